What follows belongs to an exercise in optimizing a design on an open flow for small area and a short achievable clock period; a production flow would make more cautious choices.
At most, simulation tests tie the RTL to the original design; equivalence was not proved.
Runs are listed by start time; runs that overlapped did not see each other's results, and the first one shown may already differ from the original design.
Not every run is shown, and edits may drop behaviour that the tests do not exercise.
The RTL of runs 2 and 3 was laid out without a check of its function.
Power and IR drop assume default switching activity.

## flow/design.v

```verilog
module single_cycle (
   input  logic           clk_i,
   input  logic           rst_ni,
   input  logic  [W-1:0]  io_sw_i,
   input  logic  [W-1:0]  imem_rdata_i,
   output logic  [W-1:0]  pc_debug_o,
   output logic  [W-1:0]  io_lcd_o,
   output logic  [W-1:0]  io_ledg_o,
   output logic  [W-1:0]  io_ledr_o,
   output logic  [W-1:0]  io_hex0_o,
   output logic  [W-1:0]  io_hex1_o,
   output logic  [W-1:0]  io_hex2_o,
   output logic  [W-1:0]  io_hex3_o,
   output logic  [W-1:0]  io_hex4_o,
   output logic  [W-1:0]  io_hex5_o,
   output logic  [W-1:0]  io_hex6_o,
   output logic  [W-1:0]  io_hex7_o
);
parameter W = 32;
logic [31:0] pc, pcD, instrD_r, iD;
logic        bubD;
logic        hazard, taken;
logic [31:0] target;
logic [31:0] opA, opX, opY, pcE;
logic        digA, digB, digBo;
logic        wenE, dmemE, buE, pcselE, brE, jalrE, validE;
logic [1:0]  wbE;
logic [3:0]  aluE;
logic [2:0]  f3E;
logic [4:0]  rdE;
logic [31:0] alu_data;
logic [31:0] alu_dataM, auxM, resM, ld_data;
logic [1:0]  wbM;
logic [2:0]  f3M;
logic [4:0]  rdM;
logic        wenM, dmemM;
logic [31:0] resW, wb_data;
logic [4:0]  rdW;
logic        wenW, hexW;
logic [3:0]  dig;
always_ff @(posedge clk_i or negedge rst_ni) begin
   if (!rst_ni)      pc <= 32'd0;
   else if (!hazard) pc <= taken ? target : pc + 32'd4;
end
assign pc_debug_o = pc;
always_ff @(posedge clk_i or negedge rst_ni) begin
   if (!rst_ni)      bubD <= 1'b1;
   else if (!hazard) bubD <= taken;
end
always_ff @(posedge clk_i) begin
   if (!hazard) instrD_r <= imem_rdata_i;
   pcD <= pc;
end
assign iD = bubD ? 32'd0 : instrD_r;
logic [4:0] opD, rs1D, rs2D, rdD;
logic [2:0] f3D;
assign opD  = iD[6:2];
assign f3D  = iD[14:12];
assign rs1D = iD[19:15];
assign rs2D = iD[24:20];
assign rdD  = iD[11:7];
logic       wenD, dmemD, opaD, opbD, pcselD, brD, buD, jalrD;
logic [1:0] wbD;
logic [3:0] aluD;
always_comb begin
   wenD = 1'b0; dmemD = 1'b0; opaD = 1'b0; opbD = 1'b0;
   pcselD = 1'b0; brD = 1'b0; buD = 1'b0; wbD = 2'b00; aluD = 4'd0;
   case (opD)
      5'b11111: begin wbD = 2'b11; wenD = 1'b1; end                   
      5'b01100: begin                                                 
         wenD = 1'b1;
         case (f3D)
            3'b000: aluD = iD[30] ? 4'd1 : 4'd0;
            3'b001: aluD = 4'd5;
            3'b010: aluD = 4'd8;
            3'b011: begin aluD = 4'd9; buD = 1'b1; end
            3'b100: aluD = 4'd2;
            3'b101: aluD = iD[30] ? 4'd7 : 4'd6;
            3'b110: aluD = 4'd4;
            default: aluD = 4'd3;
         endcase
      end
      5'b00100: begin                                                 
         wenD = 1'b1; opbD = 1'b1;
         case (f3D)
            3'b000: aluD = 4'd0;
            3'b001: aluD = 4'd5;
            3'b010: aluD = 4'd8;
            3'b011: begin aluD = 4'd9; buD = 1'b1; end
            3'b100: aluD = 4'd2;
            3'b101: aluD = iD[30] ? 4'd7 : 4'd6;
            3'b110: aluD = 4'd4;
            default: aluD = 4'd3;
         endcase
      end
      5'b00000: begin wenD = 1'b1; opbD = 1'b1; wbD = 2'b01; end      
      5'b01000: begin dmemD = 1'b1; opbD = 1'b1; end                  
      5'b11000: if (f3D[2:1] != 2'b01) begin                          
         pcselD = 1'b1; brD = 1'b1; buD = f3D[1];
      end
      5'b01101: begin wenD = 1'b1; opbD = 1'b1; aluD = 4'd10; end     
      5'b00101: begin wenD = 1'b1; opaD = 1'b1; opbD = 1'b1; end      
      5'b11011: begin pcselD = 1'b1; wbD = 2'b10; wenD = 1'b1; end    
      5'b11001: begin pcselD = 1'b1; wbD = 2'b10; wenD = 1'b1; end    
      default: ;
   endcase
end
assign jalrD = (iD[6:0] == 7'b1100111);
logic [31:0] immI, immS, immB, immU, immJ, immX, immT, tgtD;
assign immI = {{20{iD[31]}}, iD[31:20]};
assign immS = {{20{iD[31]}}, iD[31:25], iD[11:7]};
assign immB = {{19{iD[31]}}, iD[31], iD[7], iD[30:25], iD[11:8], 1'b0};
assign immU = {iD[31:12], 12'b0};
assign immJ = {{12{iD[31]}}, iD[19:12], iD[20], iD[30:21], 1'b0};
assign immX = opD[0] ? immU : (opD[3] ? immS : immI);
assign immT = !opD[0] ? immB : (opD[1] ? immJ : immI);
assign tgtD = jalrD ? immT : pcD + immT;
logic [31:0] rf [1:31];
logic [31:1] rfv;
logic [31:0] rf_rs1, rf_rs2;
wire         rf_we = wenW & (rdW != 5'd0);
always_ff @(posedge clk_i) begin
   if (rf_we) rf[rdW] <= wb_data;
end
always_ff @(posedge clk_i or negedge rst_ni) begin
   if (!rst_ni)    rfv <= '0;
   else if (rf_we) rfv[rdW] <= 1'b1;
end
always_comb begin
   rf_rs1 = 32'd0;
   rf_rs2 = 32'd0;
   for (int k = 1; k < 32; k++) begin
      if (rs1D == 5'(k) && rfv[k]) rf_rs1 = rf[k];
      if (rs2D == 5'(k) && rfv[k]) rf_rs2 = rf[k];
   end
end
assign hazard = dmemE & validE & ((rdE == rs1D) | (rdE == rs2D));
wire wenEv = wenE & validE;
wire hexM  = (wbM == 2'b11);
wire mA = (rs1D == rdE) & wenEv & (rdE != 5'd0);
wire wA = (rs1D == rdM) & wenM  & (rdM != 5'd0);
wire tA = (rs1D == rdW) & wenM  & (rdW != 5'd0);
wire mB = (rs2D == rdE) & wenEv & (rdE != 5'd0);
wire wB = (rs2D == rdM) & wenM  & (rdM != 5'd0);
wire tB = (rs2D == rdW) & wenM  & (rdW != 5'd0);
wire [31:0] rs1n = wA ? resM : (tA ? wb_data : rf_rs1);
wire [31:0] rs2n = wB ? resM : (tB ? wb_data : rf_rs2);
always_ff @(posedge clk_i) begin
   opA   <= (mA & !opaD)  ? alu_data : (opaD  ? pcD  : rs1n);
   opX   <= (mB & !opbD)  ? alu_data : (opbD  ? immX : rs2n);
   opY   <= (mB & dmemD)  ? alu_data : (dmemD ? rs2n : tgtD);
   pcE   <= pcD;
   digA  <= !opaD & !mA & wA & hexM;
   digB  <= !mB & wB & hexM;
   digBo <= !opbD & !mB & wB & hexM;
   wenE  <= wenD;
   dmemE <= dmemD;
   wbE   <= wbD;
   aluE  <= aluD;
   buE   <= buD;
   pcselE <= pcselD;
   brE   <= brD;
   jalrE <= jalrD;
   f3E   <= f3D;
   rdE   <= rdD;
end
always_ff @(posedge clk_i or negedge rst_ni) begin
   if (!rst_ni) validE <= 1'b0;
   else         validE <= !(taken | hazard);
end
logic [31:0] a, b;
assign a = digA  ? {28'd0, dig} : opA;
assign b = digBo ? {28'd0, dig} : opX;
logic        eq, ltu, lts, lt, cond;
logic [31:0] sum;
assign eq  = (a == b);
assign ltu = (a < b);
assign lts = (a[31] ^ b[31]) ? a[31] : (ltu | (eq & a[31]));
assign lt  = buE ? ltu : lts;
assign sum = (aluE == 4'd1) ? a - b : a + b;
wire [63:0] sra = {{32{a[31]}}, a} >> b[4:0];
always_comb begin
   case (aluE)
      4'd0, 4'd1: alu_data = sum;
      4'd2:       alu_data = a ^ b;
      4'd3:       alu_data = a & b;
      4'd4:       alu_data = a | b;
      4'd5:       alu_data = a << b[4:0];
      4'd6:       alu_data = a >> b[4:0];
      4'd7:       alu_data = sra[31:0];
      4'd8, 4'd9: alu_data = {31'd0, lt};
      4'd10:      alu_data = b;
      default:    alu_data = 32'd0;
   endcase
end
assign cond   = f3E[2] ? (lt ^ f3E[0]) : (eq ^ f3E[0]);
assign taken  = validE & pcselE & (!brE | cond);
assign target = jalrE ? a + opY : opY;
wire [31:0] sdE = digB ? {28'd0, dig} : opY;
always_ff @(posedge clk_i) begin
   alu_dataM <= alu_data;
   auxM      <= (wbE == 2'b10) ? pcE + 32'd4 : sdE;
   wbM       <= wbE;
   f3M       <= f3E;
end
always_ff @(posedge clk_i or negedge rst_ni) begin
   if (!rst_ni) begin
      wenM <= 1'b0; dmemM <= 1'b0; rdM <= 5'd0;
   end else begin
      wenM  <= wenE & validE;
      dmemM <= dmemE & validE;
      rdM   <= validE ? rdE : 5'd0;
   end
end
logic [31:0] dm [0:15];
logic [31:0] io [0:10];
logic [3:0]  mask;
logic [31:0] rw;
logic [7:0]  ld_b;
logic [15:0] ld_h;
wire  [31:0] addr = alu_dataM;
wire         peri_ok = (addr[3:2] == 2'b00) && (addr[7:4] <= 4'hA);
always_comb begin
   case (f3M[1:0])
      2'b00:   mask = 4'b0001 << addr[1:0];
      2'b01:   mask = addr[1] ? 4'b1100 : 4'b0011;
      2'b10:   mask = 4'b1111;
      default: mask = 4'b0000;
   endcase
end
always_ff @(posedge clk_i) begin
   if (dmemM && !addr[11]) begin
      for (int j = 0; j < 4; j++)
         if (mask[j]) dm[addr[5:2]][8*j +: 8] <= auxM[8*j +: 8];
   end
   if (dmemM && addr[11:8] == 4'h8 && peri_ok) begin
      for (int j = 0; j < 4; j++)
         if (mask[j]) io[addr[7:4]][8*j +: 8] <= auxM[8*j +: 8];
   end
end
always_comb begin
   if (!addr[11])                rw = dm[addr[5:2]];
   else if (addr[11:8] == 4'h8)  rw = peri_ok ? io[addr[7:4]] : 32'd0;
   else if (addr[11:8] == 4'h9)  rw = io_sw_i;
   else                          rw = 32'd0;
end
assign ld_b = rw[8*addr[1:0] +: 8];
assign ld_h = addr[1] ? rw[31:16] : rw[15:0];
always_comb begin
   case (f3M[1:0])
      2'b00:   ld_data = {(f3M[2] ? 24'd0 : {24{ld_b[7]}}), ld_b};
      2'b01:   ld_data = {(f3M[2] ? 16'd0 : {16{ld_h[15]}}), ld_h};
      default: ld_data = rw;
   endcase
end
assign resM = (wbM == 2'b01) ? ld_data : ((wbM == 2'b10) ? auxM : alu_dataM);
assign io_hex0_o = io[0];
assign io_hex1_o = io[1];
assign io_hex2_o = io[2];
assign io_hex3_o = io[3];
assign io_hex4_o = io[4];
assign io_hex5_o = io[5];
assign io_hex6_o = io[6];
assign io_hex7_o = io[7];
assign io_ledr_o = io[8];
assign io_ledg_o = io[9];
assign io_lcd_o  = io[10];
always_ff @(posedge clk_i) begin
   resW <= resM;
   hexW <= hexM;
end
always_ff @(posedge clk_i or negedge rst_ni) begin
   if (!rst_ni) begin
      wenW <= 1'b0; rdW <= 5'd0;
   end else begin
      wenW <= wenM; rdW <= rdM;
   end
end
assign wb_data = hexW ? {28'd0, dig} : resW;
localparam CV_IDLE = 2'd0, CV_RUN = 2'd1, CV_GAP = 2'd2, CV_FIN = 2'd3;
logic [1:0]  cph;
logic [4:0]  ccnt;
logic [3:0]  cstg;
logic [4:0]  cacc;
logic [31:0] cquo;
logic [3:0]  digs [0:9];
wire        cstart = (io_sw_i == rf_rs1);
wire        cge    = (cacc >= 5'd10);
wire [3:0]  cred   = cge ? (cacc[3:0] - 4'd10) : cacc[3:0];
always_ff @(posedge clk_i or negedge rst_ni) begin
   if (!rst_ni) begin
      cph  <= CV_IDLE;
      ccnt <= 5'd0;
      cstg <= 4'd0;
      for (int k = 0; k < 10; k++) digs[k] <= 4'd0;
   end else begin
      case (cph)
         CV_IDLE: if (cstart) begin cph <= CV_RUN; ccnt <= 5'd0; cstg <= 4'd0; end
         CV_RUN: begin
            if (ccnt == 5'd31) begin
               digs[cstg] <= cred;
               cph <= (cstg == 4'd9) ? CV_FIN : CV_GAP;
            end else begin
               ccnt <= ccnt + 5'd1;
            end
         end
         CV_GAP: begin cph <= CV_RUN; ccnt <= 5'd0; cstg <= cstg + 4'd1; end
         default: ;
      endcase
   end
end
always_ff @(posedge clk_i) begin
   case (cph)
      CV_IDLE: begin cacc <= {4'd0, rf_rs1[31]}; cquo <= {rf_rs1[30:0], 1'b0}; end
      CV_RUN:  begin cacc <= {cred, cquo[31]};   cquo <= {cquo[30:0], cge}; end
      CV_GAP:  begin cacc <= {4'd0, cquo[31]};   cquo <= {cquo[30:0], 1'b0}; end
      default: ;
   endcase
end
wire [3:0] dsel = imem_rdata_i[31:28];
assign dig = (dsel < 4'd10) ? digs[dsel] : 4'd0;
endmodule
```

## flow/run.sh

```bash
#!/bin/bash
# synth_recipe.tcl (not shown) runs the flow's synth.tcl, then flattens the netlist and writes it again
# the make line also repeats each setting of config.mk as NAME=value (left out here)
make -C /OpenROAD-flow-scripts/flow DESIGN_CONFIG=/design/flow/config.mk WORK_HOME=/design/flow/orfs CLKGATE_MAP_FILE= SYNTH_SCRIPT=/design/flow/synth_recipe.tcl finish
```

## flow/config.mk

```make
export PLATFORM = sky130hd
export DESIGN_NAME = single_cycle
export DESIGN_NICKNAME = single_cycle
export VERILOG_FILES = /design/flow/design.v
export SDC_FILE = /design/flow/constraint.sdc
export NUM_CORES = 4
export LEC_CHECK = 0
export CAP_MARGIN = 20
export CELL_PAD_IN_SITES_DETAIL_PLACEMENT = 1
export CELL_PAD_IN_SITES_GLOBAL_PLACEMENT = 2
export CORE_MARGIN = 2
export CORE_UTILIZATION = 35
export PLACE_DENSITY = 0.5
export SLEW_MARGIN = 20
```

## flow/constraint.sdc

```tcl
create_clock -name core_clock -period 12.0 [get_ports {clk_i}]
set_input_delay 2.4000 -clock core_clock [delete_from_list [all_inputs] [get_ports {clk_i}]]
set_output_delay 2.4000 -clock core_clock [all_outputs]
set_load 0.01 [all_outputs]
```

==> flow_summary.yaml, run 1 <==
outcome:
  status: "timing/DRC/antenna clean"
sta:
  finClkSkew_ps: 108
  tightest_slew_ps: 1350
  finalSetupTns_ps: 0
  rsz0062_at_grt: "false"
  finalHoldViolations: 0
  slew_violations: 0
  whs_ps: 349
  fin_crit_sh_pct: 81.6
  fmax_ghz: 0.102
  maxSlewHeadroom_pct: 9.22
  min_period_ps: 9790
  setup_viol: 0
  setup_ws_ps: 2210
logic_synthesis:
  synth_compound_area_share_pct: 17.0
  netlist_top_cells_area: "edfxtp_1, mux4_2, dfxtp_1"
  yosys.area.top_type_share_pct: 51.1
  ys_seq_elements: 2398
  synth.area.mux_share_pct: 7.27
  synthesis.area_um2: 117000
  async_flop_share_pct: 5.38
  ys.warnings.count: 2
  ys.flop_type: "edfxtp_1"
  yosys.cell_count.top_type: "edfxtp_1"
  ys_types: 100
  synth_common_cells: "edfxtp_1, nand2_1, nor2_1"
  synth_top_family_by_area: "compound AO/OA/AOI/OAI gates"
  synth_edf_count: 1984
  post-synth-top-area-cell: "edfxtp_1"
  avgSynthCellArea_um2: 12.1
  yosys.area_share.simple_pct: 10.9
  synth_adder_area_share_pct: 2.05
  seq_area_frac_synth_pct: 58.7
  synth_cells: 9637
  yosys.area_share.xor_xnor_pct: 1.11
layout:
  utilization_pct: 41.6
  multi_input_area_um2: 45900
  layout.nets: 10500
  area_growth_pct: 18.5
  fillCellCount: 34900
  register_area_um2: 68500
  layout-drive-gt1-share_pct: 14.4
worst_setup_path:
  r2r_cells: 19
  start_kind: "input port"
  r2r_setup_slack_ps: 3980
  cp-end-kind: "register"
  cp_data_arrival_time_ps: 10580
  crit_end: "opX[31]"
  critPathMaxFanout: 24
  rr_endpoint: "cstg[3]"
  critPathLaunch: "imem_rdata_i[30]"
  required_ps: 12790
  critical_path_class: "in2reg"
  regToRegStartpoint: "bubD"
floorplanning:
  die_w_um: 581
  coreArea_um2: 333000
  die_height_um: 581
  io_pins: 450
  rows: 212
  die_area_um2: 338000
  start_util_pct: 35.1
placed_design:
  hpwl_um: 510000
  gp_congestion: 1.01
  place_worst_setup_slack_ps: 1400
  portBuffers: 449
clock_network:
  clk_latency_ps: 960
  cts_hold_buf: 0
  post_cts_buffers: 0
  cts_tree: "done"
  cts_buffers: 287
  cts_repair_resize_count: 0
  clk_pin_slew_ps: 60
  clkSinkCount: 2398
  htreeDepth: 5
  cts-root-buf: "clkbuf_16"
  clock_path_buffers: 4
power:
  leakage_uw: 0.0475
  power_density_nw_per_um2: 221
  ir_drop_mv: 0.141
global_routing:
  overflow: 0
  track_usage_pct: 40.4
  grt_max_degree: 96
  grt_pass1_vias: 97800
  antenna_found_initial: 119
  grt_pass1_wl_um: 928000
worst_hold_path:
  hold_class: "reg2reg"
  hold_path.startpoint: "f3E[1]"
drt:
  viasPerCell: 6.79
  post_drt_wl_per_cell_um: 47.1
  vias: 101000
  final_antenna_net_count: 0
  routed_wl_um: 702000
  first_pass_iters: 9
  drc_errors: 0
  first_iter_violations: 16500
job:
  cap_violations: 0
routing by layer:
| metal | vias up | share of wire (%) | GRT usage (%) |
|---|---|---|---|
| li1 | 39200 | - | - |
| met1 | 53100 | 40 | 54.6 |
| met2 | 7238 | 42 | 58.1 |
| met3 | 1542 | 12 | 12.7 |
| met4 | 66 | 5.8 | 20.1 |
| met5 | - | 0.064 | 0 |
power breakdown:
part	internal, uW	switching (uW)	total (uW)
Combinational	2840	7150	9990
Sequential	10500	1140	11700
Clock	5030	3810	8840
Total	18400	12100	30500
worst max-delay path, stage by stage:
cell and delay, ps:
clkdlybuf4s50_1 810, nor2b_1 340, a22o_1 280, a222oi_1 530, a21oi_1 310, mux2i_1 870
ha_1 490, nor3_1 300, o21a_1 210, a2111oi_0 80, buf_4 180, a211oi_1 640
o31ai_1 240, a2111oi_0 860, o21ai_0 360, a21oi_1 200, a311oi_1 70, xor2_1 160
a21oi_1 690, o22ai_1 240, mux2_2 310
layout by cell type (no fill, tap or decap), types with 59 or more instances in the layout:
cell,Yosys,layout
inv_1,192,187
mux4_2,270,270
a222oi_1,82,82
mux2i_1,141,141
o221ai_1,77,77
a21o_1,81,78
clkdlybuf4s50_1,0,448
xor2_1,67,67
edfxtp_1,1984,1984
a22o_1,74,74
a22oi_1,281,281
nor3_1,165,145
conb_1,1,59
a211oi_1,125,116
nor2b_1,125,99
clkbuf_1,558,59
o211ai_1,91,91
o21ai_0,552,541
nand2b_1,76,74
a221oi_1,126,125
nand3_1,302,298
a21oi_1,556,548
nand2_1,689,685
dfxtp_1,285,272
buf_4,2,471
a31oi_1,121,120
and2_1,70,68
and3_1,111,107
xnor2_1,81,81
mux2_2,88,88
nor2_1,686,645
o22ai_1,220,220
nand4_1,83,83
dfrtp_1,128,128
ha_1,185,185
clkbuf_16,0,294
sequential cells by signal, indices dropped and copies added, names as in the netlist, 31 cells and up:
signal and flops:
auxM 32, rf 992, instrD_r 32, cquo 32
resW 32, pcE 32, dm 512, opX 32
io 411, opA 32, opY 32, pcD 32
pc 32, alu_dataM 32, rfv 31, digs 40
area by class of cell:
cell class,count,area share (%)
inverters,200,0.543
clock inverters,149,1.06
well taps,4387,3.97
diodes,50,0.0905
flip-flops and latches,2398,49.6
clock buffers,366,5.61
repair buffers,933,5.98
multi-input cells,6415,33.2
through the flow:
| stage | power (uW) | area (um^2) | instances |
|---|---|---|---|
| floorplan | 15900 | 117000 | 9695 |
| global placement | 21300 | 129000 | 14300 |
| detailed placement | 21400 | 129000 | 14300 |
| CTS | 30200 | 138000 | 14800 |
| global route | 31100 | 138000 | 14900 |
| finish | 30500 | 138000 | 14900 |
worst min-delay path by stage:
stage | to | slack, ps | cells past startpoint
floorplan | f3M[1] | 310 | 0
global placement | wbM[0] | 330 | 0
detailed placement | f3M[1] | 340 | 0
CTS | f3M[1] | 360 | 0
global route | f3M[1] | 360 | 0
finish | f3M[1] | 350 | 0
kinds of logic (layout without fill, tap and decap cells):
family	Yosys count	after routing
adders and majority gates	189	189
xor gates and xnor gates	148	148
and+or+nand+nor	2607	2607
buffers and inverters	882	1648
DFF	2398	2398
other	1	109
muxes	499	499
AOI/OAI and AO/OA	2913	2913
==> run 2, diff against run 1 <==
--- a/flow/design.v
+++ b/flow/design.v
@@ -22,7 +22,7 @@
 logic        hazard, taken;
 logic [31:0] target;
 logic [31:0] opA, opX, opY, pcE;
-logic        digA, digB, digBo;
+logic        digA, digB, digBo, subE;
 logic        wenE, dmemE, buE, pcselE, brE, jalrE, validE;
 logic [1:0]  wbE;
 logic [3:0]  aluE;
@@ -51,24 +51,28 @@
    if (!hazard) instrD_r <= imem_rdata_i;
    pcD <= pc;
 end
-assign iD = bubD ? 32'd0 : instrD_r;
+assign iD = instrD_r;
 logic [4:0] opD, rs1D, rs2D, rdD;
 logic [2:0] f3D;
 assign opD  = iD[6:2];
 assign f3D  = iD[14:12];
-assign rs1D = iD[19:15];
-assign rs2D = iD[24:20];
-assign rdD  = iD[11:7];
+assign rs1D = bubD ? 5'd0 : iD[19:15];
+assign rs2D = bubD ? 5'd0 : iD[24:20];
+assign rdD  = bubD ? 5'd0 : iD[11:7];
 logic       wenD, dmemD, opaD, opbD, pcselD, brD, buD, jalrD;
+logic       wenDr, dmemDr, pcselDr;
 logic [1:0] wbD;
 logic [3:0] aluD;
+assign wenD   = wenDr | bubD;
+assign dmemD  = dmemDr & !bubD;
+assign pcselD = pcselDr & !bubD;
 always_comb begin
-   wenD = 1'b0; dmemD = 1'b0; opaD = 1'b0; opbD = 1'b0;
-   pcselD = 1'b0; brD = 1'b0; buD = 1'b0; wbD = 2'b00; aluD = 4'd0;
+   wenDr = 1'b0; dmemDr = 1'b0; opaD = 1'b0; opbD = 1'b0;
+   pcselDr = 1'b0; brD = 1'b0; buD = 1'b0; wbD = 2'b00; aluD = 4'd0;
    case (opD)
-      5'b11111: begin wbD = 2'b11; wenD = 1'b1; end                   
+      5'b11111: begin wbD = 2'b11; wenDr = 1'b1; end                   
       5'b01100: begin                                                 
-         wenD = 1'b1;
+         wenDr = 1'b1;
          case (f3D)
             3'b000: aluD = iD[30] ? 4'd1 : 4'd0;
             3'b001: aluD = 4'd5;
@@ -81,7 +85,7 @@
          endcase
       end
       5'b00100: begin                                                 
-         wenD = 1'b1; opbD = 1'b1;
+         wenDr = 1'b1; opbD = 1'b1;
          case (f3D)
             3'b000: aluD = 4'd0;
             3'b001: aluD = 4'd5;
@@ -93,15 +97,15 @@
             default: aluD = 4'd3;
          endcase
       end
-      5'b00000: begin wenD = 1'b1; opbD = 1'b1; wbD = 2'b01; end      
-      5'b01000: begin dmemD = 1'b1; opbD = 1'b1; end                  
+      5'b00000: begin wenDr = 1'b1; opbD = 1'b1; wbD = 2'b01; end      
+      5'b01000: begin dmemDr = 1'b1; opbD = 1'b1; end                  
       5'b11000: if (f3D[2:1] != 2'b01) begin                          
-         pcselD = 1'b1; brD = 1'b1; buD = f3D[1];
+         pcselDr = 1'b1; brD = 1'b1; buD = f3D[1];
       end
-      5'b01101: begin wenD = 1'b1; opbD = 1'b1; aluD = 4'd10; end     
-      5'b00101: begin wenD = 1'b1; opaD = 1'b1; opbD = 1'b1; end      
-      5'b11011: begin pcselD = 1'b1; wbD = 2'b10; wenD = 1'b1; end    
-      5'b11001: begin pcselD = 1'b1; wbD = 2'b10; wenD = 1'b1; end    
+      5'b01101: begin wenDr = 1'b1; opbD = 1'b1; aluD = 4'd10; end     
+      5'b00101: begin wenDr = 1'b1; opaD = 1'b1; opbD = 1'b1; end      
+      5'b11011: begin pcselDr = 1'b1; wbD = 2'b10; wenDr = 1'b1; end    
+      5'b11001: begin pcselDr = 1'b1; wbD = 2'b10; wenDr = 1'b1; end    
       default: ;
    endcase
 end
@@ -126,14 +130,9 @@
    if (!rst_ni)    rfv <= '0;
    else if (rf_we) rfv[rdW] <= 1'b1;
 end
-always_comb begin
-   rf_rs1 = 32'd0;
-   rf_rs2 = 32'd0;
-   for (int k = 1; k < 32; k++) begin
-      if (rs1D == 5'(k) && rfv[k]) rf_rs1 = rf[k];
-      if (rs2D == 5'(k) && rfv[k]) rf_rs2 = rf[k];
-   end
-end
+wire [31:0] rfv0 = {rfv, 1'b0};
+assign rf_rs1 = rfv0[rs1D] ? rf[rs1D] : 32'd0;
+assign rf_rs2 = rfv0[rs2D] ? rf[rs2D] : 32'd0;
 assign hazard = dmemE & validE & ((rdE == rs1D) | (rdE == rs2D));
 wire wenEv = wenE & validE;
 wire hexM  = (wbM == 2'b11);
@@ -146,9 +145,10 @@
 wire [31:0] rs1n = wA ? resM : (tA ? wb_data : rf_rs1);
 wire [31:0] rs2n = wB ? resM : (tB ? wb_data : rf_rs2);
 always_ff @(posedge clk_i) begin
-   opA   <= (mA & !opaD)  ? alu_data : (opaD  ? pcD  : rs1n);
-   opX   <= (mB & !opbD)  ? alu_data : (opbD  ? immX : rs2n);
-   opY   <= (mB & dmemD)  ? alu_data : (dmemD ? rs2n : tgtD);
+   opA   <= (mA & !opaD)  ? alu_data : (opaD  ? pcD  : (wA & hexM ? 32'd0 : rs1n));
+   opX   <= (mB & !opbD)  ? alu_data : (opbD  ? immX : (wB & hexM ? 32'd0 : rs2n));
+   opY   <= (mB & dmemD)  ? alu_data : (dmemD ? (wB & hexM ? 32'd0 : rs2n) : tgtD);
+   subE  <= (aluD == 4'd1);
    pcE   <= pcD;
    digA  <= !opaD & !mA & wA & hexM;
    digB  <= !mB & wB & hexM;
@@ -168,17 +168,30 @@
    if (!rst_ni) validE <= 1'b0;
    else         validE <= !(taken | hazard);
 end
-logic [31:0] a, b;
-assign a = digA  ? {28'd0, dig} : opA;
-assign b = digBo ? {28'd0, dig} : opX;
-logic        eq, ltu, lts, lt, cond;
+logic [3:0]  dA, dB;
+logic [31:0] a, b, bs;
+assign dA = digA  ? dig : 4'd0;
+assign dB = digBo ? dig : 4'd0;
+assign a  = {opA[31:4], opA[3:0] | dA};
+assign b  = {opX[31:4], opX[3:0] | dB};
+assign bs = subE ? ~b : b;
+logic [4:0]  s_lo;
+logic [27:0] s_h0, s_h1;
 logic [31:0] sum;
-assign eq  = (a == b);
-assign ltu = (a < b);
+assign s_lo = {1'b0, a[3:0]} + {1'b0, bs[3:0]} + {4'd0, subE};
+assign s_h0 = a[31:4] + bs[31:4];
+assign s_h1 = a[31:4] + bs[31:4] + 28'd1;
+assign sum  = {({28{s_lo[4]}} & s_h1) | ({28{~s_lo[4]}} & s_h0), s_lo[3:0]};
+logic        eq, ltu, lts, lt, cond, h_eq, h_lt, l_eq, l_lt;
+assign h_eq = (a[31:4] == b[31:4]);
+assign h_lt = (a[31:4] <  b[31:4]);
+assign l_eq = (a[3:0] == b[3:0]);
+assign l_lt = (a[3:0] <  b[3:0]);
+assign eq  = h_eq & l_eq;
+assign ltu = h_lt | (h_eq & l_lt);
 assign lts = (a[31] ^ b[31]) ? a[31] : (ltu | (eq & a[31]));
 assign lt  = buE ? ltu : lts;
-assign sum = (aluE == 4'd1) ? a - b : a + b;
-wire [63:0] sra = {{32{a[31]}}, a} >> b[4:0];
+wire [63:0] srx = {{32{a[31] & (aluE == 4'd7)}}, a} >> b[4:0];
 always_comb begin
    case (aluE)
       4'd0, 4'd1: alu_data = sum;
@@ -186,8 +199,7 @@
       4'd3:       alu_data = a & b;
       4'd4:       alu_data = a | b;
       4'd5:       alu_data = a << b[4:0];
-      4'd6:       alu_data = a >> b[4:0];
-      4'd7:       alu_data = sra[31:0];
+      4'd6, 4'd7: alu_data = srx[31:0];
       4'd8, 4'd9: alu_data = {31'd0, lt};
       4'd10:      alu_data = b;
       default:    alu_data = 32'd0;
@@ -195,8 +207,13 @@
 end
 assign cond   = f3E[2] ? (lt ^ f3E[0]) : (eq ^ f3E[0]);
 assign taken  = validE & pcselE & (!brE | cond);
-assign target = jalrE ? a + opY : opY;
-wire [31:0] sdE = digB ? {28'd0, dig} : opY;
+logic [4:0]  t_lo;
+logic [27:0] t_h0, t_h1;
+assign t_lo = {1'b0, a[3:0]} + {1'b0, opY[3:0]};
+assign t_h0 = a[31:4] + opY[31:4];
+assign t_h1 = a[31:4] + opY[31:4] + 28'd1;
+assign target = jalrE ? {({28{t_lo[4]}} & t_h1) | ({28{~t_lo[4]}} & t_h0), t_lo[3:0]} : opY;
+wire [31:0] sdE = {opY[31:4], opY[3:0] | (digB ? dig : 4'd0)};
 always_ff @(posedge clk_i) begin
    alu_dataM <= alu_data;
    auxM      <= (wbE == 2'b10) ? pcE + 32'd4 : sdE;
--- a/flow/config.mk
+++ b/flow/config.mk
@@ -9,6 +9,6 @@
 export CELL_PAD_IN_SITES_DETAIL_PLACEMENT = 1
 export CELL_PAD_IN_SITES_GLOBAL_PLACEMENT = 2
 export CORE_MARGIN = 2
-export CORE_UTILIZATION = 35
-export PLACE_DENSITY = 0.5
+export CORE_UTILIZATION = 55
+export PLACE_DENSITY = 0.65
 export SLEW_MARGIN = 20
==> run 2 against run 1 <==
  * Synthesized cell count down 3.4%
  * Worst hold slack worse by 17 ps
  * Core utilization increased by 21 points
  * Sequential share of layout area rose by 0.71 points
  * Cell area decreased by 2.7%
  * Register-to-register slack better by 930 ps
  * Clock power decreased by 8.7%
  * First-iteration DRC count down 0.41%
  * Maximum frequency is 12% higher
  * Largest power group unchanged
==> flow_summary.yaml, run 2 <==
worst_setup_path:
  start_kind: "input port"
  cp_data_arrival_time_ps: 9530
  critPathSlowestCell: "clkdlybuf4s50_1"
  cpPeakStageDelay_ps: 1130
  cp-end-kind: "register"
  critPathTopFamily: "compound AO/OA/AOI/OAI gates"
  required_ps: 12780
  critPathMaxFanout: 47
  cp_num_buf_inv: 2
  cp_cell_sequence: "clkdlybuf4s50_1, mux4_2, a211o_1, a21o_2, inv_4, xnor2_1, ha_1, a21o_1, a21o_1, and4_1, nand2_1, or4_1, nor3_1, o2111ai_1, nor4_2, nand2b_1, xnor2_1, o2111ai_1, o21ai_0, a21oi_1"
  critical_path_class: "in2reg"
logic_synthesis:
  ys_types: 115
  async_flop_share_pct: 5.45
  yosys.area_share.xor_xnor_pct: 1.65
  yosys.area_share.simple_pct: 8.67
  netlist_top_cells_area: "edfxtp_1, mux4_2, dfxtp_1"
  synth_cells: 9314
  synth_top_family_by_area: "multiplexers"
  synth_adder_area_share_pct: 2.37
  synth_common_cells: "edfxtp_1, nand2_1, nor2_1"
  synth.area.mux_share_pct: 13.4
  ys.warnings.count: 2
  yosys.area.top_type_share_pct: 49.6
  avgSynthCellArea_um2: 12.7
  synthesis.area_um2: 118000
  synth_edf_count: 1953
  ys.flop_type: "edfxtp_1"
  synth_compound_area_share_pct: 13.4
  yosys.cell_count.top_type: "edfxtp_1"
  seq_area_frac_synth_pct: 57.2
  ys_seq_elements: 2368
  post-synth-top-area-cell: "edfxtp_1"
global_routing:
  grt_max_degree: 118
  overflow: 0
  grt_pass1_wl_um: 749000
  grt_pass1_vias: 95700
  track_usage_pct: 48.5
  antenna_found_initial: 38
drt:
  final_antenna_net_count: 0
  routed_wl_um: 539000
  vias: 96800
  first_iter_violations: 16400
  post_drt_wl_per_cell_um: 42.4
  drc_errors: 0
  viasPerCell: 7.61
  first_pass_iters: 9
clock_network:
  cts_tree: "done"
  clkSinkCount: 2368
  clk_latency_ps: 970
  cts-root-buf: "clkbuf_16"
  cts_repair_resize_count: 0
  clock_path_buffers: 3
  cts_hold_buf: 0
  cts_buffers: 238
  post_cts_buffers: 0
  htreeDepth: 4
  clk_pin_slew_ps: 80
power:
  switching_share_pct: 37.0
  ir_drop_mv: 0.195
  power_density_nw_per_um2: 202
  sequentialPowerShare_pct: 41.9
  p_switching_uw: 10100
  cell_internal_pwr_uw: 17100
  p_clk_share_pct: 29.7
  comb_power_share_pct: 28.4
  leakage_uw: 0.0471
placed_design:
  hpwl_um: 347000
  place_worst_setup_slack_ps: 2510
  portBuffers: 449
  gp_congestion: 1.05
sta:
  maxSlewHeadroom_pct: 9.94
  min_period_ps: 8760
  rsz0062_at_grt: "false"
  slew_violations: 0
  tightest_slew_ps: 1350
  fin_crit_sh_pct: 73.0
  finClkSkew_ps: 114
  finalSetupTns_ps: 0
  fmax_ghz: 0.114
  finalHoldViolations: 0
  setup_viol: 0
  setup_ws_ps: 3240
layout:
  largest_register: "rf"
  largest_reg_flops: 992
  layout-drive-gt1-share_pct: 13.9
  layout.nets: 9938
  final_cell_mix: "edfxtp_1, nand2_1, nor2_1"
  final_common_cell: "edfxtp_1"
  area_growth_pct: 13.9
job:
  cap_violations: 0
floorplanning:
  coreArea_um2: 214000
  die_area_um2: 219000
  start_util_pct: 55.2
  die_w_um: 468
  die_height_um: 468
  io_pins: 450
  rows: 170
outcome:
  status: "timing/DRC/antenna clean"
worst_hold_path:
  hold_class: "reg2reg"
==> run 2: cell count changes in the layout (fill, tap and decap cells not counted), moves of 74 or more <==
cell,before,now
mux2i_1,141,559
a22oi_1,281,28
buf_4,471,276
nand3_1,298,145
o21ai_0,541,399
mux4_2,270,402
a211oi_1,116,206
a21oi_1,548,462
a311oi_1,6,80
==> run 2: final cells by class <==
class	instances	area [um^2]
Tap cell	2838	3550
Clock buffer	293	6390
Multi-Input combinational cell	6068	47300
Inverter	236	888
Fill cell	20400	79600
Clock inverter	158	1880
Antenna cell	19	47.5
Timing Repair Buffer	739	6860
Sequential cell	2368	67600
==> run 2: stage by stage <==
step	instances	hold slack [ps]	instance area [um^2]	util, %	power (uW)
final	12700	332	135000	62.8	27200
after floorplan	9341	310	118000	-	15000
after global routing	12700	340	135000	62.8	27500
after global placement	12200	314	126000	58.9	18300
after CTS	12700	331	134000	62.8	26700
after detailed placement	12200	314	126000	58.9	18600
==> run 2: cell families (layout without fill, tap and decap cells) <==
logic type / count (synthesis) / count (layout)
adder cells (fa/ha/maj): 221 / 221
flip-flops: 2368 / 2368
multiplexers: 1069 / 1069
AO/OA/AOI/OAI: 2317 / 2317
buffers and inverters: 905 / 1426
AND/OR/NAND/NOR: 2210 / 2210
XOR/XNOR: 223 / 223
other: 1 / 47
==> run 2: layer usage <==
metal | GRT usage (%) | vias to the layer above | routed length (um) | part of all wire, %
met5 | 0 | - | 101 | 0.019
met4 | 31.3 | 14 | 43500 | 8.1
met3 | 14.3 | 2119 | 74200 | 14
met2 | 71.0 | 8787 | 233000 | 43
met1 | 63.0 | 48900 | 189000 | 35
li1 | - | 37000 | - | -
==> run 2: power groups by stage <==
stage               logic [uW]  clock network (uW)  registers, uW
floorplan                 4120                   0          10900
global placement          6920                   0          11400
detailed placement        7150                   0          11400
CTS                       7340                8030          11300
global route              7900                8290          11300
finish                    7700                8070          11400
==> run 2: final timing paths <==
check                                  from       to  slack, ps  cells past startpoint
max                        imem_rdata_i[28]  opX[25]       3240                     20
min                                  f3E[1]   f3M[1]        330                      0
min in group asynchronous            rst_ni  rfv[20]       1510                      1
max reg2reg                    instrD_r[15]  ccnt[3]       4910                     16
max in group asynchronous            rst_ni    pc[8]       8980                      2
min reg2reg                          f3E[1]   f3M[1]        330                      0
==> run 3, diff against run 2 <==
--- a/flow/config.mk
+++ b/flow/config.mk
@@ -11,4 +11,5 @@
 export CORE_MARGIN = 2
 export CORE_UTILIZATION = 55
 export PLACE_DENSITY = 0.65
+export SETUP_SLACK_MARGIN = 4
 export SLEW_MARGIN = 20
==> run 3 against run 2 <==
  * Wire length is essentially flat
  * Count of clock-buffer cells in the layout did not move
  * Combinational power about the same
  * Clock skew increased by 5.6 ps
  * Register-to-register slack got worse by 120 ps
==> flow_summary.yaml, run 3 <==
drt:
  post_drt_wl_per_cell_um: 42.4
  first_pass_iters: 8
  routed_wl_um: 539000
  first_iter_violations: 16400
  vias: 96700
  final_antenna_net_count: 0
  viasPerCell: 7.60
  drc_errors: 0
layout:
  final_cell_mix: "edfxtp_1, nand2_1, nor2_1"
  largest_reg_flops: 992
  final_common_cell: "edfxtp_1"
  layout-drive-gt1-share_pct: 14.0
  fillCellCount: 20400
  multi_input_area_um2: 47300
  layout.nets: 9938
  largest_register: "rf"
  area_growth_pct: 13.9
  register_area_um2: 67600
sta:
  min_period_ps: 7630
  finalSetupTns_ps: 0
  finClkSkew_ps: 120
  setup_ws_ps: 4370
  finalHoldViolations: 0
  slew_violations: 0
  fin_crit_sh_pct: 63.5
  tightest_slew_ps: 1320
  fmax_ghz: 0.131
  setup_viol: 0
  maxSlewHeadroom_pct: 12.0
  rsz0062_at_grt: "false"
worst_setup_path:
  critPathSlowestCell: "or4_1"
  cp_cell_sequence: "buf_2, mux4_2, a211o_1, a21o_2, inv_8, xnor2_1, ha_1, a21o_1, a21o_1, and4_1, nand2_1, or4_1, nor3_1, o2111ai_1, nor4_4, nand2b_1, xnor2_1, o2111ai_1, o21ai_0, a21oi_1"
  critPathMaxFanout: 47
  critPathLaunch: "imem_rdata_i[28]"
  cp-end-kind: "register"
  r2r_setup_slack_ps: 4790
  required_ps: 12770
  cpPeakStageDelay_ps: 590
  cp_data_arrival_time_ps: 8400
  start_kind: "input port"
  regToRegStartpoint: "instrD_r[15]"
  r2r_cells: 16
  rr_endpoint: "ccnt[2]"
  critical_path_class: "in2reg"
  crit_end: "opX[25]"
logic_synthesis:
  ys_seq_elements: 2368
  synth_common_cells: "edfxtp_1, nand2_1, nor2_1"
  ys_types: 115
  async_flop_share_pct: 5.45
  ys.warnings.count: 2
  synth_cells: 9314
  yosys.cell_count.top_type: "edfxtp_1"
  avgSynthCellArea_um2: 12.7
  synthesis.area_um2: 118000
  ys.flop_type: "edfxtp_1"
  netlist_top_cells_area: "edfxtp_1, mux4_2, dfxtp_1"
  synth_edf_count: 1953
  yosys.area.top_type_share_pct: 49.6
  post-synth-top-area-cell: "edfxtp_1"
  seq_area_frac_synth_pct: 57.2
outcome:
  status: "timing/DRC/antenna clean"
floorplanning:
  die_w_um: 468
  rows: 170
  die_area_um2: 219000
  coreArea_um2: 214000
  io_pins: 450
  start_util_pct: 55.2
  die_height_um: 468
job:
  cap_violations: 0
global_routing:
  antenna_found_initial: 38
  grt_max_degree: 118
  overflow: 0
  grt_pass1_vias: 95700
  grt_pass1_wl_um: 749000
  track_usage_pct: 48.4
clock_network:
  clk_pin_slew_ps: 80
  cts_tree: "done"
  clk_latency_ps: 970
  clkSinkCount: 2368
  clock_path_buffers: 3
  cts_buffers: 238
  htreeDepth: 4
  post_cts_buffers: 0
  cts-root-buf: "clkbuf_16"
worst_hold_path:
  hold_path.startpoint: "f3E[1]"
  hold_class: "reg2reg"
placed_design:
  gp_congestion: 1.05
  hpwl_um: 347000
  place_worst_setup_slack_ps: 2510
  portBuffers: 449
power:
  leakage_uw: 0.0471
  ir_drop_mv: 0.195
  power_density_nw_per_um2: 202
[run 3: cell counts after synthesis]
Identical to the previous run, type by type.
[run 3: power by group]
part | total, uW | switching [uW] | internal, uW
logic | 7710 | 5300 | 2410
registers | 11400 | 1160 | 10200
clock network | 8070 | 3590 | 4470
[run 3: worst max-delay path, delay by kind of cell]
kind | cells | cell delay (ps)
AO/OA/AOI/OAI | 8 | 2180
AND/OR/NAND/NOR | 6 | 1780
buffers and inverters | 2 | 750
multiplexers | 1 | 560
adder cells (fa/ha/maj) | 1 | 370
XOR/XNOR | 2 | 270
[run 3: per-stage QoR]
| stage | instance area (um^2) | power, uW | util [%] | hold WS, ps | std cells |
|---|---|---|---|---|---|
| floorplan | 118000 | 15000 | - | 310 | 9341 |
| global placement | 126000 | 18300 | 58.9 | 314 | 12200 |
| detailed placement | 126000 | 18600 | 58.9 | 314 | 12200 |
| CTS | 134000 | 26700 | 62.8 | 331 | 12700 |
| global route | 135000 | 27500 | 62.8 | 340 | 12700 |
| finish | 135000 | 27200 | 62.8 | 331 | 12700 |
[run 3: layout make-up]
cell class	count	area share [%]
tap	2838	2.64
multi-input combinational	6068	35.2
clock inverter	158	1.40
timing repair buffer	739	5.08
inverter	236	0.664
clock buffer	293	4.75
sequential	2368	50.3
antenna	21	0.0390
[run 3: cell families (layout without fill, tap and decap cells)]
logic type,Yosys count,count (layout),share of synthesized area (%)
xor gates and xnor gates,223,223,1.65
and+or+nand+nor,2210,2210,8.67
buffers and inverters,905,1426,3.31
AOI/OAI and AO/OA,2317,2317,13.4
muxes,1069,1069,13.4
adders and majority gates,221,221,2.37
DFF,2368,2368,57.2
other,1,49,0.00317
[run 3: what timing repair did]
action | 4_1_cts | 5_1_grt
gates resized for setup | 9 | 9
hold buffers | 0 | 0
setup endpoints to repair | 50 | 38
[run 3: worst min path at each step]
stage	to	slack, ps	cells past startpoint
2_1_floorplan	f3M[1]	310	0
3_3_place_gp	f3M[1]	310	0
3_5_place_dp	f3M[1]	310	0
4_1_cts	f3M[1]	330	0
5_1_grt	f3M[1]	340	0
6_report	f3M[1]	330	0
[run 3: per-layer routing]
layer | global-route usage [%] | share of wire (%) | vias up
met2 | 70.9 | 43 | 8868
met4 | 31.4 | 8.2 | 14
li1 | - | - | 37000
met1 | 62.9 | 35 | 48700
met3 | 14.4 | 14 | 2156
met5 | 0 | 0.019 | -
==> run 4, diff against run 3 <==
--- a/flow/design.v
+++ b/flow/design.v
@@ -23,9 +23,9 @@
 logic [31:0] target;
 logic [31:0] opA, opX, opY, pcE;
 logic        digA, digB, digBo, subE;
+logic        oAdd, oXor, oAnd, oOr, oSll, oSr, oSra, oSlt, oLui;
 logic        wenE, dmemE, buE, pcselE, brE, jalrE, validE;
 logic [1:0]  wbE;
-logic [3:0]  aluE;
 logic [2:0]  f3E;
 logic [4:0]  rdE;
 logic [31:0] alu_data;
@@ -38,14 +38,16 @@
 logic [4:0]  rdW;
 logic        wenW, hexW;
 logic [3:0]  dig;
+logic [31:0] pc_n;
+mux_late u_pc (.s(taken), .a(target), .b(hazard ? pc : pc + 32'd4), .y(pc_n));
 always_ff @(posedge clk_i or negedge rst_ni) begin
    if (!rst_ni)      pc <= 32'd0;
-   else if (!hazard) pc <= taken ? target : pc + 32'd4;
+   else              pc <= pc_n;
 end
 assign pc_debug_o = pc;
 always_ff @(posedge clk_i or negedge rst_ni) begin
    if (!rst_ni)      bubD <= 1'b1;
-   else if (!hazard) bubD <= taken;
+   else              bubD <= taken | (hazard & bubD);
 end
 always_ff @(posedge clk_i) begin
    if (!hazard) instrD_r <= imem_rdata_i;
@@ -144,11 +146,27 @@
 wire tB = (rs2D == rdW) & wenM  & (rdW != 5'd0);
 wire [31:0] rs1n = wA ? resM : (tA ? wb_data : rf_rs1);
 wire [31:0] rs2n = wB ? resM : (tB ? wb_data : rf_rs2);
+logic [31:0] opA_n, opX_n, opY_n;
+mux_late u_mA (.s(mA & !opaD), .a(alu_data),
+               .b(opaD  ? pcD  : (wA & hexM ? 32'd0 : rs1n)), .y(opA_n));
+mux_late u_mX (.s(mB & !opbD), .a(alu_data),
+               .b(opbD  ? immX : (wB & hexM ? 32'd0 : rs2n)), .y(opX_n));
+mux_late u_mY (.s(mB & dmemD), .a(alu_data),
+               .b(dmemD ? (wB & hexM ? 32'd0 : rs2n) : tgtD), .y(opY_n));
 always_ff @(posedge clk_i) begin
-   opA   <= (mA & !opaD)  ? alu_data : (opaD  ? pcD  : (wA & hexM ? 32'd0 : rs1n));
-   opX   <= (mB & !opbD)  ? alu_data : (opbD  ? immX : (wB & hexM ? 32'd0 : rs2n));
-   opY   <= (mB & dmemD)  ? alu_data : (dmemD ? (wB & hexM ? 32'd0 : rs2n) : tgtD);
+   opA   <= opA_n;
+   opX   <= opX_n;
+   opY   <= opY_n;
    subE  <= (aluD == 4'd1);
+   oAdd  <= (aluD == 4'd0) | (aluD == 4'd1);
+   oXor  <= (aluD == 4'd2);
+   oAnd  <= (aluD == 4'd3);
+   oOr   <= (aluD == 4'd4);
+   oSll  <= (aluD == 4'd5);
+   oSr   <= (aluD == 4'd6) | (aluD == 4'd7);
+   oSra  <= (aluD == 4'd7);
+   oSlt  <= (aluD == 4'd8) | (aluD == 4'd9);
+   oLui  <= (aluD == 4'd10);
    pcE   <= pcD;
    digA  <= !opaD & !mA & wA & hexM;
    digB  <= !mB & wB & hexM;
@@ -156,7 +174,6 @@
    wenE  <= wenD;
    dmemE <= dmemD;
    wbE   <= wbD;
-   aluE  <= aluD;
    buE   <= buD;
    pcselE <= pcselD;
    brE   <= brD;
@@ -168,52 +185,57 @@
    if (!rst_ni) validE <= 1'b0;
    else         validE <= !(taken | hazard);
 end
-logic [3:0]  dA, dB;
-logic [31:0] a, b, bs;
-assign dA = digA  ? dig : 4'd0;
-assign dB = digBo ? dig : 4'd0;
-assign a  = {opA[31:4], opA[3:0] | dA};
-assign b  = {opX[31:4], opX[3:0] | dB};
-assign bs = subE ? ~b : b;
+logic [3:0]  dA, dB, a_lo, b_lo, bs_lo;
+logic [27:0] a_hi, b_hi, bs_hi;
+assign dA    = dig & {4{digA}};
+assign dB    = dig & {4{digBo}};
+assign a_hi  = opA[31:4];
+assign b_hi  = opX[31:4];
+assign a_lo  = opA[3:0] | dA;
+assign b_lo  = opX[3:0] | dB;
+assign bs_hi = subE ? ~b_hi : b_hi;
+assign bs_lo = subE ? ~b_lo : b_lo;
 logic [4:0]  s_lo;
 logic [27:0] s_h0, s_h1;
-logic [31:0] sum;
-assign s_lo = {1'b0, a[3:0]} + {1'b0, bs[3:0]} + {4'd0, subE};
-assign s_h0 = a[31:4] + bs[31:4];
-assign s_h1 = a[31:4] + bs[31:4] + 28'd1;
-assign sum  = {({28{s_lo[4]}} & s_h1) | ({28{~s_lo[4]}} & s_h0), s_lo[3:0]};
-logic        eq, ltu, lts, lt, cond, h_eq, h_lt, l_eq, l_lt;
-assign h_eq = (a[31:4] == b[31:4]);
-assign h_lt = (a[31:4] <  b[31:4]);
-assign l_eq = (a[3:0] == b[3:0]);
-assign l_lt = (a[3:0] <  b[3:0]);
-assign eq  = h_eq & l_eq;
-assign ltu = h_lt | (h_eq & l_lt);
-assign lts = (a[31] ^ b[31]) ? a[31] : (ltu | (eq & a[31]));
-assign lt  = buE ? ltu : lts;
-wire [63:0] srx = {{32{a[31] & (aluE == 4'd7)}}, a} >> b[4:0];
-always_comb begin
-   case (aluE)
-      4'd0, 4'd1: alu_data = sum;
-      4'd2:       alu_data = a ^ b;
-      4'd3:       alu_data = a & b;
-      4'd4:       alu_data = a | b;
-      4'd5:       alu_data = a << b[4:0];
-      4'd6, 4'd7: alu_data = srx[31:0];
-      4'd8, 4'd9: alu_data = {31'd0, lt};
-      4'd10:      alu_data = b;
-      default:    alu_data = 32'd0;
-   endcase
-end
-assign cond   = f3E[2] ? (lt ^ f3E[0]) : (eq ^ f3E[0]);
-assign taken  = validE & pcselE & (!brE | cond);
+add4 u_add_lo (.a(a_lo), .b(bs_lo), .ci(subE), .s(s_lo[3:0]), .co(s_lo[4]));
+assign s_h0 = a_hi + bs_hi;
+assign s_h1 = a_hi + bs_hi + 28'd1;
+logic        eq, lt, h_eq, h_lt, l_eq, l_lt;
+assign h_eq = (a_hi == b_hi);
+assign h_lt = (a_hi <  b_hi);
+assign l_eq = (a_lo == b_lo);
+assign l_lt = (a_lo <  b_lo);
+ex_cmp u_cmp (
+   .h_eq(h_eq), .h_lt(h_lt), .l_eq(l_eq), .l_lt(l_lt),
+   .a31(opA[31]), .b31(opX[31]), .bu(buE), .f3(f3E),
+   .en(validE & pcselE), .br(brE),
+   .eq(eq), .lt(lt), .taken(taken)
+);
+logic [31:0] sh;
+ex_shift u_shift (
+   .a(opA), .da(dA), .amt(opX[4:0]), .db(dB), .left(oSll), .arith(oSra), .y(sh)
+);
+logic [27:0] o_hi, p0_hi, alu_hi;
+logic [3:0]  o_lo;
+assign o_hi  = ({28{oXor}} & (a_hi ^ b_hi)) | ({28{oAnd}} & (a_hi & b_hi)) |
+               ({28{oOr}}  & (a_hi | b_hi)) | ({28{oLui}} & b_hi);
+assign p0_hi = oAdd ? s_h0 : o_hi;
+ex_fin u_fin (
+   .shift(oSll | oSr), .sh(sh[31:4]), .c1(oAdd & s_lo[4]), .h1(s_h1), .h0(p0_hi),
+   .y(alu_hi)
+);
+assign o_lo = ({4{oAdd}} & s_lo[3:0]) | ({4{oXor}} & (a_lo ^ b_lo)) |
+              ({4{oAnd}} & (a_lo & b_lo)) | ({4{oOr}} & (a_lo | b_lo)) |
+              ({4{oLui}} & b_lo) | {3'd0, oSlt & lt};
+assign alu_data = {alu_hi, (oSll | oSr) ? sh[3:0] : o_lo};
 logic [4:0]  t_lo;
-logic [27:0] t_h0, t_h1;
-assign t_lo = {1'b0, a[3:0]} + {1'b0, opY[3:0]};
-assign t_h0 = a[31:4] + opY[31:4];
-assign t_h1 = a[31:4] + opY[31:4] + 28'd1;
-assign target = jalrE ? {({28{t_lo[4]}} & t_h1) | ({28{~t_lo[4]}} & t_h0), t_lo[3:0]} : opY;
-wire [31:0] sdE = {opY[31:4], opY[3:0] | (digB ? dig : 4'd0)};
+logic [27:0] t_h0, t_h1, t_hi;
+add4 u_tgt_lo (.a(a_lo), .b(opY[3:0]), .ci(1'b0), .s(t_lo[3:0]), .co(t_lo[4]));
+assign t_h0 = a_hi + opY[31:4];
+assign t_h1 = a_hi + opY[31:4] + 28'd1;
+ex_csel u_tgt_sel (.c(t_lo[4]), .h0(t_h0), .h1(t_h1), .y(t_hi));
+assign target = jalrE ? {t_hi, t_lo[3:0]} : opY;
+wire [31:0] sdE = {opY[31:4], opY[3:0] | (dig & {4{digB}})};
 always_ff @(posedge clk_i) begin
    alu_dataM <= alu_data;
    auxM      <= (wbE == 2'b10) ? pcE + 32'd4 : sdE;
@@ -334,6 +356,118 @@
       default: ;
    endcase
 end
-wire [3:0] dsel = imem_rdata_i[31:28];
-assign dig = (dsel < 4'd10) ? digs[dsel] : 4'd0;
+logic [9:0] dsel_oh;
+hex_onehot u_doh (.sel(imem_rdata_i[31:28]), .oh(dsel_oh));
+hex_pick u_dig (
+   .oh(dsel_oh),
+   .d0(digs[0]), .d1(digs[1]), .d2(digs[2]), .d3(digs[3]), .d4(digs[4]),
+   .d5(digs[5]), .d6(digs[6]), .d7(digs[7]), .d8(digs[8]), .d9(digs[9]),
+   .dig(dig)
+);
+endmodule
+module ex_csel (
+   input  logic        c,
+   input  logic [27:0] h0,
+   input  logic [27:0] h1,
+   output logic [27:0] y
+);
+assign y = c ? h1 : h0;
+endmodule
+module ex_cmp (
+   input  logic       h_eq, h_lt, l_eq, l_lt, a31, b31, bu,
+   input  logic [2:0] f3,
+   input  logic       en, br,
+   output logic       eq, lt, taken
+);
+logic ltu, lts, cond;
+assign eq    = h_eq & l_eq;
+assign ltu   = h_lt | (h_eq & l_lt);
+assign lts   = (a31 ^ b31) ? a31 : (ltu | (eq & a31));
+assign lt    = bu ? ltu : lts;
+assign cond  = f3[2] ? (lt ^ f3[0]) : (eq ^ f3[0]);
+assign taken = en & (!br | cond);
+endmodule
+module hex_onehot (
+   input  logic [3:0] sel,
+   output logic [9:0] oh
+);
+logic [3:0] lo;
+logic [2:0] hi;
+logic       hi_unused;
+hex_pre2 u_lo (.s(sel[1:0]), .p(lo));
+hex_pre2 u_hi (.s(sel[3:2]), .p({hi_unused, hi}));
+always_comb begin
+   for (int k = 0; k < 10; k++) oh[k] = hi[k / 4] & lo[k % 4];
+end
+endmodule
+module hex_pre2 (
+   input  logic [1:0] s,
+   output logic [3:0] p
+);
+assign p = 4'b0001 << s;
+endmodule
+module hex_pick (
+   input  logic [9:0] oh,
+   input  logic [3:0] d0, d1, d2, d3, d4, d5, d6, d7, d8, d9,
+   output logic [3:0] dig
+);
+assign dig = ({4{oh[0]}} & d0) | ({4{oh[1]}} & d1) | ({4{oh[2]}} & d2) |
+             ({4{oh[3]}} & d3) | ({4{oh[4]}} & d4) | ({4{oh[5]}} & d5) |
+             ({4{oh[6]}} & d6) | ({4{oh[7]}} & d7) | ({4{oh[8]}} & d8) |
+             ({4{oh[9]}} & d9);
+endmodule
+module ex_fin (
+   input  logic        shift,
+   input  logic [27:0] sh,
+   input  logic        c1,
+   input  logic [27:0] h1,
+   input  logic [27:0] h0,
+   output logic [27:0] y
+);
+assign y = shift ? sh : (c1 ? h1 : h0);
+endmodule
+module ex_shift (
+   input  logic [31:0] a,
+   input  logic [3:0]  da,
+   input  logic [4:0]  amt,
+   input  logic [3:0]  db,
+   input  logic        left,
+   input  logic        arith,
+   output logic [31:0] y
+);
+logic [31:0] x;
+logic [4:0]  n;
+logic [63:0] r;
+assign x = {a[31:4], a[3:0] | da};
+assign n = {amt[4], amt[3:0] | db};
+assign r = {{32{arith & x[31]}}, x} >> n;
+assign y = left ? (x << n) : r[31:0];
+endmodule
+module add4 (
+   input  logic [3:0] a,
+   input  logic [3:0] b,
+   input  logic       ci,
+   output logic [3:0] s,
+   output logic       co
+);
+logic [3:0] g, p;
+logic [4:0] c;
+assign g = a & b;
+assign p = a ^ b;
+assign c[0] = ci;
+assign c[1] = g[0] | (p[0] & ci);
+assign c[2] = g[1] | (p[1] & g[0]) | (p[1] & p[0] & ci);
+assign c[3] = g[2] | (p[2] & g[1]) | (p[2] & p[1] & g[0]) | (p[2] & p[1] & p[0] & ci);
+assign c[4] = g[3] | (p[3] & g[2]) | (p[3] & p[2] & g[1]) | (p[3] & p[2] & p[1] & g[0]) |
+              (p[3] & p[2] & p[1] & p[0] & ci);
+assign s  = p ^ c[3:0];
+assign co = c[4];
+endmodule
+module mux_late (
+   input  logic        s,
+   input  logic [31:0] a,
+   input  logic [31:0] b,
+   output logic [31:0] y
+);
+assign y = s ? a : b;
 endmodule
==> flow/flow/run.sh (new file) <==
#!/bin/bash
set -euo pipefail
bash standard.sh SETUP_SLACK_MARGIN=8 finish > standard_flow.log 2>&1
==> flow/standard.sh (new file) <==
#!/bin/bash
# synth_recipe.tcl (not shown) runs the flow's synth.tcl, then flattens the netlist and writes it again
# the make line also repeats each setting of config.mk as NAME=value (left out here)
make -C /OpenROAD-flow-scripts/flow DESIGN_CONFIG=/design/flow/config.mk WORK_HOME=/design/flow/orfs CLKGATE_MAP_FILE= SYNTH_SCRIPT=/design/flow/synth_recipe.tcl "${@:-finish}"
--- a/flow/config.mk
+++ b/flow/config.mk
@@ -11,5 +11,5 @@
 export CORE_MARGIN = 2
 export CORE_UTILIZATION = 55
 export PLACE_DENSITY = 0.65
-export SETUP_SLACK_MARGIN = 4
 export SLEW_MARGIN = 20
+export SYNTH_HIERARCHICAL = 1
removed: flow/run.sh
==> run 4 against run 3 <==
  * Sequential power about the same
  * Area after synthesis is 2.2% higher
  * Critical path type is now reg2reg
  * Combinational power up 23%
  * Power is 6.0% higher
  * Maximum frequency up 34%
  * Highest routed layer unchanged
==> flow_summary.yaml, run 4 <==
worst_hold_path:
  hold_path.startpoint: "f3E[1]"
  hold_class: "reg2reg"
  min_to: "f3M[1]"
  hold-path-cell-count: 0
global_routing:
  grt_pass1_wl_um: 782000
  track_usage_pct: 49.8
  antenna_found_initial: 45
  grt_pass1_vias: 99000
  overflow: 0
  grt_max_degree: 76
floorplanning:
  die_area_um2: 223000
  rows: 171
  die_w_um: 473
  io_pins: 450
  coreArea_um2: 218000
  die_height_um: 473
  start_util_pct: 55.5
worst_setup_path:
  required_ps: 12840
  critPathTopFamily: "compound AO/OA/AOI/OAI gates"
  start_kind: "register"
  r2r_cells: 15
  cp_num_buf_inv: 3
  critical_path_class: "reg2reg"
  critPathSlowestCell: "a2111oi_0"
  cpPeakStageDelay_ps: 580
  rr_endpoint: "opY[20]"
  critPathMaxFanout: 65
  r2r_setup_slack_ps: 6300
  cp-end-kind: "register"
  cp_cell_sequence: "buf_4, buf_12, o21ba_2, buf_12, nor2_1, a2111oi_0, nor3_1, a311oi_1, a21oi_2, nor3_1, o21ai_0, o21ai_0, nor2_1, a31oi_2, mux2_4"
  regToRegStartpoint: "instrD_r[20]"
  cp_data_arrival_time_ps: 6540
job:
  cap_violations: 0
sta:
  fin_crit_sh_pct: 47.5
  fmax_ghz: 0.175
  rsz0062_at_grt: "true"
  finalHoldViolations: 0
  min_period_ps: 5700
  maxSlewHeadroom_pct: 16.8
  finalSetupTns_ps: 0
  slew_violations: 0
  whs_ps: 341
  setup_viol: 0
  finClkSkew_ps: 110
  tightest_slew_ps: 1250
placed_design:
  dp.cells: 12100
  placed_cell_area_um2: 129000
  hpwl_um: 361000
  portBuffers: 449
  gp_congestion: 1.02
layout:
  layout-drive-gt1-share_pct: 27.9
  fillCellCount: 20400
  design_area_um2: 141000
  area_growth_pct: 17.1
  largest_reg_flops: 992
  final_cell_mix: "edfxtp_1, nand2_1, nor2_1"
  layout.nets: 10200
  final_common_cell: "edfxtp_1"
  largest_register: "rf"
  fin_cells: 13000
power:
  cell_internal_pwr_uw: 18200
  sequentialPowerShare_pct: 39.0
  ir_drop_mv: 0.188
  comb_power_share_pct: 33.0
  p_switching_uw: 10600
  switching_share_pct: 36.9
  power_density_nw_per_um2: 204
  p_clk_share_pct: 28.0
  leakage_uw: 0.0507
clock_network:
  cts-root-buf: "clkbuf_16"
  clk_pin_slew_ps: 60
  htreeDepth: 5
  clock_path_buffers: 4
  clk_latency_ps: 990
  cts_hold_buf: 0
  clkSinkCount: 2369
  cts_buffers: 274
  cts_tree: "done"
logic_synthesis:
  avgSynthCellArea_um2: 13.2
  synth_cells: 9120
  ys.warnings.count: 10
  synthesis.area_um2: 121000
drt:
  vias: 98700
  post_drt_wl_per_cell_um: 44.0
  routed_wl_um: 571000
  first_pass_iters: 9
  drc_errors: 0
  viasPerCell: 7.61
  first_iter_violations: 16800
  final_antenna_net_count: 0
outcome:
  status: "timing/DRC/antenna clean"
## run 4: area by class of cell
type | instances | area [um^2] | share of cell area [%]
clock buffer | 345 | 7370 | 5.21
multi-input combinational | 5947 | 51600 | 36.5
timing repair buffer | 1093 | 9540 | 6.75
sequential | 2369 | 67700 | 47.9
antenna | 37 | 92.6 | 0.0655
tap | 2854 | 3570 | 2.53
inverter | 203 | 767 | 0.542
clock inverter | 120 | 807 | 0.571
## run 4: metal layers
| metal | part of all wire [%] | up-vias | GRT usage (%) |
|---|---|---|---|
| li1 | - | 37100 | - |
| met1 | 34 | 49600 | 61.8 |
| met2 | 43 | 9458 | 73.3 |
| met3 | 15 | 2463 | 17.1 |
| met4 | 8.9 | 30 | 34.7 |
| met5 | 0.036 | - | 0 |
## run 4: timing repair
action | in CTS | in global routing
buffers inserted | 270 | 46
pin swaps | 60 | 48
gates cloned | 30 | 3
endpoints found under the setup margin | 1086 | 408
resized for setup | 2010 | 207
## run 4: worst max-delay path by stage
stage                           from  endpoint  cells after the start
floorplan           imem_rdata_i[31]     pc[0]                     21
global placement    imem_rdata_i[31]   opY[31]                     17
detailed placement  imem_rdata_i[31]   opY[31]                     17
CTS                 imem_rdata_i[31]    pc[12]                     25
global route        imem_rdata_i[31]    pc[21]                     25
finish                  instrD_r[20]   opY[20]                     15
## run 4: through the flow
step                utilization [%]  setup slack (ps)  total power [uW]
floorplan                         -              6200             15800
global placement               59.1              4230             19200
detailed placement             59.1              4180             19500
CTS                            64.4              6410             27900
global route                   65.0              6340             29100
finish                         65.0              6300             28800
## run 4: power groups by stage
stage	Combinational, uW	Clock (uW)	Sequential (uW)
after floorplan	4810	0	11000
after global placement	7870	0	11400
after detailed placement	8140	0	11400
after CTS	8830	7930	11200
after global routing	9670	8250	11200
final	9510	8060	11200
## run 4: worst reg2reg max path: cells and delay by family (launching register included)
family,cells,cell delay [ps]
muxes,1,260
buffers and inverters,3,1120
DFF,1,330
and+or+nand+nor,4,940
AOI/OAI and AO/OA,7,2940
==> run 5, diff against run 4 <==
--- a/flow/design.v
+++ b/flow/design.v
@@ -22,6 +22,7 @@
 logic        hazard, taken;
 logic [31:0] target;
 logic [31:0] opA, opX, opY, pcE;
+logic        fMA, fMB, fMY, fWA, fWB, fWY;
 logic        digA, digB, digBo, subE;
 logic        oAdd, oXor, oAnd, oOr, oSll, oSr, oSra, oSlt, oLui;
 logic        wenE, dmemE, buE, pcselE, brE, jalrE, validE;
@@ -37,13 +38,22 @@
 logic [31:0] resW, wb_data;
 logic [4:0]  rdW;
 logic        wenW, hexW;
-logic [3:0]  dig;
-logic [31:0] pc_n;
-mux_late u_pc (.s(taken), .a(target), .b(hazard ? pc : pc + 32'd4), .y(pc_n));
+logic [3:0]  dig, dig_wb, dS;
+logic [9:0]  dsel_oh;
+logic        dsel_none;
+logic        takenR;
+logic [31:0] targetR, seqR;
+assign pc = takenR ? targetR : seqR;
 always_ff @(posedge clk_i or negedge rst_ni) begin
-   if (!rst_ni)      pc <= 32'd0;
-   else              pc <= pc_n;
+   if (!rst_ni) begin
+      takenR <= 1'b0;
+      seqR   <= 32'd0;
+   end else begin
+      takenR <= taken;
+      seqR   <= hazard ? pc : pc + 32'd4;
+   end
 end
+always_ff @(posedge clk_i) targetR <= target;
 assign pc_debug_o = pc;
 always_ff @(posedge clk_i or negedge rst_ni) begin
    if (!rst_ni)      bubD <= 1'b1;
@@ -60,6 +70,9 @@
 assign f3D  = iD[14:12];
 assign rs1D = bubD ? 5'd0 : iD[19:15];
 assign rs2D = bubD ? 5'd0 : iD[24:20];
+logic [4:0] rs1R, rs2R;
+assign rs1R = iD[19:15];
+assign rs2R = iD[24:20];
 assign rdD  = bubD ? 5'd0 : iD[11:7];
 logic       wenD, dmemD, opaD, opbD, pcselD, brD, buD, jalrD;
 logic       wenDr, dmemDr, pcselDr;
@@ -132,31 +145,46 @@
    if (!rst_ni)    rfv <= '0;
    else if (rf_we) rfv[rdW] <= 1'b1;
 end
-wire [31:0] rfv0 = {rfv, 1'b0};
-assign rf_rs1 = rfv0[rs1D] ? rf[rs1D] : 32'd0;
-assign rf_rs2 = rfv0[rs2D] ? rf[rs2D] : 32'd0;
+logic [31:1] rd1_oh, rd2_oh;
+always_comb begin
+   for (int k = 1; k < 32; k++) begin
+      rd1_oh[k] = (rs1R == 5'(k)) & rfv[k];
+      rd2_oh[k] = (rs2R == 5'(k)) & rfv[k];
+   end
+end
+always_comb begin
+   rf_rs1 = 32'd0;
+   rf_rs2 = 32'd0;
+   for (int k = 1; k < 32; k++) begin
+      rf_rs1 = rf_rs1 | ({32{rd1_oh[k]}} & rf[k]);
+      rf_rs2 = rf_rs2 | ({32{rd2_oh[k]}} & rf[k]);
+   end
+end
 assign hazard = dmemE & validE & ((rdE == rs1D) | (rdE == rs2D));
 wire wenEv = wenE & validE;
 wire hexM  = (wbM == 2'b11);
-wire mA = (rs1D == rdE) & wenEv & (rdE != 5'd0);
-wire wA = (rs1D == rdM) & wenM  & (rdM != 5'd0);
-wire tA = (rs1D == rdW) & wenM  & (rdW != 5'd0);
-wire mB = (rs2D == rdE) & wenEv & (rdE != 5'd0);
-wire wB = (rs2D == rdM) & wenM  & (rdM != 5'd0);
-wire tB = (rs2D == rdW) & wenM  & (rdW != 5'd0);
-wire [31:0] rs1n = wA ? resM : (tA ? wb_data : rf_rs1);
-wire [31:0] rs2n = wB ? resM : (tB ? wb_data : rf_rs2);
+wire mA = (rs1R == rdE) & wenEv & (rdE != 5'd0);
+wire wA = (rs1R == rdM) & wenM  & (rdM != 5'd0);
+wire tA = (rs1R == rdW) & wenM  & (rdW != 5'd0);
+wire mB = (rs2R == rdE) & wenEv & (rdE != 5'd0);
+wire wB = (rs2R == rdM) & wenM  & (rdM != 5'd0);
+wire tB = (rs2R == rdW) & wenM  & (rdW != 5'd0);
+wire [31:0] rs1n = tA ? wb_data : rf_rs1;
+wire [31:0] rs2n = tB ? wb_data : rf_rs2;
 logic [31:0] opA_n, opX_n, opY_n;
-mux_late u_mA (.s(mA & !opaD), .a(alu_data),
-               .b(opaD  ? pcD  : (wA & hexM ? 32'd0 : rs1n)), .y(opA_n));
-mux_late u_mX (.s(mB & !opbD), .a(alu_data),
-               .b(opbD  ? immX : (wB & hexM ? 32'd0 : rs2n)), .y(opX_n));
-mux_late u_mY (.s(mB & dmemD), .a(alu_data),
-               .b(dmemD ? (wB & hexM ? 32'd0 : rs2n) : tgtD), .y(opY_n));
+assign opA_n = opaD  ? pcD  : ((mA | wA) ? 32'd0 : rs1n);
+assign opX_n = opbD  ? immX : ((mB | wB) ? 32'd0 : rs2n);
+assign opY_n = dmemD ? ((mB | wB) ? 32'd0 : rs2n) : tgtD;
 always_ff @(posedge clk_i) begin
    opA   <= opA_n;
    opX   <= opX_n;
    opY   <= opY_n;
+   fMA   <= mA & !opaD;
+   fMB   <= mB & !opbD;
+   fMY   <= mB & dmemD;
+   fWA   <= wA & !hexM & !mA & !opaD;
+   fWB   <= wB & !hexM & !mB & !opbD;
+   fWY   <= wB & !hexM & !mB & dmemD;
    subE  <= (aluD == 4'd1);
    oAdd  <= (aluD == 4'd0) | (aluD == 4'd1);
    oXor  <= (aluD == 4'd2);
@@ -185,35 +213,57 @@
    if (!rst_ni) validE <= 1'b0;
    else         validE <= !(taken | hazard);
 end
+logic [31:0] opAe, opXe, opYe;
+assign opAe = ({32{fMA}} & alu_dataM) | ({32{fWA}} & resW) | opA;
+assign opXe = ({32{fMB}} & alu_dataM) | ({32{fWB}} & resW) | opX;
+assign opYe = ({32{fMY}} & alu_dataM) | ({32{fWY}} & resW) | opY;
 logic [3:0]  dA, dB, a_lo, b_lo, bs_lo;
 logic [27:0] a_hi, b_hi, bs_hi;
-assign dA    = dig & {4{digA}};
-assign dB    = dig & {4{digBo}};
-assign a_hi  = opA[31:4];
-assign b_hi  = opX[31:4];
-assign a_lo  = opA[3:0] | dA;
-assign b_lo  = opX[3:0] | dB;
+logic [3:0] dBs;
+logic [3:0] gA [0:9];
+logic [3:0] gB [0:9];
+logic [3:0] gBs [0:9];
+logic [3:0] gS [0:9];
+always_comb begin
+   for (int k = 0; k < 10; k++) begin
+      gA[k]  = digs[k] & {4{digA}};
+      gB[k]  = digs[k] & {4{digBo}};
+      gBs[k] = (digs[k] ^ {4{subE}}) & {4{digBo}};
+      gS[k]  = digs[k] & {4{digB}};
+   end
+end
+hex_pick u_pA (.oh(dsel_oh), .d0(gA[0]), .d1(gA[1]), .d2(gA[2]), .d3(gA[3]), .d4(gA[4]),
+   .d5(gA[5]), .d6(gA[6]), .d7(gA[7]), .d8(gA[8]), .d9(gA[9]), .dig(dA));
+hex_pick u_pB (.oh(dsel_oh), .d0(gB[0]), .d1(gB[1]), .d2(gB[2]), .d3(gB[3]), .d4(gB[4]),
+   .d5(gB[5]), .d6(gB[6]), .d7(gB[7]), .d8(gB[8]), .d9(gB[9]), .dig(dB));
+hex_pick u_pBs (.oh(dsel_oh), .d0(gBs[0]), .d1(gBs[1]), .d2(gBs[2]), .d3(gBs[3]), .d4(gBs[4]),
+   .d5(gBs[5]), .d6(gBs[6]), .d7(gBs[7]), .d8(gBs[8]), .d9(gBs[9]), .dig(dBs));
+hex_pick u_pS (.oh(dsel_oh), .d0(gS[0]), .d1(gS[1]), .d2(gS[2]), .d3(gS[3]), .d4(gS[4]),
+   .d5(gS[5]), .d6(gS[6]), .d7(gS[7]), .d8(gS[8]), .d9(gS[9]), .dig(dS));
+assign a_hi  = opAe[31:4];
+assign b_hi  = opXe[31:4];
+assign a_lo  = opAe[3:0] | dA;
+assign b_lo  = opXe[3:0] | dB;
 assign bs_hi = subE ? ~b_hi : b_hi;
-assign bs_lo = subE ? ~b_lo : b_lo;
+assign bs_lo = dBs | ((digBo & dsel_none) ? {4{subE}} : (digBo ? 4'd0 : (opXe[3:0] ^ {4{subE}})));
 logic [4:0]  s_lo;
 logic [27:0] s_h0, s_h1;
 add4 u_add_lo (.a(a_lo), .b(bs_lo), .ci(subE), .s(s_lo[3:0]), .co(s_lo[4]));
-assign s_h0 = a_hi + bs_hi;
-assign s_h1 = a_hi + bs_hi + 28'd1;
-logic        eq, lt, h_eq, h_lt, l_eq, l_lt;
+add2 u_sum_hi (.a(a_hi), .b(bs_hi), .s0(s_h0), .s1(s_h1), .c0(), .c1());
+logic        lt, h_eq, h_lt, l_eq, l_lt;
 assign h_eq = (a_hi == b_hi);
 assign h_lt = (a_hi <  b_hi);
 assign l_eq = (a_lo == b_lo);
 assign l_lt = (a_lo <  b_lo);
 ex_cmp u_cmp (
    .h_eq(h_eq), .h_lt(h_lt), .l_eq(l_eq), .l_lt(l_lt),
-   .a31(opA[31]), .b31(opX[31]), .bu(buE), .f3(f3E),
+   .a31(opAe[31]), .b31(opXe[31]), .bu(buE), .f3(f3E),
    .en(validE & pcselE), .br(brE),
-   .eq(eq), .lt(lt), .taken(taken)
+   .lt(lt), .taken(taken)
 );
 logic [31:0] sh;
 ex_shift u_shift (
-   .a(opA), .da(dA), .amt(opX[4:0]), .db(dB), .left(oSll), .arith(oSra), .y(sh)
+   .a(opAe), .da(dA), .amt(opXe[4:0]), .db(dB), .left(oSll), .arith(oSra), .y(sh)
 );
 logic [27:0] o_hi, p0_hi, alu_hi;
 logic [3:0]  o_lo;
@@ -231,11 +281,10 @@
 logic [4:0]  t_lo;
 logic [27:0] t_h0, t_h1, t_hi;
 add4 u_tgt_lo (.a(a_lo), .b(opY[3:0]), .ci(1'b0), .s(t_lo[3:0]), .co(t_lo[4]));
-assign t_h0 = a_hi + opY[31:4];
-assign t_h1 = a_hi + opY[31:4] + 28'd1;
-ex_csel u_tgt_sel (.c(t_lo[4]), .h0(t_h0), .h1(t_h1), .y(t_hi));
-assign target = jalrE ? {t_hi, t_lo[3:0]} : opY;
-wire [31:0] sdE = {opY[31:4], opY[3:0] | (dig & {4{digB}})};
+add2 u_tgt_hi (.a(a_hi), .b(opY[31:4]), .s0(t_h0), .s1(t_h1), .c0(), .c1());
+ex_csel u_tgt_sel (.c(jalrE & t_lo[4]), .h0(jalrE ? t_h0 : opY[31:4]), .h1(t_h1), .y(t_hi));
+assign target = {t_hi, jalrE ? t_lo[3:0] : opY[3:0]};
+wire [31:0] sdE = {opYe[31:4], opYe[3:0] | dS};
 always_ff @(posedge clk_i) begin
    alu_dataM <= alu_data;
    auxM      <= (wbE == 2'b10) ? pcE + 32'd4 : sdE;
@@ -277,11 +326,17 @@
          if (mask[j]) io[addr[7:4]][8*j +: 8] <= auxM[8*j +: 8];
    end
 end
+logic [15:0] dm_oh;
+logic [10:0] io_oh;
+wire         sw_sel = (addr[11:8] == 4'h9);
+always_comb begin
+   for (int k = 0; k < 16; k++) dm_oh[k] = !addr[11] & (addr[5:2] == 4'(k));
+   for (int k = 0; k < 11; k++) io_oh[k] = (addr[11:8] == 4'h8) & (addr[3:2] == 2'b00) & (addr[7:4] == 4'(k));
+end
 always_comb begin
-   if (!addr[11])                rw = dm[addr[5:2]];
-   else if (addr[11:8] == 4'h8)  rw = peri_ok ? io[addr[7:4]] : 32'd0;
-   else if (addr[11:8] == 4'h9)  rw = io_sw_i;
-   else                          rw = 32'd0;
+   rw = {32{sw_sel}} & io_sw_i;
+   for (int k = 0; k < 16; k++) rw = rw | ({32{dm_oh[k]}} & dm[k]);
+   for (int k = 0; k < 11; k++) rw = rw | ({32{io_oh[k]}} & io[k]);
 end
 assign ld_b = rw[8*addr[1:0] +: 8];
 assign ld_h = addr[1] ? rw[31:16] : rw[15:0];
@@ -315,7 +370,7 @@
       wenW <= wenM; rdW <= rdM;
    end
 end
-assign wb_data = hexW ? {28'd0, dig} : resW;
+assign wb_data = hexW ? {28'd0, dig_wb} : resW;
 localparam CV_IDLE = 2'd0, CV_RUN = 2'd1, CV_GAP = 2'd2, CV_FIN = 2'd3;
 logic [1:0]  cph;
 logic [4:0]  ccnt;
@@ -323,7 +378,8 @@
 logic [4:0]  cacc;
 logic [31:0] cquo;
 logic [3:0]  digs [0:9];
-wire        cstart = (io_sw_i == rf_rs1);
+wire        cstart = bubD ? (io_sw_i == 32'd0) : (io_sw_i == rf_rs1);
+logic       cst_r;
 wire        cge    = (cacc >= 5'd10);
 wire [3:0]  cred   = cge ? (cacc[3:0] - 4'd10) : cacc[3:0];
 always_ff @(posedge clk_i or negedge rst_ni) begin
@@ -334,7 +390,7 @@
       for (int k = 0; k < 10; k++) digs[k] <= 4'd0;
    end else begin
       case (cph)
-         CV_IDLE: if (cstart) begin cph <= CV_RUN; ccnt <= 5'd0; cstg <= 4'd0; end
+         CV_IDLE: if (cst_r) begin cph <= CV_RUN; ccnt <= 5'd1; cstg <= 4'd0; end
          CV_RUN: begin
             if (ccnt == 5'd31) begin
                digs[cstg] <= cred;
@@ -348,21 +404,25 @@
       endcase
    end
 end
+always_ff @(posedge clk_i or negedge rst_ni) begin
+   if (!rst_ni) cst_r <= 1'b0;
+   else         cst_r <= cstart & (cph == CV_IDLE) & !cst_r;
+end
 always_ff @(posedge clk_i) begin
    case (cph)
-      CV_IDLE: begin cacc <= {4'd0, rf_rs1[31]}; cquo <= {rf_rs1[30:0], 1'b0}; end
+      CV_IDLE: if (cst_r) begin cacc <= {cred, cquo[31]}; cquo <= {cquo[30:0], cge}; end
+               else        begin cacc <= {4'd0, rf_rs1[31] & !bubD}; cquo <= {rf_rs1[30:0] & {31{!bubD}}, 1'b0}; end
       CV_RUN:  begin cacc <= {cred, cquo[31]};   cquo <= {cquo[30:0], cge}; end
       CV_GAP:  begin cacc <= {4'd0, cquo[31]};   cquo <= {cquo[30:0], 1'b0}; end
       default: ;
    endcase
 end
-logic [9:0] dsel_oh;
-hex_onehot u_doh (.sel(imem_rdata_i[31:28]), .oh(dsel_oh));
-hex_pick u_dig (
+hex_onehot u_doh (.sel(imem_rdata_i[31:28]), .oh(dsel_oh), .none(dsel_none));
+hex_pick u_dig_wb (
    .oh(dsel_oh),
    .d0(digs[0]), .d1(digs[1]), .d2(digs[2]), .d3(digs[3]), .d4(digs[4]),
    .d5(digs[5]), .d6(digs[6]), .d7(digs[7]), .d8(digs[8]), .d9(digs[9]),
-   .dig(dig)
+   .dig(dig_wb)
 );
 endmodule
 module ex_csel (
@@ -377,18 +437,48 @@
    input  logic       h_eq, h_lt, l_eq, l_lt, a31, b31, bu,
    input  logic [2:0] f3,
    input  logic       en, br,
-   output logic       eq, lt, taken
+   output logic       lt, taken
+);
+logic [2:0] lt3, tk3;
+ex_cmp_pre u_pre (
+   .h_eq(h_eq), .h_lt(h_lt), .a31(a31), .b31(b31), .bu(bu), .f3(f3), .en(en), .br(br),
+   .lt3(lt3), .tk3(tk3)
 );
-logic ltu, lts, cond;
-assign eq    = h_eq & l_eq;
-assign ltu   = h_lt | (h_eq & l_lt);
-assign lts   = (a31 ^ b31) ? a31 : (ltu | (eq & a31));
-assign lt    = bu ? ltu : lts;
-assign cond  = f3[2] ? (lt ^ f3[0]) : (eq ^ f3[0]);
-assign taken = en & (!br | cond);
+ex_cmp_sel u_sel (.l_lt(l_lt), .l_eq(l_eq), .lt3(lt3), .tk3(tk3), .lt(lt), .taken(taken));
+endmodule
+module ex_cmp_pre (
+   input  logic       h_eq, h_lt, a31, b31, bu,
+   input  logic [2:0] f3,
+   input  logic       en, br,
+   output logic [2:0] lt3,
+   output logic [2:0] tk3
+);
+always_comb begin
+   for (int k = 0; k < 3; k++) begin
+      logic l_lt, l_eq, eq, ltu, lts, lt, cond;
+      l_lt  = (k == 0);
+      l_eq  = (k == 1);
+      eq    = h_eq & l_eq;
+      ltu   = h_lt | (h_eq & l_lt);
+      lts   = (a31 ^ b31) ? a31 : (ltu | (eq & a31));
+      lt    = bu ? ltu : lts;
+      cond  = f3[2] ? (lt ^ f3[0]) : (eq ^ f3[0]);
+      lt3[k] = lt;
+      tk3[k] = en & (!br | cond);
+   end
+end
+endmodule
+module ex_cmp_sel (
+   input  logic       l_lt, l_eq,
+   input  logic [2:0] lt3, tk3,
+   output logic       lt, taken
+);
+assign lt    = l_lt ? lt3[0] : (l_eq ? lt3[1] : lt3[2]);
+assign taken = l_lt ? tk3[0] : (l_eq ? tk3[1] : tk3[2]);
 endmodule
 module hex_onehot (
    input  logic [3:0] sel,
+   output logic       none,
    output logic [9:0] oh
 );
 logic [3:0] lo;
@@ -399,6 +489,7 @@
 always_comb begin
    for (int k = 0; k < 10; k++) oh[k] = hi[k / 4] & lo[k % 4];
 end
+assign none = hi_unused | (hi[2] & (lo[2] | lo[3]));
 endmodule
 module hex_pre2 (
    input  logic [1:0] s,
@@ -435,13 +526,15 @@
    input  logic        arith,
    output logic [31:0] y
 );
-logic [31:0] x;
+logic [31:0] x, xr, r, rr, fill;
 logic [4:0]  n;
-logic [63:0] r;
 assign x = {a[31:4], a[3:0] | da};
 assign n = {amt[4], amt[3:0] | db};
-assign r = {{32{arith & x[31]}}, x} >> n;
-assign y = left ? (x << n) : r[31:0];
+always_comb for (int i = 0; i < 32; i++) xr[i] = x[31 - i];
+assign r    = (left ? xr : x) >> n;
+always_comb for (int i = 0; i < 32; i++) rr[i] = r[31 - i];
+assign fill = (arith & x[31]) ? ~(32'hFFFFFFFF >> n) : 32'd0;
+assign y    = left ? rr : (r | fill);
 endmodule
 module add4 (
    input  logic [3:0] a,
@@ -471,3 +564,35 @@
 );
 assign y = s ? a : b;
 endmodule
+module add2 (
+   input  logic [27:0] a,
+   input  logic [27:0] b,
+   output logic [27:0] s0,
+   output logic [27:0] s1,
+   output logic        c0,
+   output logic        c1
+);
+logic [27:0] p, G, P;
+always_comb begin
+   logic [27:0] Gn, Pn;
+   p = a ^ b;
+   G = a & b;
+   P = p;
+   for (int l = 0; l < 5; l++) begin
+      Gn = G;
+      Pn = P;
+      for (int i = 0; i < 28; i++) begin
+         if (((i >> l) & 1) == 1) begin
+            Gn[i] = G[i] | (P[i] & G[((i >> l) << l) - 1]);
+            Pn[i] = P[i] & P[((i >> l) << l) - 1];
+         end
+      end
+      G = Gn;
+      P = Pn;
+   end
+end
+assign s0 = p ^ {G[26:0], 1'b0};
+assign s1 = p ^ {G[26:0] | P[26:0], 1'b1};
+assign c0 = G[27];
+assign c1 = G[27] | P[27];
+endmodule
==> flow/flow/run.sh (replaced) <==
#!/bin/bash
set -euo pipefail
bash standard.sh SETUP_SLACK_MARGIN=7 \
   "BUFFER_PORTS_ARGS=-buffer_cell sky130_fd_sc_hd__buf_1" \
   finish > standard_flow.log 2>&1
--- a/flow/config.mk
+++ b/flow/config.mk
@@ -10,6 +10,8 @@
 export CELL_PAD_IN_SITES_GLOBAL_PLACEMENT = 2
 export CORE_MARGIN = 2
 export CORE_UTILIZATION = 55
+export CTS_CLUSTER_DIAMETER = 100
+export CTS_CLUSTER_SIZE = 20
 export PLACE_DENSITY = 0.65
 export SLEW_MARGIN = 20
 export SYNTH_HIERARCHICAL = 1
==> run 5 against run 4 <==
  * Flip-flop and latch count increased by 16
  * Combinational power decreased by about 10%
  * Register-to-register slack improved by 450 ps
  * Power decreased by 11%
  * First-iteration DRC count increased by 16%
==> flow_summary.yaml, run 5 <==
logic_synthesis:
  avgSynthCellArea_um2: 12.7
  ys.warnings.count: 21
  synthesis.area_um2: 111000
  synth_cells: 8741
worst_setup_path:
  r2r_setup_slack_ps: 6750
  r2r_cells: 12
  critPathMaxFanout: 19
  start_kind: "register"
  critPathLaunch: "instrD_r[18]"
  required_ps: 12790
  regToRegStartpoint: "instrD_r[18]"
  crit_end: "cst_r"
  cp-end-kind: "register"
  critical_path_class: "reg2reg"
  rr_endpoint: "cst_r"
  cp_data_arrival_time_ps: 6040
layout:
  area_growth_pct: 9.80
  layout.nets: 9403
  design_area_um2: 122000
  largest_reg_flops: 992
  layout-drive-gt1-share_pct: 12.6
  final_common_cell: "edfxtp_1"
  final_cell_mix: "edfxtp_1, a22oi_1, buf_1"
  largest_register: "rf"
floorplanning:
  coreArea_um2: 202000
  die_area_um2: 206000
  start_util_pct: 55.2
  io_pins: 450
  die_height_um: 454
  rows: 165
  die_w_um: 454
clock_network:
  clock_path_buffers: 3
  clk_pin_slew_ps: 100
  cts_buffers: 141
  clkSinkCount: 2385
  cts_hold_buf: 0
  cts-root-buf: "clkbuf_16"
  clk_latency_ps: 900
  htreeDepth: 4
  cts_tree: "done"
sta:
  maxSlewHeadroom_pct: 15.0
  rsz0062_at_grt: "true"
  min_period_ps: 5250
  fmax_ghz: 0.190
  setup_viol: 0
  fin_crit_sh_pct: 43.8
  slew_violations: 0
  finalSetupTns_ps: 0
  finalHoldViolations: 0
  tightest_slew_ps: 1240
  finClkSkew_ps: 55.7
job:
  cap_violations: 0
power:
  cell_internal_pwr_uw: 15300
  power_density_nw_per_um2: 209
  comb_power_share_pct: 33.4
  leakage_uw: 0.0425
  sequentialPowerShare_pct: 46.4
  p_switching_uw: 10200
  switching_share_pct: 39.9
  ir_drop_mv: 0.196
  p_clk_share_pct: 20.2
placed_design:
  portBuffers: 449
  hpwl_um: 371000
  placed_cell_area_um2: 117000
  gp_congestion: 1.01
worst_hold_path:
  hold_class: "reg2reg"
  hold_path.startpoint: "f3E[1]"
drt:
  post_drt_wl_per_cell_um: 47.0
  final_antenna_net_count: 0
  first_iter_violations: 19500
  routed_wl_um: 559000
  viasPerCell: 8.07
  first_pass_iters: 13
  vias: 95900
  drc_errors: 0
global_routing:
  track_usage_pct: 52.7
  grt_max_degree: 86
  antenna_found_initial: 56
  grt_pass1_vias: 92200
  overflow: 0
  grt_pass1_wl_um: 750000
outcome:
  status: "timing/DRC/antenna clean"
[run 5: power by group through the flow]
stage	registers [uW]	clock network (uW)	logic [uW]
final	11800	5150	8520
after global routing	11800	5290	8710
after CTS	11700	5040	7930
after detailed placement	11900	0	7820
after global placement	11900	0	7560
after floorplan	11200	0	4530
[run 5: metal layers]
layer	up-vias	part of all wire [%]	track usage, %
li1	35400	-	-
met1	47000	32	61.8
met2	9978	42	76.1
met3	3453	15	19.5
met4	40	11	45.3
met5	-	0.11	1.63
[run 5: how the worst min path moves through the flow]
stage,endpoint,slack [ps],cells past startpoint
2_1_floorplan,f3M[1],310,0
3_3_place_gp,f3M[1],310,0
3_5_place_dp,f3M[1],330,0
5_1_grt,f3M[1],360,0
4_1_cts,f3M[1],360,0
6_report,f3M[1],360,0
[run 5: what timing repair did]
action | CTS | global route
setup endpoints to repair | 74 | 95
gates resized for setup | 55 | 109
cloned | 5 | 10
pin swaps | 11 | 36
buffers inserted | 20 | 33
[run 5: metrics by stage]
| step | instances | util, % | hold slack, ps | setup slack, ps | power [uW] |
|---|---|---|---|---|---|
| after floorplan | 8742 | - | 310 | 6600 | 15700 |
| after detailed placement | 11600 | 57.9 | 329 | 5300 | 19700 |
| after global routing | 11900 | 60.6 | 359 | 6890 | 25800 |
| after CTS | 11800 | 60.1 | 356 | 6930 | 24700 |
| after global placement | 11600 | 57.9 | 315 | 5410 | 19400 |
| final | 11900 | 60.6 | 360 | 6750 | 25500 |
[run 5: layout make-up]
| class | instances | area (um^2) |
|---|---|---|
| Antenna cell | 46 | 115 |
| Clock buffer | 183 | 3700 |
| Tap cell | 2672 | 3340 |
| Clock inverter | 22 | 302 |
| Inverter | 184 | 692 |
| Timing Repair Buffer | 829 | 4720 |
| Fill cell | 19700 | 79500 |
| Sequential cell | 2385 | 67700 |
| Multi-Input combinational cell | 5567 | 41600 |
[run 5: critical path, cell delays in order, from the launching register on]
cell and delay [ps]:
edfxtp_1 400, buf_4 260, nor4b_2 800, and2_2 800
buf_4 660, a22oi_1 150, nand4_1 130, or4_1 510
xor2_1 140, nor4_1 440, nand4_1 190, nor4_1 220
a41o_2 360
==> run 6, diff against run 5 <==
--- a/flow/config.mk
+++ b/flow/config.mk
@@ -9,9 +9,9 @@
 export CELL_PAD_IN_SITES_DETAIL_PLACEMENT = 1
 export CELL_PAD_IN_SITES_GLOBAL_PLACEMENT = 2
 export CORE_MARGIN = 2
-export CORE_UTILIZATION = 55
+export CORE_UTILIZATION = 50
 export CTS_CLUSTER_DIAMETER = 100
 export CTS_CLUSTER_SIZE = 20
-export PLACE_DENSITY = 0.65
+export PLACE_DENSITY = 0.6
 export SLEW_MARGIN = 20
 export SYNTH_HIERARCHICAL = 1
==> run 6 against run 5 <==
  * Power barely moved
  * Die area grew 9.9%
  * Maximum frequency grew 0.77%
  * Area after synthesis is the same
  * Cell count rose by 2.9%
  * Critical path depth down 2
  * Non-clock buffer count grew 41
  * Synthesized cell count unchanged
  * Wire length rose by 0.88%
  * Global-route usage fell by 4.2 points
  * Largest cell class unchanged
  * Highest routed layer unchanged
==> flow_summary.yaml, run 6 <==
layout:
  final_cell_mix: "edfxtp_1, a22oi_1, buf_1"
  largest_reg_flops: 992
  area_growth_pct: 10.4
  largest_register: "rf"
  layout.nets: 9440
  layout-drive-gt1-share_pct: 12.7
  final_common_cell: "edfxtp_1"
  design_area_um2: 123000
floorplanning:
  die_area_um2: 226000
  start_util_pct: 50.2
  die_w_um: 476
  coreArea_um2: 222000
  io_pins: 450
  rows: 173
  die_height_um: 476
drt:
  vias: 93900
  first_pass_iters: 9
  final_antenna_net_count: 0
  post_drt_wl_per_cell_um: 46.1
  drc_errors: 0
  first_iter_violations: 18000
  routed_wl_um: 564000
  viasPerCell: 7.67
global_routing:
  grt_pass1_wl_um: 753000
  grt_max_degree: 86
  grt_pass1_vias: 89400
  antenna_found_initial: 60
  overflow: 0
  track_usage_pct: 48.4
power:
  comb_power_share_pct: 33.3
  p_switching_uw: 10200
  power_density_nw_per_um2: 208
  sequentialPowerShare_pct: 46.3
  p_clk_share_pct: 20.4
  ir_drop_mv: 0.173
  power.total_uw: 25500
  switching_share_pct: 39.8
  leakage_uw: 0.0427
  cell_internal_pwr_uw: 15400
clock_network:
  clock_path_buffers: 3
  cts_tree: "done"
  cts_buffers: 141
  cts-root-buf: "clkbuf_16"
  clk_latency_ps: 890
  clkSinkCount: 2385
  htreeDepth: 4
  clk_pin_slew_ps: 90
sta:
  fin_crit_sh_pct: 43.4
  maxSlewHeadroom_pct: 9.09
  min_period_ps: 5210
  finalHoldViolations: 0
  fmax_ghz: 0.192
  finClkSkew_ps: 63.4
  rsz0062_at_grt: "true"
  slew_violations: 0
  tightest_slew_ps: 1360
  setup_viol: 0
  setup_ws_ps: 6790
  finalSetupTns_ps: 0
  whs_ps: 362
worst_setup_path:
  cpPeakStageDelay_ps: 980
  r2r_cells: 10
  r2r_setup_slack_ps: 6790
  critPathMaxFanout: 19
  required_ps: 12680
  cp_cell_sequence: "buf_4, and3b_1, and4b_2, buf_4, buf_4, a22o_1, a221oi_1, nand4_1, mux2i_1, o21ai_0"
  rr_endpoint: "opA[23]"
  start_kind: "register"
  crit_top_cell: "buf_4"
  critical_path_class: "reg2reg"
  critPathSlowestCell: "mux2i_1"
  cp-end-kind: "register"
  cp_data_arrival_time_ps: 5890
  regToRegStartpoint: "instrD_r[18]"
placed_design:
  portBuffers: 449
  gp_congestion: 0.990
  placed_cell_area_um2: 118000
  place_worst_setup_slack_ps: 5150
  hpwl_um: 378000
logic_synthesis:
  synthesis.area_um2: 111000
  ys.warnings.count: 21
  synth_cells: 8741
  avgSynthCellArea_um2: 12.7
worst_hold_path:
  hold_path.startpoint: "f3E[1]"
  min_to: "f3M[1]"
  hold_class: "reg2reg"
  hold-path-cell-count: 0
job:
  cap_violations: 0
outcome:
  status: "timing/DRC/antenna clean"
-- run 6: changes by cell type in the layout (fill, tap and decap cells not counted), sizes merged --
| cell | previous run | this run |
|---|---|---|
| buf | 823 | 867 |
| diode | 46 | 48 |
| and2 | 246 | 242 |
| clkbuf | 189 | 192 |
| clkinv | 13 | 10 |
| inv | 192 | 196 |
| bufinv | 0 | 1 |
-- run 6: final cells by class --
cell class | instances | area [um^2]
timing repair buffer | 870 | 5020
clock buffer | 189 | 3750
fill | 22200 | 99000
sequential | 2385 | 67700
clock inverter | 24 | 389
antenna | 48 | 120
inverter | 184 | 691
tap | 2975 | 3720
multi-input combinational | 5563 | 41500
-- run 6: per-stage QoR --
stage,utilization (%),instances
after global routing,55.3,12200
after CTS,55.1,12200
after global placement,53.0,11900
after detailed placement,53.0,11900
after floorplan,-,8742
final,55.4,12200
-- run 6: per-layer routing --
layer | track usage (%) | wire length (um) | vias up
li1 | - | - | 35500
met1 | 59.1 | 190000 | 46800
met2 | 71.8 | 240000 | 8795
met3 | 15.1 | 77700 | 2771
met4 | 37.0 | 55600 | 34
met5 | 0 | 273 | -
-- run 6: worst max path at each step --
stage | startpoint | to | slack (ps)
after detailed placement | imem_rdata_i[28] | alu_dataM[1] | 5150
after CTS | imem_rdata_i[29] | alu_dataM[1] | 6970
after global placement | imem_rdata_i[29] | alu_dataM[1] | 5230
after global routing | imem_rdata_i[30] | alu_dataM[26] | 6870
after floorplan | imem_rdata_i[31] | alu_dataM[2] | 6600
final | instrD_r[18] | opA[23] | 6790
-- run 6: worst max-delay path, delay by kind of cell, from the launching register on --
kind / cells / cell delay, ps
AO/OA/AOI/OAI: 3 / 700
buffers and inverters: 3 / 1070
flip-flops: 1 / 340
multiplexers: 1 / 980
AND/OR/NAND/NOR: 3 / 1800
-- run 6: power groups by stage --
| stage | clock [uW] | combinational (uW) | sequential [uW] |
|---|---|---|---|
| finish | 5200 | 8500 | 11800 |
| global route | 5400 | 8770 | 11800 |
| CTS | 5150 | 8070 | 11700 |
| detailed placement | 0 | 7960 | 11900 |
| global placement | 0 | 7780 | 11900 |
| floorplan | 0 | 4530 | 11200 |
-- run 6: repair_timing --
item / in CTS / in global routing
setup endpoints to repair: 86 / 87
pin swaps: 18 / 21
hold buffers: 0 / 0
gates resized for setup: 54 / 71
gates cloned: 7 / 3
setup buffers: 29 / 26
==> run 7, diff against run 6 <==
--- a/flow/design.v
+++ b/flow/design.v
@@ -378,8 +378,9 @@
 logic [4:0]  cacc;
 logic [31:0] cquo;
 logic [3:0]  digs [0:9];
-wire        cstart = bubD ? (io_sw_i == 32'd0) : (io_sw_i == rf_rs1);
-logic       cst_r;
+logic [31:0] swR;
+logic        cmp_ok;
+wire         cst_r  = cmp_ok & (cph == CV_IDLE) & (swR == {cacc[0], cquo[31:1]});
 wire        cge    = (cacc >= 5'd10);
 wire [3:0]  cred   = cge ? (cacc[3:0] - 4'd10) : cacc[3:0];
 always_ff @(posedge clk_i or negedge rst_ni) begin
@@ -405,9 +406,10 @@
    end
 end
 always_ff @(posedge clk_i or negedge rst_ni) begin
-   if (!rst_ni) cst_r <= 1'b0;
-   else         cst_r <= cstart & (cph == CV_IDLE) & !cst_r;
+   if (!rst_ni) cmp_ok <= 1'b0;
+   else         cmp_ok <= 1'b1;
 end
+always_ff @(posedge clk_i) swR <= io_sw_i;
 always_ff @(posedge clk_i) begin
    case (cph)
       CV_IDLE: if (cst_r) begin cacc <= {cred, cquo[31]}; cquo <= {cquo[30:0], cge}; end
--- a/flow/config.mk
+++ b/flow/config.mk
@@ -9,9 +9,9 @@
 export CELL_PAD_IN_SITES_DETAIL_PLACEMENT = 1
 export CELL_PAD_IN_SITES_GLOBAL_PLACEMENT = 2
 export CORE_MARGIN = 2
-export CORE_UTILIZATION = 50
+export CORE_UTILIZATION = 55
 export CTS_CLUSTER_DIAMETER = 100
 export CTS_CLUSTER_SIZE = 20
-export PLACE_DENSITY = 0.6
+export PLACE_DENSITY = 0.65
 export SLEW_MARGIN = 20
 export SYNTH_HIERARCHICAL = 1
==> run 7 against run 6 <==
  * Cell count decreased by 3.4%
  * Sequential share of layout area is 0.65 points higher
  * Core utilization increased by 5.3 points
  * Worst hold slack worse by 18 ps
  * Cell area fell by 0.25%
  * Clock skew fell by 5.2 ps
  * Power increased by 2.5%
  * Maximum frequency down 2.3%
  * Critical path depth did not move
  * Synthesized cell count shrank 0.55%
  * Critical path type unchanged
  * Largest power group unchanged
==> flow_summary.yaml, run 7 <==
outcome:
  status: "timing/DRC/antenna clean"
sta:
  maxSlewHeadroom_pct: 10.3
  rsz0062_at_grt: "true"
  finClkSkew_ps: 58.2
  slew_violations: 0
  min_period_ps: 5330
  setup_viol: 0
  fmax_ghz: 0.188
  tightest_slew_ps: 1320
  finalHoldViolations: 0
  fin_crit_sh_pct: 44.4
  finalSetupTns_ps: 0
  whs_ps: 345
logic_synthesis:
  synth_cells: 8693
  avgSynthCellArea_um2: 12.8
  synthesis.area_um2: 112000
  ys.warnings.count: 21
layout:
  largest_register: "rf"
  layout.nets: 9322
  final_common_cell: "edfxtp_1"
  largest_reg_flops: 992
  multi_input_area_um2: 41300
  final_cell_mix: "edfxtp_1, a22oi_1, buf_1"
  fillCellCount: 19700
  area_growth_pct: 9.89
  register_area_um2: 68400
  layout-drive-gt1-share_pct: 12.3
floorplanning:
  die_height_um: 454
  die_w_um: 454
  coreArea_um2: 202000
  start_util_pct: 55.2
  io_pins: 450
  rows: 165
  die_area_um2: 206000
drt:
  drc_errors: 0
  routed_wl_um: 558000
  final_antenna_net_count: 0
  viasPerCell: 7.99
  first_pass_iters: 11
  first_iter_violations: 20100
  post_drt_wl_per_cell_um: 47.2
  vias: 94500
clock_network:
  clk_pin_slew_ps: 90
  cts_tree: "done"
  cts-root-buf: "clkbuf_16"
  clkSinkCount: 2417
  htreeDepth: 4
  cts_buffers: 141
  clock_path_buffers: 3
  cts_hold_buf: 0
  clk_latency_ps: 890
global_routing:
  antenna_found_initial: 59
  track_usage_pct: 52.8
  grt_pass1_wl_um: 749000
  grt_pass1_vias: 91000
  grt_max_degree: 86
  overflow: 0
worst_setup_path:
  cp-end-kind: "register"
  required_ps: 12630
  critPathMaxFanout: 18
  critical_path_class: "reg2reg"
  start_kind: "register"
  cp_data_arrival_time_ps: 5960
power:
  leakage_uw: 0.0421
  power_density_nw_per_um2: 213
  ir_drop_mv: 0.176
worst_hold_path:
  hold_class: "reg2reg"
job:
  cap_violations: 0
placed_design:
  portBuffers: 449
  hpwl_um: 368000
  gp_congestion: 1.01
[run 7: report_power, final]
part,switching (uW),internal (uW),total (uW)
registers,1210,10700,11900
clock network,2940,2280,5220
logic,6390,2680,9070
total,10500,15600,26200
[run 7: stage by stage]
step / cells / setup WS (ps) / instance area (um^2) / util [%] / power (uW)
finish: 11800 / 6670 / 123000 / 60.7 / 26200
global route: 11800 / 6860 / 122000 / 60.7 / 26500
CTS: 11800 / 6910 / 122000 / 60.3 / 25400
detailed placement: 11500 / 4830 / 117000 / 58.0 / 20300
global placement: 11500 / 4870 / 117000 / 57.9 / 20000
floorplan: 8694 / 6600 / 112000 / - / 16100
[run 7: layout make-up]
class                   count  area share [%]
well taps                2672            2.73
multi-input cells        5468            33.7
flip-flops and latches   2417            55.8
clock buffers             213            3.16
repair buffers            815            3.76
diodes                     41          0.0837
clock inverters            17           0.264
inverters                 184           0.563
[run 7: worst paths after layout]
kind,start,endpoint,slack (ps),cells past startpoint
min in group asynchronous,rst_ni,cmp_ok,1520,1
max in group asynchronous,rst_ni,rfv[28],8440,3
hold / removal,f3E[1],f3M[1],340,0
setup reg to reg,instrD_r[16],opA[15],6670,10
setup / recovery,instrD_r[16],opA[15],6670,10
hold reg to reg,f3E[1],f3M[1],340,0
[run 7: per-layer routing]
layer,track usage [%],wire (um)
met5,0.700,337
met4,46.2,63800
met3,21.0,87500
met2,75.2,230000
met1,61.8,177000
[run 7: what timing repair did]
item                                    CTS  global route
pin swaps                                18            25
endpoints found under the setup margin  117            91
setup buffers                            28            19
hold endpoints to repair                  0             0
gates cloned                              6             4
gates resized for setup                  64            93
[run 7: worst max-delay path: stages (launching register included)]
cell and delay, ps:
edfxtp_1 1160, nor3b_1 300, and3_2 320, buf_4 360, buf_4 410, a22o_1 290, a221oi_1 210, nand3_1 110
or4_1 850, mux2i_1 670, o21ai_0 320
==> run 8, diff against run 7 <==
--- a/flow/config.mk
+++ b/flow/config.mk
@@ -9,9 +9,9 @@
 export CELL_PAD_IN_SITES_DETAIL_PLACEMENT = 1
 export CELL_PAD_IN_SITES_GLOBAL_PLACEMENT = 2
 export CORE_MARGIN = 2
-export CORE_UTILIZATION = 55
+export CORE_UTILIZATION = 50
 export CTS_CLUSTER_DIAMETER = 100
 export CTS_CLUSTER_SIZE = 20
-export PLACE_DENSITY = 0.65
+export PLACE_DENSITY = 0.6
 export SLEW_MARGIN = 20
 export SYNTH_HIERARCHICAL = 1
==> run 8 against run 7 <==
  * Still clean on timing, DRC and antenna
  * Flip-flop and latch count did not move
  * Wire length rose by 0.92%
  * Cell area rose by 0.47%
  * Clock power barely moved
  * Synthesized cell count did not move
  * Die area rose by 9.9%
  * Sequential power barely moved
  * Worst setup slack improved by 130 ps
  * Combinational power fell by 0.8%
  * Largest cell class unchanged
==> flow_summary.yaml, run 8 <==
sta:
  fin_crit_sh_pct: 43.4
  finClkSkew_ps: 46.1
  whs_ps: 363
  tightest_slew_ps: 1290
  min_period_ps: 5200
  setup_viol: 0
  finalSetupTns_ps: 0
  rsz0062_at_grt: "true"
  finalHoldViolations: 0
  fmax_ghz: 0.192
  slew_violations: 0
  maxSlewHeadroom_pct: 13.2
worst_setup_path:
  r2r_cells: 8
  cp-end-kind: "register"
  cp_data_arrival_time_ps: 5890
  critPathMaxFanout: 24
  critPathSlowestCell: "edfxtp_1"
  critical_path_class: "reg2reg"
  cpPeakStageDelay_ps: 980
  required_ps: 12690
  start_kind: "register"
  cp_cell_sequence: "nor2b_1, and3_2, buf_4, a222oi_1, nand3_1, or4_1, mux2i_1, o21ai_0"
worst_hold_path:
  hold-path-cell-count: 0
  hold_class: "reg2reg"
floorplanning:
  rows: 173
  io_pins: 450
  start_util_pct: 50.2
  die_height_um: 476
  die_w_um: 476
  coreArea_um2: 222000
  die_area_um2: 227000
layout:
  multi_input_area_um2: 41200
  register_area_um2: 68300
  layout-drive-gt1-share_pct: 12.6
  fillCellCount: 22100
  final_common_cell: "edfxtp_1"
  final_cell_mix: "edfxtp_1, a22oi_1, buf_1"
  largest_reg_flops: 992
  layout.nets: 9358
  area_growth_pct: 10.4
  largest_register: "rf"
power:
  ir_drop_mv: 0.176
  leakage_uw: 0.0423
  power_density_nw_per_um2: 212
  p_switching_uw: 10500
  p_clk_share_pct: 20.0
  comb_power_share_pct: 34.5
  sequentialPowerShare_pct: 45.6
  switching_share_pct: 40.0
  cell_internal_pwr_uw: 15700
global_routing:
  grt_max_degree: 78
  overflow: 0
  grt_pass1_wl_um: 757000
  track_usage_pct: 48.0
  grt_pass1_vias: 90000
  antenna_found_initial: 53
placed_design:
  portBuffers: 449
  hpwl_um: 374000
  gp_congestion: 0.985
clock_network:
  htreeDepth: 4
  cts_tree: "done"
  clk_latency_ps: 890
  cts_buffers: 143
  clk_pin_slew_ps: 90
  clkSinkCount: 2417
  clock_path_buffers: 3
  cts_hold_buf: 0
  cts-root-buf: "clkbuf_16"
drt:
  final_antenna_net_count: 0
  vias: 92700
  drc_errors: 0
  viasPerCell: 7.63
  post_drt_wl_per_cell_um: 46.4
  routed_wl_um: 563000
  first_iter_violations: 17300
  first_pass_iters: 10
logic_synthesis:
  avgSynthCellArea_um2: 12.8
  ys.warnings.count: 21
  synthesis.area_um2: 112000
  synth_cells: 8693
outcome:
  status: "timing/DRC/antenna clean"
job:
  cap_violations: 0
## run 8: changes by cell type in the layout (fill, tap and decap cells not counted), sizes merged
cell      change
buf          +33
bufinv        +1
diode        -16
clkbuf       -13
clkinvlp      +2
inv           +3
and2          -1
## run 8: final timing paths
path | from | endpoint | slack [ps]
max | instrD_r[18] | opA[29] | 6800
min | f3E[1] | f3M[1] | 360
max reg2reg | instrD_r[18] | opA[29] | 6800
min reg2reg | f3E[1] | f3M[1] | 360
max in group asynchronous | rst_ni | rfv[18] | 8540
min in group asynchronous | rst_ni | cmp_ok | 1530
## run 8: critical path, delay by kind of cell, from the launching register on
family | cells | cell delay, ps
buffers and inverters | 1 | 720
and+or+nand+nor | 4 | 2210
muxes | 1 | 200
DFF | 1 | 980
AOI/OAI and AO/OA | 2 | 880
## run 8: routing by layer
layer | track usage, % | up-vias | wire length [um]
met5 | 0 | - | 259
met4 | 38.6 | 32 | 56700
met3 | 14.5 | 2481 | 75200
met2 | 71.2 | 8449 | 241000
met1 | 58.1 | 46400 | 190000
li1 | - | 35300 | -
## run 8: metrics by stage
stage	utilization [%]	cells	total power (uW)	instance area (um^2)	worst slack, ps
6_report	55.5	12100	26100	123000	6800
3_3_place_gp	52.9	11800	20200	117000	4960
4_1_cts	55.1	12100	25500	122000	6890
2_1_floorplan	-	8694	16100	112000	6600
3_5_place_dp	52.9	11800	20400	118000	4900
5_1_grt	55.4	12100	26600	123000	6830
## run 8: timing repair
action / in CTS / in global routing
setup endpoints to repair: 110 / 66
endpoints found under the hold margin: 0 / 0
cloned: 5 / 3
buffers inserted: 42 / 37
gates resized for setup: 61 / 83
pin swaps: 18 / 38
## run 8: final cells by class
type | count | area share (%)
inverter | 184 | 0.561
tap | 2975 | 3.02
antenna | 25 | 0.0508
multi-input combinational | 5467 | 33.5
clock inverter | 23 | 0.256
timing repair buffer | 850 | 4.03
clock buffer | 198 | 3.12
sequential | 2417 | 55.5
## run 8: power by group through the flow
stage / logic, uW / clock network (uW) / registers [uW]
after CTS: 8500 / 5170 / 11800
after global placement: 8170 / 0 / 12000
after detailed placement: 8390 / 0 / 12000
after floorplan: 4710 / 0 / 11400
final: 9000 / 5220 / 11900
after global routing: 9290 / 5420 / 11900

## port drivers added, routing unchanged
How much do the figures lean on ideal ports? The routed layouts below were timed once more, with nothing changed but the port constraints. Step 1: set_driving_cell puts a clkbuf_16 on clk_i and a buf_2 on each other input, an assumption about the parent block. Step 2, shift: input delay + t, output delay - t, t = (earliest + latest rising clock arrival at the registers) / 2. This alone moves slack from input paths to output paths. Slacks: ideal ports / drivers / drivers and shift; pairs: ideal ports / drivers.
run | shift t [ns] | slack for setup (ns) | worst setup path after step 2 | worst data-port slew with drivers (ns) | cell pins on the clock port's net
run 1 | 1.039 | 2.210 / 2.312 / 1.273 | input to register | 0.17 | 1
run 2 | 1.022 | 3.241 / 3.326 / 2.305 | input to register | 0.24 | 1
run 3 | 1.028 | 4.375 / 4.461 / 3.434 | input to register | 0.24 | 1
run 4 | 1.036 | 6.299 / 6.299 / 5.356 | input to register | 0.28 | 1
run 5 | 0.988 | 6.749 / 6.749 / 6.046 | input to register | 0.12 | 1
run 6 | 0.955 | 6.789 / 6.789 / 6.065 | input to register | 0.14 | 1
run 7 | 0.975 | 6.669 / 6.669 / 5.983 | input to register | 0.18 | 1
run 8 | 0.966 | 6.798 / 6.798 / 5.832 | input to register | 0.15 | 1
After both steps every run listed still meets setup and hold. For run 8, which loses most, drivers alone change the setup slack by 0.000 ns; drivers and shift together by -0.966 ns.
